Background: an optimization exercise with open tools, aiming at small area. Do not read the settings as production practice.
Function was checked by simulation only, so behaviour that the tests miss may differ from the original.
The runs stand in the order in which they began. Some may have run side by side, so a run need not build on the results above it, and the first need not be the original design.
Some runs may be left out. An edit can pass the tests and still lose a function that they never use.
Power and IR drop assume default switching activity.

[flow/run.sh]
#!/bin/bash
# synth_recipe.tcl (not shown) runs the flow's synth.tcl, then flattens the netlist and writes it again
# the make line also repeats each setting of config.mk as NAME=value (left out here)
make -C /OpenROAD-flow-scripts/flow DESIGN_CONFIG=/design/flow/config.mk WORK_HOME=/design/flow/orfs CLKGATE_MAP_FILE= SYNTH_SCRIPT=/design/flow/synth_recipe.tcl finish
[flow/constraint.sdc]
create_clock -name core_clock -period 150.0 [get_ports {clk}]
set_input_delay 30.0000 -clock core_clock [delete_from_list [all_inputs] [get_ports {clk}]]
set_output_delay 30.0000 -clock core_clock [all_outputs]
set_load 0.01 [all_outputs]
[flow/config.mk]
export PLATFORM = sky130hd
export DESIGN_NAME = volume_meter
export DESIGN_NICKNAME = volume_meter
export VERILOG_FILES = /design/flow/design.v
export SDC_FILE = /design/flow/constraint.sdc
export NUM_CORES = 4
export LEC_CHECK = 0
export CAP_MARGIN = 20
export CORE_MARGIN = 2
export CORE_UTILIZATION = 40
export SLEW_MARGIN = 20
[flow/design.v]
`timescale 1ns / 1ps
module averaging(
    input clk,
    input rst,
    input en,
    input take_average,
    input [9:0] waveform,
    output reg [9:0] averaged_waveform,
    output reg average_state
    );
    reg [31:0] counter;
    reg [31:0] intermediate;
    always @ (posedge clk) begin
        if (rst) begin
            intermediate <= 32'd0;
            counter <= 32'd0;
            averaged_waveform <= 10'd0;
            average_state <= 1'b0;
        end else if (en) begin
        intermediate <= (counter < 32'd4000 & take_average == 1) ? intermediate + waveform : intermediate;
        counter <= (counter < 32'd4000 & take_average == 1) ? (counter + 1) : counter;
        averaged_waveform <= (counter < 32'd4000 & take_average == 1) ? averaged_waveform : (intermediate / (counter+1));
        average_state <= (counter == 32'd4000 || take_average == 1) ? 1 : 0;
        end
    end
endmodule
`timescale 1ns / 1ps
module LED_calibrate(
    input clk,
    input rst,
    input en_20k,
    input en_5Hz,
    input sw4, 
    input btnC,
    input [9:0]wave,
    output reg [9:0]new_threshold,
    output reg [9:0]interval
    );
    localparam [9:0] max_value = 10'd1023;
    reg [9:0] base;
    reg [9:0] LEDs_needed;
    reg [9:0] difference;
    wire [9:0] average;
    wire average_state;
    wire [9:0] ratio = (LEDs_needed == 0) ? 10'd0 : (difference / LEDs_needed);
    averaging averaged(clk, rst, en_20k, sw4, wave, average, average_state);
    always @ (posedge clk) begin
        if (rst) begin
            base <= 10'd575;
            new_threshold <= 10'd575;
            difference <= 10'd0;
            LEDs_needed <= 10'd0;
            interval <= 10'd28;
        end else if (en_5Hz) begin
        base <= (sw4 == 1) ? ((wave < average) ? (wave + average) : wave) : (btnC == 0) ? base : 10'd575;
        new_threshold <= base;
        difference <= max_value - new_threshold;
        LEDs_needed <= (difference < 16) ? difference : 10'd16;
        interval <= (btnC == 1) ? ratio : (difference < 16 && sw4 == 1) ? 10'd1 : ((sw4 == 1) ? ratio : interval);
        end
    end
endmodule
`timescale 1ns / 1ps
module volume_indicator(
    input clk,
    input rst,
    input en_20k,
    input en_5Hz,
    input sw4,
    input btnC,
    input [9:0] wave,
    output reg [15:0] LED,
    output [9:0] base,
    output [9:0] interval
    );
    localparam [15:0] power = 16'b1111111111111111;
    LED_calibrate calibrate(clk, rst, en_20k, en_5Hz, sw4, btnC, wave, base, interval);
    always @ (posedge clk) begin
        if (rst) begin
            LED <= 16'd0;
        end else if (en_5Hz) begin
        LED <= (wave <= base) ? 0 :
                        (wave <= base + interval) ? power[1:0] :
                        (wave <= base + (interval * 2)) ? power[2:0] :
                        (wave <= base + (interval * 3)) ? power[3:0] :
                        (wave <= base + (interval * 4)) ? power[4:0] :
                        (wave <= base + (interval * 5)) ? power[5:0] :
                        (wave <= base + (interval * 6)) ? power[6:0] :
                        (wave <= base + (interval * 7)) ? power[7:0] :
                        (wave <= base + (interval * 8)) ? power[8:0] :
                        (wave <= base + (interval * 9)) ? power[9:0] :
                        (wave <= base + (interval * 10)) ? power[10:0] :
                        (wave <= base + (interval * 11)) ? power[11:0] :
                        (wave <= base + (interval * 12)) ? power[12:0] :
                        (wave <= base + (interval * 13)) ? power[13:0] :
                        (wave <= base + (interval * 14)) ? power[14:0] :
                        power;             
        end
    end
endmodule
`timescale 1ns / 1ps
module volume_meter(
    input clk,
    input rst,
    input en_20k,
    input en_5hz,
    input sw4,
    input btnC,
    input [9:0] wave,
    output [15:0] led,
    output [9:0] threshold,
    output [9:0] interval
    );
    volume_indicator vi(
        .clk(clk), .rst(rst), .en_20k(en_20k), .en_5Hz(en_5hz),
        .sw4(sw4), .btnC(btnC), .wave(wave),
        .LED(led), .base(threshold), .interval(interval)
    );
endmodule
==> impl_results.md, run 1 <==
* Final Cycle Share at 62.9%
* Clock skew at 18.0 ps
* First-pass GRT wire length at 288 mm
* Die height at 351 um
* Clock latency on the worst-skew pair at 490 ps
* Pin count of the biggest net entering global routing at 62
* DR WL/cell at 23.0 um
* Number of library cell types mapped by synthesis at 109
* CTS tree: built
* Most common cell in the synthesized netlist: ha_1
* # diodes at 0
* Routed vias at 51,100
* I/O pin cnt at 52
* Worst relative slew slack at 24.6%
* Syn_nets at 7,668
* H-tree levels at 4
* Wirelength, routed at 190 mm
* Sequential fraction of the synthesis area at 5.77%
* Highest clock rate at 0.0106 GHz
* CTS resizes at 0
* Slowest stage delay, CP at 940 ps
* Worst-path clk slew at 60 ps
* Max FO, Critical Path at 37
* Startpoint Class: flip-flop
* Clk sinks at 139
* Crit path kind: flip-flop to flip-flop
* RSZ-0062 raised after global routing: false
* Cts hold-fix bufs at 0
* Main synth FF type: dfxtp_1
* Hold crit path type: flip-flop to flip-flop
* Port Buffers at 51
* Die width at 351 um
* Cell Area, Synth at 48,300 um^2
* Synth cell count leaders: 918 x ha_1, 617 x nor2_1, 555 x a21oi_1
* Global-route usage over all layers at 30.0%
* Asr flop ratio synth at 0%
* Yosys warnings at 3
* Top Registers: vi.calibrate.averaged.counter (32), vi.calibrate.averaged.intermediate (32), vi.LED (15)
* FP Rows at 127
* Layout cells sized above 1 at 5.69%
* Initial antenna violation count at 0
* Postcts setup bufs at 0
* Syn Area/Cell at 7.21 um^2
* Outcome: timing/DRC/antenna clean
* Post-route ant nets at 0
* Final Critical Period at 94,420 ps
* Max-cap check violation count at 0
* Cell taking the most area after synthesis: ha_1
* Cell mode on critical path: a21oi_1
* Synth Instances at 6,690
* Gr ovfl total at 0
* Clock tree root driver cell: clkbuf_16
* Vias in the first global route at 47,600
* Via-to-Cell Ratio at 6.18
* DRC at 0
* Placer Congestion at 1.01
* Clock buffer depth at 2
* Worst path slowest cell: nor3_2
* Crit end category: flip-flop
* Synth Register Bits at 139
* Nets at 7,627
* Hpwl dp at 149 mm
* TNS Setup at 0 ps
* EDFF count, synth at 0
* Num CTS Buffers at 17
* Slew @ Worst Pin at 1120 ps
* Endpoints failing setup at 0
* DRT Pass-1 Iters at 6
* DR iter-0 viols at 5,069
* Max Slew Vio Count at 0
* Initial Util at 40.3%
* Area grow syn2layout at 6.77%
* Hold Vio Cnt, Final at 0
* Synth top area cells: ha_1 24%, dfxtp_1 5.8%, a21oi_1 5.8%
* Core region area at 120,000 um^2
* Die Footprint at 123,000 um^2
* Arr. time, crit path at 94,740 ps
* R2r setup slk at 55,580 ps
* Req. time, crit path at 150,320 ps
* Top-area cell type share of the netlist area at 23.8%
-- path summary, 6_finish.rpt --
check,startpoint,end,cells after the start
max reg2reg,vi.calibrate.averaged.counter[1],vi.calibrate.averaged.averaged_waveform[0],334
min reg2reg,vi.LED[5],vi.LED[5],2
max,vi.calibrate.averaged.counter[1],vi.calibrate.averaged.averaged_waveform[0],334
min,vi.LED[5],vi.LED[5],2
-- cell usage in the layout (no fill, tap or decap), types with 109 or more instances in the layout --
| cell type | count |
|---|---|
| dfxtp_1 | 138 |
| nor2_1 | 614 |
| xor2_1 | 207 |
| nand3_1 | 194 |
| o21a_1 | 211 |
| nand4_1 | 112 |
| xnor2_1 | 309 |
| nand2_1 | 532 |
| o21bai_1 | 109 |
| nor3_1 | 239 |
| inv_1 | 382 |
| a21oi_1 | 553 |
| ha_1 | 918 |
| a21o_1 | 245 |
| o21ai_0 | 337 |
-- area by class of cell --
cell class,instances,area [um^2]
clock buffers,20,447
flip-flops and latches,139,2780
clock inverters,12,183
repair buffers,157,1300
multi-input cells,5947,43300
well taps,1612,2020
inverters,387,1450
fillers,12400,68300
-- per-stage QoR --
stage                     setup slack (ps)  hold slack, ps  std cells  instance area (um^2)  utilization, %
after floorplan                      72310             441       6690                 48300               -
after global placement               59050             448       8242                 50900            42.5
after detailed placement             58550             455       8242                 50900            42.5
after CTS                            58240             465       8274                 51500            43.0
after global routing                 49280             485       8274                 51500            43.0
final                                55580             459       8274                 51500            43.0
-- kinds of logic (layout without fill, tap and decap cells) --
logic type	Yosys count	in the layout	synth area share, %
adders and majority gates	962	962	25.6
DFF	139	139	5.77
xor gates and xnor gates	528	528	9.58
muxes	137	137	3.05
buffers and inverters	604	576	4.88
and+or+nand+nor	2253	2253	22.8
AOI/OAI and AO/OA	2067	2067	28.3
-- worst max-delay path, delay by kind of cell (launching register included) --
kind | cells | cell delay (ps)
compound gates | 177 | 47890
flops | 1 | 480
fa+ha+maj | 32 | 10440
simple gates | 97 | 28420
buf+inv | 21 | 3950
mux | 7 | 2850
-- per-layer routing --
metal / up-vias / GRT usage, % / wire length [um] / share of wire, %
met3: 427 / 4.25 / 15300 / 8.0
met2: 2096 / 46.8 / 81500 / 43
met5: - / 0 / 0 / 0
li1: 24600 / - / - / -
met1: 24000 / 41.1 / 84300 / 44
met4: 0 / 12.5 / 9020 / 4.7
Power of run 1 is left out: the tool's default activity adds up to more than one toggle a clock period on the data nets, which glitch-free logic cannot reach.
==> inputs of run 2 (changes only) <==
==> flow/design.v (replaced) <==
`timescale 1ns / 1ps
module averaging(
    input clk,
    input rst,
    input en,
    input take_average,
    input [9:0] waveform,
    output [9:0] averaged_waveform
    );
    reg [11:0] cnt1;
    reg [21:0] sum;
    reg [9:0] avg_reg;
    reg [6:0] rem_hi;
    reg pending;
    wire done = &{cnt1[11:7], cnt1[5], cnt1[0]};
    wire acc = take_average & ~done;
    wire start = en & ~acc & ~pending;
    wire [16:0] num = pending ? {rem_hi, avg_reg[4:0], sum[4:0]} : sum[21:5];
    wire [4:0] q;
    wire [12:0] w5, w4, w3, w2, w1, w0;
    wire [12:0] dv = {1'b0, cnt1};
    wire [12:0] r4, r3, r2, r1, r0;
    vm_divstep #(13) s4(.t(num[16:4]), .d(dv), .q(q[4]), .r(r4));
    vm_divstep #(13) s3(.t({r4[11:0], num[3]}), .d(dv), .q(q[3]), .r(r3));
    vm_divstep #(13) s2(.t({r3[11:0], num[2]}), .d(dv), .q(q[2]), .r(r2));
    vm_divstep #(13) s1(.t({r2[11:0], num[1]}), .d(dv), .q(q[1]), .r(r1));
    vm_divstep #(13) s0(.t({r1[11:0], num[0]}), .d(dv), .q(q[0]), .r(r0));
    assign averaged_waveform = pending ? {avg_reg[9:5], q} : avg_reg;
    wire [21:0] sum_next;
    wire c10;
    vm_add #(10) add_lo(.a(sum[9:0]), .b(waveform), .ci(1'b0), .s(sum_next[9:0]), .co(c10));
    vm_inc #(12) add_hi(.a(sum[21:10]), .ci(c10), .s(sum_next[21:10]));
    wire [11:0] cnt1_next;
    vm_inc #(12) inc(.a(cnt1), .ci(1'b1), .s(cnt1_next));
    always @(posedge clk) begin
        rem_hi <= r0[11:5];
        if (rst) begin
            sum <= 22'd0;
            cnt1 <= 12'd1;
            avg_reg <= 10'd0;
            pending <= 1'b0;
        end else begin
            pending <= start;
            if (en & acc) begin
                sum <= sum_next;
                cnt1 <= cnt1_next;
            end
            if (start)
                avg_reg <= {q, r0[4:0]};
            else if (pending)
                avg_reg[4:0] <= q;
        end
    end
endmodule
`timescale 1ns / 1ps
module LED_calibrate(
    input clk,
    input rst,
    input en_20k,
    input en_5Hz,
    input sw4,
    input btnC,
    input [9:0] wave,
    output reg [9:0] new_threshold,
    output reg [9:0] interval
    );
    reg [9:0] base;
    reg [4:0] LEDs_needed;
    reg [9:0] difference;
    wire [9:0] average;
    averaging averaged(clk, rst, en_20k, sw4, wave, average);
    wire [9:0] q;
    wire [4:0] r9, r8, r7, r6, r5, r4, r3, r2, r1, r0;
    vm_divstep #(5) d9(.t({4'd0, difference[9]}), .d(LEDs_needed), .q(q[9]), .r(r9));
    vm_divstep #(5) d8(.t({r9[3:0], difference[8]}), .d(LEDs_needed), .q(q[8]), .r(r8));
    vm_divstep #(5) d7(.t({r8[3:0], difference[7]}), .d(LEDs_needed), .q(q[7]), .r(r7));
    vm_divstep #(5) d6(.t({r7[3:0], difference[6]}), .d(LEDs_needed), .q(q[6]), .r(r6));
    vm_divstep #(5) d5(.t({r6[3:0], difference[5]}), .d(LEDs_needed), .q(q[5]), .r(r5));
    vm_divstep #(5) d4(.t({r5[3:0], difference[4]}), .d(LEDs_needed), .q(q[4]), .r(r4));
    vm_divstep #(5) d3(.t({r4[3:0], difference[3]}), .d(LEDs_needed), .q(q[3]), .r(r3));
    vm_divstep #(5) d2(.t({r3[3:0], difference[2]}), .d(LEDs_needed), .q(q[2]), .r(r2));
    vm_divstep #(5) d1(.t({r2[3:0], difference[1]}), .d(LEDs_needed), .q(q[1]), .r(r1));
    vm_ge #(5) d0(.a({r1[3:0], difference[0]}), .b(LEDs_needed), .ge(q[0]));
    wire [9:0] ratio = q & {10{|LEDs_needed}};
    wire diff_small = (difference[9:4] == 6'd0);
    wire lt_n;
    vm_ge #(10) cmp(.a(wave), .b(average), .ge(lt_n));
    wire lt = ~lt_n;
    wire [9:0] base_sw;
    wire unused_co;
    vm_add #(10) add(.a(wave), .b(average & {10{lt}}), .ci(1'b0), .s(base_sw), .co(unused_co));
    always @(posedge clk) begin
        if (rst) begin
            base <= 10'd575;
            new_threshold <= 10'd575;
            difference <= 10'd0;
            LEDs_needed <= 5'd0;
            interval <= 10'd28;
        end else if (en_5Hz) begin
            if (sw4)
                base <= base_sw;
            else if (btnC)
                base <= 10'd575;
            new_threshold <= base;
            difference <= ~new_threshold;
            LEDs_needed <= diff_small ? {1'b0, difference[3:0]} : 5'd16;
            if (btnC)
                interval <= ratio;
            else if (sw4)
                interval <= diff_small ? 10'd1 : ratio;
        end
    end
endmodule
`timescale 1ns / 1ps
module volume_indicator(
    input clk,
    input rst,
    input en_20k,
    input en_5Hz,
    input sw4,
    input btnC,
    input [9:0] wave,
    output [15:0] LED,
    output [9:0] base,
    output [9:0] interval
    );
    reg [3:0] level;
    LED_calibrate calibrate(clk, rst, en_20k, en_5Hz, sw4, btnC, wave, base, interval);
    wire [9:0] e;
    wire above;
    wire [9:0] nb = ~base;
    vm_add #(10) ge_(.a(wave), .b(nb), .ci(1'b0), .s(e), .co(above));
    wire wrap;
    wire [9:0] unused_s;
    vm_add #(10) top(.a(base), .b(interval), .ci(1'b0), .s(unused_s), .co(wrap));
    wire [3:0] q;
    wire [6:0] r3;
    wire [7:0] r2;
    wire [8:0] r1;
    wire q3g, q2g, q1g;
    vm_sub #(7) q3s(.a(e[9:3]), .b(interval[6:0]), .d(r3), .ge(q3g));
    assign q[3] = q3g & (interval[9:7] == 3'd0);
    wire [6:0] m3 = q[3] ? r3 : e[9:3];
    vm_sub #(8) q2s(.a({m3, e[2]}), .b(interval[7:0]), .d(r2), .ge(q2g));
    assign q[2] = q2g & (interval[9:8] == 2'd0);
    wire [7:0] m2 = q[2] ? r2 : {m3, e[2]};
    vm_sub #(9) q1s(.a({m2, e[1]}), .b(interval[8:0]), .d(r1), .ge(q1g));
    assign q[1] = q1g & ~interval[9];
    wire [8:0] m1 = q[1] ? r1 : {m2, e[1]};
    vm_ge #(10) q0s(.a({m1, e[0]}), .b(interval), .ge(q[0]));
    wire [3:0] next_level = !above ? 4'd0 : wrap ? 4'd2 : (q == 4'd15) ? 4'd15 : q + 4'd1;
    always @(posedge clk) begin
        if (rst)
            level <= 4'd0;
        else if (en_5Hz)
            level <= next_level;
    end
    genvar i;
    generate
        for (i = 0; i < 16; i = i + 1) begin : bar
            assign LED[i] = (level >= ((i == 0) ? 1 : i));
        end
    endgenerate
endmodule
`timescale 1ns / 1ps
module volume_meter(
    input clk,
    input rst,
    input en_20k,
    input en_5hz,
    input sw4,
    input btnC,
    input [9:0] wave,
    output [15:0] led,
    output [9:0] threshold,
    output [9:0] interval
    );
    volume_indicator vi(
        .clk(clk), .rst(rst), .en_20k(en_20k), .en_5Hz(en_5hz),
        .sw4(sw4), .btnC(btnC), .wave(wave),
        .LED(led), .base(threshold), .interval(interval)
    );
endmodule
module vm_sub #(parameter W = 8) (
    input [W-1:0] a,
    input [W-1:0] b,
    output [W-1:0] d,
    output ge
    );
    wire [W:0] c;
    assign c[0] = 1'b1;
    genvar i;
    generate
        for (i = 0; i < W; i = i + 1) begin : bit_
            assign d[i] = a[i] ^ ~b[i] ^ c[i];
            assign c[i+1] = (a[i] & ~b[i]) | (c[i] & (a[i] | ~b[i]));
        end
    endgenerate
    assign ge = c[W];
endmodule
module vm_ge #(parameter W = 8) (
    input [W-1:0] a,
    input [W-1:0] b,
    output ge
    );
    wire [W:0] c;
    assign c[0] = 1'b1;
    genvar i;
    generate
        for (i = 0; i < W; i = i + 1) begin : bit_
            assign c[i+1] = (a[i] & ~b[i]) | (c[i] & (a[i] | ~b[i]));
        end
    endgenerate
    assign ge = c[W];
endmodule
module vm_add #(parameter W = 8) (
    input [W-1:0] a,
    input [W-1:0] b,
    input ci,
    output [W-1:0] s,
    output co
    );
    wire [W:0] c;
    assign c[0] = ci;
    genvar i;
    generate
        for (i = 0; i < W; i = i + 1) begin : bit_
            assign s[i] = a[i] ^ b[i] ^ c[i];
            assign c[i+1] = (a[i] & b[i]) | (c[i] & (a[i] | b[i]));
        end
    endgenerate
    assign co = c[W];
endmodule
module vm_inc #(parameter W = 8) (
    input [W-1:0] a,
    input ci,
    output [W-1:0] s
    );
    wire [W:0] c;
    assign c[0] = ci;
    genvar i;
    generate
        for (i = 0; i < W; i = i + 1) begin : bit_
            assign s[i] = a[i] ^ c[i];
            assign c[i+1] = a[i] & c[i];
        end
    endgenerate
endmodule
module vm_divstep #(parameter W = 8) (
    input [W-1:0] t,
    input [W-1:0] d,
    output q,
    output [W-1:0] r
    );
    wire [W-1:0] diff;
    vm_sub #(W) s(.a(t), .b(d), .d(diff), .ge(q));
    assign r = q ? diff : t;
endmodule
==> run 2 against run 1 <==
  * Synthesized cell count is 84% lower
  * Global-route usage down 11 points
  * Critical path type is now input port to flip-flop
  * Routed wire length decreased by 87%
  * Worst hold slack better by 17 ps
  * Count of clock-buffer cells in the layout shrank 11
==> impl_results.md, run 2 <==
* Final Cycle Share at 31.1%
* Synth Register Bits at 101
* Clk sinks at 101
* Cell mode on critical path: fa_1
* Synth Instances at 1,072
* Main synth FF type: dfxtp_1
* CTS resizes at 0
* DR WL/cell at 16.7 um
* Largest Register: vi.calibrate.averaged.sum
* DRT Pass-1 Iters at 5
* Synth top area cells: fa_1 25%, dfxtp_1 21%, ha_1 6.2%
* Most frequent cells in the layout: 122 x nand2_1, 122 x fa_1, 109 x inv_1
* Cell taking the most area after synthesis: fa_1
* Register area at 2020 um^2
* Clock latency on the worst-skew pair at 370 ps
* Power density cells at 12.1 nW/um^2
* Die width at 161 um
* Fin cells at 1,426
* Wirelength, routed at 23.9 mm
* Clock skew at 12.8 ps
* Slowest stage delay, CP at 750 ps
* RSZ-0062 raised after global routing: false
* Asr flop ratio synth at 0%
* Syn Area/Cell at 9.16 um^2
* # diodes at 0
* Routed vias at 7,599
* Fill count at 2,356
* Max reg flops at 22
* Slew @ Worst Pin at 909 ps
* Outcome: timing/DRC/antenna clean
* Sequential fraction of the synthesis area at 20.6%
* Global-route usage over all layers at 19.4%
* Hold crit path type: flip-flop to flip-flop
* DRC at 0
* Nets at 1,284
* Top Registers: vi.calibrate.averaged.sum (22), vi.calibrate.averaged.cnt1 (12)
* Initial Util at 40.6%
* Req. time, crit path at 150,230 ps
* Final Critical Period at 46,660 ps
* Vias in the first global route at 7,759
* Layout cells sized above 1 at 9.07%
* Clock tree root driver cell: clkbuf_16
* Port Buffers at 51
* Pin count of the biggest net entering global routing at 80
* Gr ovfl total at 0
* FP Rows at 57
* Worst path slowest cell: nor4b_1
* Startpoint Class: input port
* Worst relative slew slack at 38.6%
* Core region area at 24,200 um^2
* Endpoints failing setup at 0
* First-pass GRT wire length at 40.4 mm
* Die Footprint at 25,800 um^2
* Static Leak at 4.41 nW
* Syn_nets at 1,259
* Die height at 161 um
* Area taken by multi-input logic gates at 7190 um^2
* Crit end category: flip-flop
* Yosys warnings at 3
* H-tree levels at 3
* DR iter-0 viols at 417
* Placer Congestion at 0.802
* Number of library cell types mapped by synthesis at 77
* Cell Area, Synth at 9820 um^2
* Post-Place Cells at 1,410
* Via-to-Cell Ratio at 5.33
* Hpwl dp at 18.3 mm
* Hold Vio Cnt, Final at 0
* CTS tree: built
* Arr. time, crit path at 46,880 ps
* Cts hold-fix bufs at 0
* Max FO, Critical Path at 12
* Crit path kind: input port to flip-flop
* Initial antenna violation count at 0
* Top-area cell type share of the netlist area at 24.9%
* TNS Setup at 0 ps
* Max Slew Vio Count at 0
* Post-route ant nets at 0
* Num CTS Buffers at 9
* Peak supply drop at 0.00000919 V
* Max-cap check violation count at 0
* Highest clock rate at 0.0214 GHz
* Synth cell count leaders: 122 x fa_1, 122 x nand2_1, 109 x inv_1
* Postcts setup bufs at 0
* Area grow syn2layout at 11.3%
* I/O pin cnt at 52
* Clock buffer depth at 2
* Worst-path clk slew at 80 ps
* EDFF count, synth at 0
## run 2: changes by cell type in the layout (fill, tap and decap cells not counted), sizes merged, moves of 276 or more
cell,previous run,this run
a21oi,558,75
ha,918,49
inv,391,115
nand2,534,123
nor2,622,90
o21ai,354,23
xnor2,317,3
## run 2: area by class of cell
cell class / count / share of cell area, %
clock inverters: 7 / 0.767
flip-flops and latches: 101 / 18.5
repair buffers: 61 / 5.27
multi-input cells: 811 / 65.8
well taps: 324 / 3.71
clock buffers: 9 / 2.06
inverters: 113 / 3.88
## run 2: worst paths after layout
path / slack [ps] / from / depth (start not counted) / to
worst max-delay path: 103340 / wave[0] / 53 / vi.level[3]
worst min-delay path: 480 / vi.calibrate.averaged.sum[20] / 2 / vi.calibrate.averaged.sum[20]
worst max register to register: 118160 / vi.calibrate.averaged.pending / 108 / vi.calibrate.base[9]
worst min register to register: 480 / vi.calibrate.averaged.sum[20] / 2 / vi.calibrate.averaged.sum[20]
## run 2: worst max-delay path, delay by kind of cell
family | cells | cell delay, ps
AO/OA/AOI/OAI | 4 | 730
adder cells (fa/ha/maj) | 33 | 12070
buffers and inverters | 7 | 1210
multiplexers | 3 | 930
AND/OR/NAND/NOR | 6 | 1930
## run 2: kinds of logic after synthesis
logic type / synth area share (%)
and+or+nand+nor: 14.1
xor gates and xnor gates: 0.624
AOI/OAI and AO/OA: 14.0
buffers and inverters: 6.23
DFF: 20.6
adders and majority gates: 33.1
muxes: 11.3
## run 2: power by group
| group | total [mW] | internal, mW | leakage [nW] | switching (mW) |
|---|---|---|---|---|
| Sequential | 0.0322 | 0.0294 | 0.828 | 0.00280 |
| Combinational | 0.0751 | 0.0341 | 3.43 | 0.0411 |
| Clock | 0.0249 | 0.0121 | 0.152 | 0.0128 |
## run 2: layer usage
metal | part of all wire [%] | GRT usage (%) | wire length, um
met5 | 0 | 0 | 0
met4 | 1.2 | 3.77 | 295
met3 | 3.4 | 3.25 | 822
met2 | 49 | 33.4 | 11600
met1 | 47 | 25.9 | 11100
## run 2: per-stage QoR
step	power [mW]	util [%]	setup WS, ps	hold WS [ps]	area [um^2]
4_1_cts	0.134	45.2	103410	481	10900
3_5_place_dp	0.109	43.9	103040	463	10600
6_report	0.132	45.2	103340	476	10900
2_1_floorplan	0.0908	-	104780	438	9820
3_3_place_gp	0.107	43.9	103360	453	10600
5_1_grt	0.146	45.2	102550	498	10900
==> inputs of run 3 (changes only) <==
--- a/flow/config.mk
+++ b/flow/config.mk
@@ -5,6 +5,7 @@
 export SDC_FILE = /design/flow/constraint.sdc
 export NUM_CORES = 4
 export LEC_CHECK = 0
+export ABC_AREA = 1
 export CAP_MARGIN = 20
 export CORE_MARGIN = 2
 export CORE_UTILIZATION = 40
==> run 3 against run 2 <==
  * Setup slack better by 2600 ps
  * Sequential share of layout area is 0.44 points higher
  * Final area is 2.3% lower
  * Worst hold slack worse by 10 ps
  * Via count is 5.3% higher
  * Die area is 2.5% lower
==> impl_results.md, run 3 <==
* Gr ovfl total at 0
* Cts hold-fix bufs at 0
* Hold crit path type: flip-flop to flip-flop
* R2r setup slk at 118,960 ps
* Top-area cell type share of the netlist area at 25.5%
* Die width at 159 um
* Final instance area at 10,700 um^2
* Clock buffer depth at 2
* Outcome: timing/DRC/antenna clean
* Largest Register: vi.calibrate.averaged.sum
* FP Rows at 56
* Crit end category: flip-flop
* Hpwl dp at 18.9 mm
* Initial Util at 40.7%
* TNS Setup at 0 ps
* Asr flop ratio synth at 0%
* EDFF count, synth at 0
* Max reg flops at 22
* Post-Place Cells at 1,578
* Placer Congestion at 0.859
* Worst-path clk slew at 80 ps
* Crit path from: wave[0]
* Core region area at 23,500 um^2
* Die Footprint at 25,200 um^2
* Static Leak at 5.01 nW
* Post-route ant nets at 0
* CTS tree: built
* Vias in the first global route at 7,883
* Synth cell count leaders: 306 x nand2_1, 194 x inv_1, 123 x o21ai_0
* Final Cycle Share at 29.4%
* Setup crit end: vi.level[3]
* Highest clock rate at 0.0227 GHz
* Nets at 1,457
* Endpoints failing setup at 0
* Slew @ Worst Pin at 739 ps
* Die height at 159 um
* Clock latency on the worst-skew pair at 360 ps
* Initial antenna violation count at 0
* Max FO, Critical Path at 14
* Largest family of logic cells by synthesized area: adder cells
* Cell taking the most area after synthesis: fa_1
* Xor and xnor area share after synthesis at 0.366%
* Syn Area/Cell at 7.71 um^2
* Peak supply drop at 0.0000101 V
* Hold Vio Cnt, Final at 0
* Worst relative slew slack at 50.7%
* Finished Core Util at 45.5%
* DRC at 0
* Clock tree root driver cell: clkbuf_16
* H-tree levels at 3
* I/O pin cnt at 52
* Fin cells at 1,594
* Synth top area cells: fa_1 26%, dfxtp_1 21%, nand2_1 12%
* Crit path kind: input port to flip-flop
* Synth Register Bits at 101
* DR iter-0 viols at 522
* Mux cell area share after synthesis at 1.05%
* Clk sinks at 101
* Final Critical Period at 44,070 ps
* Routed vias at 8,003
* Slowest stage delay, CP at 500 ps
* Post-layout power at 0.184 mW
* Main synth FF type: dfxtp_1
* Reg2reg path depth at 121
* Synth Area in Compound Gates at 14.8%
* Yosys warnings at 3
* CTS resizes at 0
* Req. time, crit path at 150,220 ps
* Max Slew Vio Count at 0
* Dpl cell area at 10,300 um^2
* Arr. time, crit path at 44,290 ps
* Top Registers: vi.calibrate.averaged.sum (22), vi.calibrate.averaged.cnt1 (12)
* Number of library cell types mapped by synthesis at 42
* Startpoint Class: input port
* Num CTS Buffers at 9
* Via-to-Cell Ratio at 5.02
* Worst path slowest cell: clkdlybuf4s50_1
* DRT Pass-1 Iters at 5
* Clock skew at 7.88 ps
* Sequential fraction of the synthesis area at 21.1%
* Most common cell in the synthesized netlist: nand2_1
* Wirelength, routed at 24.0 mm
* R2R Path End: vi.calibrate.base[9]
* Postcts setup bufs at 0
* Worst r2r src: vi.calibrate.averaged.pending
* Syn_nets at 1,428
* Area grow syn2layout at 11.6%
* # diodes at 0
* Pin count of the biggest net entering global routing at 55
* Cell mode on critical path: fa_1
* Synth Area in Adders at 32.1%
* Max-cap check violation count at 0
* Layout cells sized above 1 at 6.59%
* Most common cell after layout, fill and taps aside: nand2_1
* Synth Instances at 1,241
* Simple-Gate Fraction of Synth Area at 20.6%
* Port Buffers at 51
* First-pass GRT wire length at 40.0 mm
* RSZ-0062 raised after global routing: false
* Most frequent cells in the layout: 306 x nand2_1, 194 x inv_1, 123 x o21ai_0
* Power density cells at 17.2 nW/um^2
* Global-route usage over all layers at 20.3%
* Cell Area, Synth at 9560 um^2
* DR WL/cell at 15.1 um
## run 3: cell types whose count changed after synthesis, moves of 14 or more
| cell | delta |
|---|---|
| o21ai_0 | +103 |
| nor2_1 | -57 |
| a21oi_1 | +19 |
| mux2_2 | -50 |
| inv_1 | +85 |
| a211oi_1 | -20 |
| nand2_1 | +184 |
| maj3_1 | -14 |
| nand3_1 | +46 |
| mux2i_1 | -42 |
## run 3: worst min-delay path by stage
stage	start	end	slack, ps	cells after the start
4_1_cts	vi.calibrate.base[8]	vi.calibrate.base[8]	470	2
6_report	vi.calibrate.averaged.avg_reg[5]	vi.calibrate.averaged.avg_reg[5]	470	2
2_1_floorplan	vi.calibrate.base[6]	vi.calibrate.base[6]	440	2
3_5_place_dp	vi.calibrate.base[8]	vi.calibrate.base[8]	460	2
3_3_place_gp	vi.calibrate.base[9]	vi.calibrate.new_threshold[9]	450	2
5_1_grt	vi.calibrate.averaged.avg_reg[5]	vi.calibrate.averaged.avg_reg[5]	490	2
## run 3: kinds of logic (layout without fill, tap and decap cells)
| family | count (synthesis) | count (layout) |
|---|---|---|
| mux | 10 | 10 |
| fa+ha+maj | 172 | 172 |
| simple gates | 443 | 443 |
| xor+xnor | 4 | 4 |
| buf+inv | 246 | 280 |
| flops | 101 | 101 |
| compound gates | 265 | 265 |
## run 3: per-stage QoR
step,hold slack (ps),worst slack (ps)
2_1_floorplan,438,107690
3_3_place_gp,453,105820
3_5_place_dp,456,105650
4_1_cts,468,106010
5_1_grt,488,104970
6_report,466,105930
## run 3: critical path: cells and delay by family
| kind | cells | cell delay, ps |
|---|---|---|
| AOI/OAI and AO/OA | 12 | 1560 |
| adders and majority gates | 28 | 10120 |
| buffers and inverters | 8 | 1680 |
| and+or+nand+nor | 7 | 920 |
## run 3: cell type report
type,count,area (um^2)
Clock buffer,9,225
Clock inverter,7,100
Fill cell,2388,12800
Inverter,207,777
Multi-Input combinational cell,894,6600
Sequential cell,101,2020
Tap cell,319,399
Timing Repair Buffer,57,551
## run 3: power by group
group | switching, mW | internal (mW) | total [mW]
clock network | 0.0122 | 0.0136 | 0.0258
logic | 0.0755 | 0.0480 | 0.123
registers | 0.00322 | 0.0312 | 0.0344
total | 0.0909 | 0.0927 | 0.184
## run 3: layer usage
metal	vias to the layer above	GRT usage [%]	wire (um)
met5	-	0	0
met3	22	3.02	1080
li1	4007	-	-
met4	0	3.86	323
met2	170	34.5	11300
met1	3804	27.5	11300
==> inputs of run 4 (changes only) <==
--- a/flow/config.mk
+++ b/flow/config.mk
@@ -9,4 +9,5 @@
 export CAP_MARGIN = 20
 export CORE_MARGIN = 2
 export CORE_UTILIZATION = 40
+export CTS_BUF_LIST = sky130_fd_sc_hd__clkbuf_8
 export SLEW_MARGIN = 20
==> run 4 against run 3 <==
  * Critical path type unchanged
  * Cell count did not move
  * Critical path depth did not move
  * Largest power group unchanged
  * Clock power fell by 23%
  * Register-to-register slack barely moved
  * Non-clock buffer count did not move
  * Largest cell class unchanged
  * Core utilization fell by 0.43 points
  * Fmax barely moved
  * Sequential power barely moved
  * Setup slack improved by 33 ps
==> impl_results.md, run 4 <==
* Outcome: timing/DRC/antenna clean
* Final Critical Period at 44,030 ps
* Combinational power share at 69.5%
* Hold path startpoint: vi.calibrate.averaged.avg_reg[5]
* FP Rows at 56
* Initial Util at 40.7%
* Req. time, crit path at 150,260 ps
* Asr flop ratio synth at 0%
* Clock latency on the worst-skew pair at 390 ps
* Worst path top cell family by delay: adder cells
* Highest clock rate at 0.0227 GHz
* Slew @ Worst Pin at 733 ps
* Cell Area, Synth at 9560 um^2
* Die width at 159 um
* Worst path slowest cell: clkdlybuf4s50_1
* Met3 WL post-DR at 1.01 mm
* Hold path endpoint: vi.calibrate.averaged.avg_reg[5]
* Max Used Layer: met4
* Top-area cell type share of the netlist area at 25.5%
* Hpwl dp at 18.9 mm
* H-tree levels at 3
* Power density cells at 16.8 nW/um^2
* Clock share of power at 11.2%
* Die height at 159 um
* Most frequent cells in the layout: 306 x nand2_1, 194 x inv_1, 123 x o21ai_0
* Hold Vio Cnt, Final at 0
* Clk sinks at 101
* TNS Setup at 0 ps
* Core region area at 23,500 um^2
* R2R Path End: vi.calibrate.base[9]
* Max FO, Critical Path at 14
* Placer Congestion at 0.859
* Clock tree root driver cell: clkbuf_8
* R2r setup slk at 118,950 ps
* Most common cell after layout, fill and taps aside: nand2_1
* Nets at 1,457
* Main synth FF type: dfxtp_1
* Reg2reg path depth at 121
* Largest Register: vi.calibrate.averaged.sum
* Max-cap check violation count at 0
* DRT Pass-1 Iters at 5
* Global-route usage over all layers at 20.2%
* Met1 Wirelength at 11.4 mm
* Worst relative slew slack at 51.1%
* Met2 WL at 11.2 mm
* Cell taking the most area after synthesis: fa_1
* RSZ-0062 raised after global routing: false
* Slowest stage delay, CP at 510 ps
* Sequential fraction of the synthesis area at 21.1%
* Area taken by multi-input logic gates at 6600 um^2
* Crit end category: flip-flop
* Post-Place Cells at 1,578
* I/O pin cnt at 52
* P_int at 0.0875 mW
* Worst-path clk slew at 110 ps
* Crit path kind: input port to flip-flop
* EDFF count, synth at 0
* CTS resizes at 0
* Sw frac at 50.8%
* DR WL/cell at 15.0 um
* Number of library cell types mapped by synthesis at 42
* Via-to-Cell Ratio at 5.02
* Cts hold-fix bufs at 0
* Startpoint Class: input port
* Most common cell in the synthesized netlist: nand2_1
* Endpoints failing setup at 0
* Peak supply drop at 0.00000972 V
* Synth Instances at 1,241
* Post-route ant nets at 0
* Register area at 2020 um^2
* Clock skew at 11.3 ps
* Postcts setup bufs at 0
* Layout cells sized above 1 at 6.59%
* Vias in the first global route at 7,866
* Gr ovfl total at 0
* Area grow syn2layout at 10.5%
* Port Buffers at 51
* Switch Pwr at 0.0902 mW
* Static Leak at 4.96 nW
* Cell mode on critical path: fa_1
* Synth Register Bits at 101
* Syn Area/Cell at 7.71 um^2
* Die Footprint at 25,200 um^2
* DR iter-0 viols at 552
* Synth top area cells: fa_1 26%, dfxtp_1 21%, nand2_1 12%
* Max Slew Vio Count at 0
* Arr. time, crit path at 44,300 ps
* Fill count at 2,404
* Initial antenna violation count at 0
* Syn_nets at 1,428
* Final Cycle Share at 29.4%
* Pin count of the biggest net entering global routing at 55
* CTS tree: built
* Top Registers: vi.calibrate.averaged.sum (22), vi.calibrate.averaged.cnt1 (12)
* DRC at 0
* Routed vias at 7,997
* Max reg flops at 22
* Clock buffer depth at 2
* Wirelength, routed at 23.9 mm
* Hold path cells at 2
* Worst r2r src: vi.calibrate.averaged.pending
* Yosys warnings at 3
* Sequential fraction of design power at 19.4%
* Worst Path Buf+Inv at 8
* Fin cells at 1,594
* Hold crit path type: flip-flop to flip-flop
* # diodes at 0
* Num CTS Buffers at 9
* First-pass GRT wire length at 39.9 mm
* Synth cell count leaders: 306 x nand2_1, 194 x inv_1, 123 x o21ai_0
run 4: cell types whose count changed in the layout (fill, tap and decap cells not counted):
cell	before	now
clkbuf_8	0	9
clkbuf_16	9	0
run 4: through the flow:
step	area [um^2]	total power, mW	hold slack [ps]	setup WS (ps)	util, %
2_1_floorplan	9560	0.132	438	107690	-
6_report	10600	0.178	472	105970	45.0
4_1_cts	10600	0.180	473	106070	45.0
5_1_grt	10600	0.202	493	105020	45.0
3_3_place_gp	10300	0.157	453	105820	44.1
3_5_place_dp	10300	0.159	456	105650	44.1
run 4: worst register-to-register path, delay by kind of cell, from the launching register on:
family / cells / cell delay, ps
compound gates: 11 / 1300
fa+ha+maj: 64 / 23640
buf+inv: 22 / 2340
flops: 1 / 360
mux: 2 / 500
simple gates: 22 / 2800
run 4: layout make-up:
| type | count | area share, % |
|---|---|---|
| inverters | 207 | 7.35 |
| repair buffers | 57 | 5.21 |
| multi-input cells | 894 | 62.4 |
| clock buffers | 9 | 1.17 |
| flip-flops and latches | 101 | 19.1 |
| well taps | 319 | 3.78 |
| clock inverters | 7 | 0.947 |
run 4: routing by layer:
| layer | up-vias | GRT usage [%] |
|---|---|---|
| met2 | 158 | 34.3 |
| li1 | 4009 | - |
| met5 | - | 0 |
| met1 | 3803 | 27.4 |
| met4 | 0 | 4.38 |
| met3 | 27 | 2.75 |
run 4: cells by family (layout without fill, tap and decap cells):
| kind of cell | count (synthesis) | in the layout | share of synthesized area (%) |
|---|---|---|---|
| AO/OA/AOI/OAI | 265 | 265 | 14.8 |
| XOR/XNOR | 4 | 4 | 0.366 |
| adder cells (fa/ha/maj) | 172 | 172 | 32.1 |
| buffers and inverters | 246 | 280 | 9.90 |
| flip-flops | 101 | 101 | 21.1 |
| multiplexers | 10 | 10 | 1.05 |
| AND/OR/NAND/NOR | 443 | 443 | 20.6 |
run 4: how the worst max path moves through the flow:
stage / start / endpoint / slack (ps) / cells after the start
floorplan: wave[0] / vi.level[3] / 107690 / 54
global placement: wave[0] / vi.level[3] / 105820 / 55
detailed placement: wave[0] / vi.level[3] / 105650 / 55
CTS: wave[0] / vi.level[3] / 106070 / 55
global route: wave[0] / vi.level[3] / 105020 / 55
finish: wave[0] / vi.level[3] / 105970 / 55
run 4: power groups by stage:
stage | clock [mW] | sequential (mW) | combinational (mW)
final | 0.0198 | 0.0344 | 0.123
after CTS | 0.0205 | 0.0344 | 0.125
after global routing | 0.0213 | 0.0349 | 0.146
after detailed placement | 0 | 0.0351 | 0.124
after global placement | 0 | 0.0350 | 0.122
after floorplan | 0 | 0.0341 | 0.0980
==> inputs of run 5 (changes only) <==
==> flow/flow/run.sh (new file) <==
#!/bin/bash
# Standard layout, except that the combinational logic of the standard
# synthesis netlist is re-mapped with an area-oriented ABC script before
# floorplanning, and ports are buffered with the smallest buffer.
# Flip-flops (instances, names, cell types) are kept as synthesis made them.
set -euo pipefail
W=$PWD
R=$W/orfs/results/$FLOW_PLATFORM/volume_meter/base
bash standard.sh synth > $W/synth.log 2>&1
cp $R/1_2_yosys.v $W/standard_1_2_yosys.v
REMAP_LIB=$FLOW_HOME/platforms/$FLOW_PLATFORM/lib/sky130_fd_sc_hd__tt_025C_1v80.lib \
REMAP_IN=$W/standard_1_2_yosys.v REMAP_OUT=$W/remap_1_2_yosys.v \
REMAP_SCRIPT=$W/flow/remap.abc REMAP_TOP=$FLOW_TOP \
  yosys -c $W/flow/remap.tcl > $W/remap.log 2>&1
cp $W/remap_1_2_yosys.v $R/1_2_yosys.v
rm -f $R/1_synth.odb $R/1_synth.sdc
bash standard.sh "BUFFER_PORTS_ARGS=-buffer_cell sky130_fd_sc_hd__buf_1" finish > $W/layout.log 2>&1
==> flow/flow/remap.abc (new file) <==
strash; ifraig; dc2; dch -f; amap -m; topo
==> flow/flow/remap.tcl (new file) <==
# Re-map the combinational logic of the standard synthesis netlist with an
# area-oriented ABC script. Flip-flops stay as they are (same instances,
# names and cell types).
set lib $::env(REMAP_LIB)
set in $::env(REMAP_IN)
set out $::env(REMAP_OUT)
set script $::env(REMAP_SCRIPT)
yosys read_liberty -ignore_miss_func $lib
yosys read_verilog $in
yosys hierarchy -top $::env(REMAP_TOP)
# keep sequential and tie cells as black boxes
yosys blackbox sky130_fd_sc_hd__df* sky130_fd_sc_hd__edf* sky130_fd_sc_hd__sdf* sky130_fd_sc_hd__dl* sky130_fd_sc_hd__conb_1
yosys flatten
yosys opt_clean -purge
yosys abc -liberty $lib -script $script -dont_use *probe* -dont_use *lpflow* -dont_use *clkdly* -dont_use *dlygate* -dont_use *dlymetal* -dont_use *clkbuf* -dont_use *clkinv*
yosys opt_clean -purge
yosys hilomap -singleton -hicell sky130_fd_sc_hd__conb_1 HI -locell sky130_fd_sc_hd__conb_1 LO
yosys insbuf -buf sky130_fd_sc_hd__buf_1 A X
yosys splitnets
yosys opt_clean -purge
yosys tee -o $out.stat stat -liberty $lib
yosys write_verilog -noattr -nohex -nodec -noexpr $out
==> flow/standard.sh (new file) <==
#!/bin/bash
# synth_recipe.tcl (not shown) runs the flow's synth.tcl, then flattens the netlist and writes it again
# the make line also repeats each setting of config.mk as NAME=value (left out here)
make -C /OpenROAD-flow-scripts/flow DESIGN_CONFIG=/design/flow/config.mk WORK_HOME=/design/flow/orfs CLKGATE_MAP_FILE= SYNTH_SCRIPT=/design/flow/synth_recipe.tcl "${@:-finish}"
removed: flow/run.sh
==> run 5 against run 4 <==
  * Still clean on timing, DRC and antenna
  * Cell count rose by 12%
  * Sequential power decreased by 11%
  * Area after synthesis decreased by 10%
  * Core utilization fell by 0.93 points
  * Clock skew is essentially flat
  * Critical path type unchanged
  * Highest routed layer unchanged
==> impl_results.md, run 5 <==
* Outcome: timing/DRC/antenna clean
* Num CTS Buffers at 9
* Worst r2r src: vi.calibrate.averaged.pending
* Startpoint Class: input port
* Final instance area at 9270 um^2
* Slowest stage delay, CP at 780 ps
* Syn Area/Cell at 5.90 um^2
* Yosys warnings at 3
* First-pass GRT wire length at 42.8 mm
* CTS tree: built
* R2R Path End: vi.calibrate.base[9]
* Final Cycle Share at 27.2%
* Initial antenna violation count at 0
* Initial Util at 40.7%
* Arr. time, crit path at 41,120 ps
* Clock tree root driver cell: clkbuf_8
* Max-cap check violation count at 0
* Port Buffers at 51
* Die Footprint at 22,600 um^2
* Max Slew Vio Count at 0
* CTS resizes at 0
* Clock buffer depth at 2
* Nets at 1,518
* Clock latency on the worst-skew pair at 390 ps
* Final Critical Period at 40,860 ps
* Placer Congestion at 0.874
* Layout cells sized above 1 at 1.92%
* Post-layout power at 0.104 mW
* Syn_nets at 1,467
* Fill count at 2,293
* Max FO, Critical Path at 11
* DR WL/cell at 15.0 um
* Max reg flops at 22
* Endpoints failing setup at 0
* Cell Area, Synth at 8560 um^2
* Crit path from: wave[1]
* Postcts setup bufs at 0
* Clock skew at 11.3 ps
* Reg2reg path depth at 167
* Cell mode on critical path: nor2_1
* Worst path slowest cell: a221oi_1
* Top Registers: vi.calibrate.averaged.sum (22), vi.calibrate.averaged.cnt1 (12)
* Most common cell after layout, fill and taps aside: nor2_1
* Hpwl dp at 20.1 mm
* Hold path cells at 1
* Most frequent cells in the layout: 370 x nor2_1, 175 x a21oi_1, 158 x inv_1
* Clk sinks at 101
* Fin cells at 1,782
* RSZ-0062 raised after global routing: false
* Peak supply drop at 0.00000473 V
* Hold Vio Cnt, Final at 0
* Crit end category: flip-flop
* Routed vias at 10,000
* Area grow syn2layout at 8.32%
* Post-Place Cells at 1,766
* Vias in the first global route at 8,726
* DRC at 0
* Hold crit path type: flip-flop to flip-flop
* H-tree levels at 3
* Highest clock rate at 0.0245 GHz
* Largest Register: vi.calibrate.averaged.sum
* Wirelength, routed at 26.7 mm
* Dpl cell area at 9100 um^2
* Die width at 150 um
* DR iter-0 viols at 553
* R2r setup slk at 120,800 ps
* Slew @ Worst Pin at 894 ps
* Core region area at 21,000 um^2
* TNS Setup at 0 ps
* Crit path kind: input port to flip-flop
* Via-to-Cell Ratio at 5.64
* Die height at 150 um
* Power density cells at 11.2 nW/um^2
* Req. time, crit path at 150,260 ps
* FP Rows at 53
* Pin count of the biggest net entering global routing at 42
* Static Leak at 3.63 nW
* Hold path startpoint: vi.calibrate.averaged.sum[21]
* Worst-path clk slew at 100 ps
* Global-route usage over all layers at 23.4%
* Worst relative slew slack at 40.4%
* Cts hold-fix bufs at 0
* # diodes at 0
* Hold path endpoint: vi.calibrate.averaged.sum[21]
* I/O pin cnt at 52
* Gr ovfl total at 0
* Synth Instances at 1,451
* Post-route ant nets at 0
* DRT Pass-1 Iters at 5
## run 5: cell types whose count changed in the layout (fill, tap and decap cells not counted), moves of 18 or more
cell	before	now
nor2_1	33	370
nand2_1	306	139
o22ai_1	13	145
fa_1	122	0
a21oi_1	92	175
nand3_1	55	2
buf_1	0	50
clkdlybuf4s50_1	50	0
ha_1	49	0
inv_1	194	158
nor2b_1	0	29
nor3_1	1	25
a211oi_1	1	21
o22a_1	0	18
## run 5: final cells by class
type | instances | area (um^2) | area share (%)
repair buffers | 62 | 275 | 2.97
clock buffers | 9 | 124 | 1.34
inverters | 158 | 593 | 6.40
flip-flops and latches | 101 | 2020 | 21.8
clock inverters | 7 | 48.8 | 0.526
multi-input cells | 1170 | 5870 | 63.3
well taps | 275 | 344 | 3.71
## run 5: metal layers
| layer | global-route usage (%) | part of all wire (%) |
|---|---|---|
| met5 | 0 | 0 |
| met4 | 4.86 | 1.5 |
| met3 | 3.45 | 3.9 |
| met2 | 42.7 | 49 |
| met1 | 29.1 | 46 |
## run 5: where the power goes
part | internal (mW) | switching [mW]
logic | 0.0206 | 0.0352
registers | 0.0291 | 0.00167
clock network | 0.00614 | 0.0108
## run 5: how the worst max path moves through the flow
| stage | to | slack, ps | cells past startpoint |
|---|---|---|---|
| CTS | vi.level[0] | 109290 | 69 |
| global placement | vi.level[0] | 109210 | 70 |
| detailed placement | vi.level[0] | 108900 | 69 |
| global route | vi.level[0] | 107610 | 67 |
| finish | vi.level[0] | 109140 | 70 |
| floorplan | vi.level[0] | 110750 | 68 |
## run 5: metrics by stage
step | setup slack [ps] | hold slack [ps] | utilization, %
finish | 109140 | 465 | 44.1
detailed placement | 108900 | 451 | 43.3
global placement | 109210 | 443 | 43.3
floorplan | 110750 | 420 | -
global route | 107610 | 489 | 44.1
CTS | 109290 | 467 | 44.1
## run 5: worst max-delay path: cells and delay by family
family | cells | cell delay (ps)
AO/OA/AOI/OAI | 37 | 7690
buffers and inverters | 8 | 1050
AND/OR/NAND/NOR | 25 | 2310
==> inputs of run 6 (changes only) <==
--- a/flow/flow/run.sh
+++ b/flow/flow/run.sh
@@ -1,7 +1,8 @@
 #!/bin/bash
 # Standard layout, except that the combinational logic of the standard
 # synthesis netlist is re-mapped with an area-oriented ABC script before
-# floorplanning, and ports are buffered with the smallest buffer.
+# floorplanning (flow/remap.tcl, flow/remap.abc), and the make variables in
+# flow/extra_args (one per line) are added to the layout steps.
 # Flip-flops (instances, names, cell types) are kept as synthesis made them.
 set -euo pipefail
 W=$PWD
@@ -14,4 +15,8 @@
   yosys -c $W/flow/remap.tcl > $W/remap.log 2>&1
 cp $W/remap_1_2_yosys.v $R/1_2_yosys.v
 rm -f $R/1_synth.odb $R/1_synth.sdc
-bash standard.sh "BUFFER_PORTS_ARGS=-buffer_cell sky130_fd_sc_hd__buf_1" finish > $W/layout.log 2>&1
+extra=()
+if [[ -f $W/flow/extra_args ]]; then
+  while IFS= read -r line; do [[ -n $line ]] && extra+=("$line"); done < $W/flow/extra_args
+fi
+bash standard.sh "${extra[@]}" finish > $W/layout.log 2>&1
==> flow/flow/extra_args (new file) <==
BUFFER_PORTS_ARGS=-buffer_cell sky130_fd_sc_hd__buf_1
CTS_ARGS=-sink_clustering_enable -repair_clock_nets -buf_list sky130_fd_sc_hd__clkbuf_8 -dont_use_dummy_load -sink_clustering_size 34 -sink_clustering_max_diameter 300
--- a/flow/flow/remap.tcl
+++ b/flow/flow/remap.tcl
@@ -11,6 +11,7 @@
 # keep sequential and tie cells as black boxes
 yosys blackbox sky130_fd_sc_hd__df* sky130_fd_sc_hd__edf* sky130_fd_sc_hd__sdf* sky130_fd_sc_hd__dl* sky130_fd_sc_hd__conb_1
 yosys flatten
+yosys rename -hide w:_*_.*
 yosys opt_clean -purge
 yosys abc -liberty $lib -script $script -dont_use *probe* -dont_use *lpflow* -dont_use *clkdly* -dont_use *dlygate* -dont_use *dlymetal* -dont_use *clkbuf* -dont_use *clkinv*
 yosys opt_clean -purge
--- a/flow/config.mk
+++ b/flow/config.mk
@@ -10,4 +10,5 @@
 export CORE_MARGIN = 2
 export CORE_UTILIZATION = 40
 export CTS_BUF_LIST = sky130_fd_sc_hd__clkbuf_8
+export GPL_TIMING_DRIVEN = 0
 export SLEW_MARGIN = 20
==> run 6 against run 5 <==
  * Via count shrank 1.2%
  * Clock power decreased by 12%
  * Sequential power is essentially flat
  * Power down 1.8%
  * Sequential cell count stayed put
  * Setup slack improved by 61 ps
  * Combinational power hardly changed
  * Clock skew is 20 ps higher
  * Non-clock buffer count down 3
  * Area after synthesis down 0.88%
  * Final area is 0.58% lower
==> impl_results.md, run 6 <==
* Outcome: timing/DRC/antenna clean
* Post-route ant nets at 0
* Arr. time, crit path at 41,020 ps
* Global-route usage over all layers at 23.3%
* Hold Vio Cnt, Final at 0
* H-tree levels at 3
* Layout cells sized above 1 at 1.27%
* Yosys warnings at 3
* Postcts setup bufs at 0
* DRC at 0
* Initial antenna violation count at 0
* Highest clock rate at 0.0245 GHz
* Clock tree root driver cell: clkbuf_8
* FP Rows at 53
* DR iter-0 viols at 510
* Cts hold-fix bufs at 0
* Max reg flops at 22
* Max-cap check violation count at 0
* CTS tree: built
* Area grow syn2layout at 8.64%
* Max Slew Vio Count at 0
* Nets at 1,515
* Worst-path clk slew at 120 ps
* Max Used Layer: met4
* DR WL/cell at 14.7 um
* Largest Register: vi.calibrate.averaged.sum
* Core region area at 21,000 um^2
* Via-to-Cell Ratio at 5.60
* TNS Setup at 0 ps
* Vias in the first global route at 8,646
* # diodes at 0
* Met1 Wirelength at 12.1 mm
* Worst Path Buf+Inv at 8
* Hpwl dp at 19.7 mm
* Cell Area, Synth at 8490 um^2
* Slew @ Worst Pin at 1050 ps
* R2R Path End: vi.calibrate.base[9]
* RSZ-0062 raised after global routing: false
* Req. time, crit path at 150,230 ps
* Dpl cell area at 9080 um^2
* Initial Util at 40.5%
* Hold path cells at 1
* Met2 WL at 12.3 mm
* Gr ovfl total at 0
* Wirelength, routed at 26.0 mm
* Clock buffer depth at 2
* Startpoint Class: input port
* Power density cells at 11.0 nW/um^2
* Clock latency on the worst-skew pair at 410 ps
* Most common cell after layout, fill and taps aside: nor2_1
* I/O pin cnt at 52
* Static Leak at 3.59 nW
* Crit end category: flip-flop
* Top Registers: vi.calibrate.averaged.sum (22), vi.calibrate.averaged.cnt1 (12)
* Most frequent cells in the layout: 370 x nor2_1, 175 x a21oi_1, 158 x inv_1
* Crit path kind: input port to flip-flop
* Clk sinks at 101
* Met3 WL post-DR at 1.14 mm
* Final Critical Period at 40,800 ps
* Endpoints failing setup at 0
* Placer Congestion at 0.869
* Worst r2r src: vi.calibrate.averaged.pending
* Post-layout power at 0.102 mW
* Cell mode on critical path: nor2_1
* Finished Core Util at 44.0%
* Worst path slowest cell: o221ai_1
* Worst relative slew slack at 30.2%
* Hold path startpoint: vi.calibrate.base[3]
* Hold crit path type: flip-flop to flip-flop
* Fill count at 2,283
* Synth Instances at 1,431
* DRT Pass-1 Iters at 5
* Worst path top cell family by delay: compound AO/OA/AOI/OAI gates
* Routed vias at 9,924
* Num CTS Buffers at 9
* Hold path endpoint: vi.calibrate.new_threshold[3]
* Pin count of the biggest net entering global routing at 34
* Clock skew at 31.7 ps
* R2r setup slk at 119,300 ps
* Die height at 150 um
* CTS resizes at 0
* Final instance area at 9220 um^2
* Die width at 150 um
* Max FO, Critical Path at 11
* Reg2reg path depth at 160
* Die Footprint at 22,400 um^2
* Slowest stage delay, CP at 680 ps
* Peak supply drop at 0.00000512 V
* Syn Area/Cell at 5.93 um^2
* Final Cycle Share at 27.2%
* Hold WS at 460 ps
* Port Buffers at 51
* Syn_nets at 1,447
* First-pass GRT wire length at 42.5 mm
## run 6: metal layers
layer / vias to the layer above / GRT usage [%]
li1: 5267 / -
met5: - / 0
met4: 0 / 5.85
met1: 4412 / 30.5
met2: 212 / 40.0
met3: 33 / 3.75
## run 6: worst reg2reg max path: cells and delay by family (launching register included)
family          cells  cell delay, ps
simple gates       73            9250
buf+inv            13            3390
compound gates     74           16950
flops               1            1000
## run 6: how the worst max path moves through the flow
stage | startpoint | endpoint | cells after the start
after floorplan | wave[1] | vi.level[0] | 68
after global placement | wave[1] | vi.level[0] | 69
after detailed placement | wave[1] | vi.level[0] | 69
after CTS | wave[1] | vi.level[0] | 69
after global routing | wave[1] | vi.level[0] | 70
final | wave[1] | vi.level[0] | 69
## run 6: power by group
part,switching [mW],internal (mW)
clock network,0.00940,0.00542
logic,0.0352,0.0208
registers,0.00177,0.0291
## run 6: layout make-up
class,count,area [um^2],share of cell area [%]
Sequential cell,101,2020,21.9
Timing Repair Buffer,57,251,2.73
Tap cell,275,344,3.73
Inverter,158,593,6.43
Multi-Input combinational cell,1170,5880,63.8
Buffer,2,7.51,0.0814
Clock buffer,9,124,1.34
## run 6: stage by stage
step                instances  worst slack [ps]
finish                   1772            109200
global route             1772            107380
CTS                      1770            108650
detailed placement       1761            108270
global placement         1757            108430
floorplan                1431            110720
==> inputs of run 7 (changes only) <==
==> flow/flow/extra_args (replaced) <==
BUFFER_PORTS_ARGS=-buffer_cell sky130_fd_sc_hd__buf_1
CTS_ARGS=-sink_clustering_enable -repair_clock_nets -buf_list sky130_fd_sc_hd__clkbuf_16 -dont_use_dummy_load -sink_clustering_size 51 -sink_clustering_max_diameter 300
==> run 7 against run 6 <==
  * Setup slack worse by 5.0 ps
  * Via count up 0.16%
  * Count of clock-buffer cells in the layout unchanged
  * Global-route usage down 0.090 points
  * Cell count unchanged
  * Area after synthesis unchanged
  * Sequential cell count unchanged
  * Sequential share of layout area down 0.24 points
  * Routed wire length up 0.17%
  * Synthesized cell count unchanged
==> impl_results.md, run 7 <==
* Outcome: timing/DRC/antenna clean
* Worst path slowest cell: o221ai_1
* Via-to-Cell Ratio at 5.61
* Area grow syn2layout at 9.83%
* Max-cap check violation count at 0
* Clock tree root driver cell: clkbuf_16
* Hold crit path type: flip-flop to flip-flop
* Worst relative slew slack at 31.6%
* Switch Pwr at 0.0470 mW
* Global-route usage over all layers at 23.2%
* Clock latency on the worst-skew pair at 360 ps
* Final Cycle Share at 27.2%
* Placer Congestion at 0.869
* Power density cells at 11.5 nW/um^2
* Crit path kind: input port to flip-flop
* Met3 Usage GRT at 3.48%
* Layout cells sized above 1 at 1.27%
* Cell mode on critical path: nor2_1
* Setup WS post-layout at 109,200 ps
* DR iter-0 viols at 522
* Clk sinks at 101
* Post-route ant nets at 0
* DRC at 0
* Max Slew Vio Count at 0
* First-pass GRT wire length at 42.5 mm
* Port Buffers at 51
* Clock skew at 20.6 ps
* Syn Area/Cell at 5.93 um^2
* Initial antenna violation count at 0
* Cell Area, Synth at 8490 um^2
* Fill count at 2,269
* Combinational power share at 52.1%
* Cts hold-fix bufs at 0
* Top Registers: vi.calibrate.averaged.sum (22), vi.calibrate.averaged.cnt1 (12)
* DRT Pass-1 Iters at 5
* Most common cell after layout, fill and taps aside: nor2_1
* Crit end category: flip-flop
* Num CTS Buffers at 9
* Startpoint Class: input port
* Busiest grt layer: met2
* CTS resizes at 0
* Endpoints failing setup at 0
* Req. time, crit path at 150,190 ps
* Final Critical Period at 40,800 ps
* P_int at 0.0605 mW
* Worst-path clk slew at 70 ps
* Pin count of the biggest net entering global routing at 34
* Static Leak at 3.64 nW
* H-tree levels at 3
* Met2 Usage GRT at 40.1%
* Arr. time, crit path at 40,990 ps
* Peak supply drop at 0.00000517 V
* Core region area at 21,000 um^2
* Max FO, Critical Path at 11
* Register area at 2020 um^2
* # diodes at 0
* Dpl ws at 108,270 ps
* Yosys warnings at 3
* Slew @ Worst Pin at 1020 ps
* Clock buffer depth at 2
* Fin cells at 1,772
* Met1 usage at 30.5%
* Syn_nets at 1,447
* Die height at 150 um
* Hpwl dp at 19.7 mm
* TNS Setup at 0 ps
* DR WL/cell at 14.7 um
* Sequential fraction of design power at 28.7%
* Synth Instances at 1,431
* Vias in the first global route at 8,662
* Initial Util at 40.5%
* Area taken by multi-input logic gates at 5880 um^2
* Largest Register: vi.calibrate.averaged.sum
* Sw frac at 43.7%
* Gr ovfl total at 0
* Clock share of power at 19.2%
* FP Rows at 53
* Slowest stage delay, CP at 670 ps
* Nets at 1,515
* Hold WS at 461 ps
* Wirelength, routed at 26.1 mm
* Max reg flops at 22
* Die width at 150 um
* Post-Place Cells at 1,761
* CTS tree: built
* Postcts setup bufs at 0
* Most frequent cells in the layout: 370 x nor2_1, 175 x a21oi_1, 158 x inv_1
* Routed vias at 9,940
* I/O pin cnt at 52
* Dpl cell area at 9080 um^2
* RSZ-0062 raised after global routing: false
* Die Footprint at 22,400 um^2
* Hold Vio Cnt, Final at 0
* Highest clock rate at 0.0245 GHz
* Final instance area at 9320 um^2
[run 7: power groups by stage]
stage	sequential (mW)	clock, mW	combinational, mW
detailed placement	0.0314	0	0.0551
global placement	0.0314	0	0.0534
finish	0.0308	0.0206	0.0560
floorplan	0.0309	0	0.0447
global route	0.0311	0.0219	0.0645
CTS	0.0308	0.0211	0.0554
[run 7: worst paths after layout]
kind | end | start | slack (ps) | cells after the start
max | vi.level[0] | wave[1] | 109200 | 69
max reg2reg | vi.calibrate.base[9] | vi.calibrate.averaged.pending | 119310 | 160
min | vi.calibrate.averaged.sum[21] | vi.calibrate.averaged.sum[21] | 460 | 1
min reg2reg | vi.calibrate.averaged.sum[21] | vi.calibrate.averaged.sum[21] | 460 | 1
[run 7: cell type report]
cell class,count,area share [%]
clock buffer,9,2.42
inverter,158,6.36
timing repair buffer,57,2.70
sequential,101,21.7
buffer,2,0.0805
multi-input combinational,1170,63.1
tap,275,3.69
[run 7: per-stage QoR]
stage	util, %	power, mW
final	44.5	0.107
after global routing	44.5	0.117
after CTS	44.4	0.107
after detailed placement	43.3	0.0866
after global placement	43.1	0.0848
after floorplan	-	0.0756
[run 7: metal layers]
metal	part of all wire, %	vias to the layer above	routed length (um)
met5	0	-	0
li1	-	5259	-
met3	4.0	26	1050
met2	47	200	12400
met1	47	4455	12200
met4	1.8	0	463
[run 7: worst max-delay path, delay by kind of cell]
kind	cells	cell delay (ps)
compound gates	37	7600
simple gates	24	2370
buf+inv	8	1030
==> inputs of run 8 (changes only) <==
==> flow/flow/extra_args (replaced) <==
BUFFER_PORTS_ARGS=-buffer_cell sky130_fd_sc_hd__buf_1
CTS_ARGS=-sink_clustering_enable -repair_clock_nets -buf_list sky130_fd_sc_hd__clkbuf_8 -dont_use_dummy_load
==> run 8 against run 7 <==
  * Still clean
  * Worst hold slack got worse by 0.99 ps
  * Area after synthesis unchanged
  * Non-clock buffer count unchanged
  * Combinational power about the same
  * Global-route usage grew 0.090 points
  * Final area fell by 1.1%
  * Highest routed layer unchanged
==> impl_results.md, run 8 <==
* Max reg flops at 22
* Clock skew at 31.7 ps
* DRC at 0
* Cts hold-fix bufs at 0
* Final Critical Period at 40,800 ps
* DRT Pass-1 Iters at 5
* Slew @ Worst Pin at 1050 ps
* Worst path slowest cell: o221ai_1
* Vias in the first global route at 8,646
* Finished Core Util at 44.0%
* Hold path cells at 1
* Worst relative slew slack at 30.2%
* Port Buffers at 51
* DR WL/cell at 14.7 um
* Layout cells sized above 1 at 1.27%
* Nets at 1,515
* CTS resizes at 0
* Clk sinks at 101
* Cell Area, Synth at 8490 um^2
* Endpoints failing setup at 0
* Final Cycle Share at 27.2%
* Global-route usage over all layers at 23.3%
* Via-to-Cell Ratio at 5.60
* DR iter-0 viols at 510
* H-tree levels at 3
* Clock share of power at 14.6%
* Die Footprint at 22,400 um^2
* Slowest stage delay, CP at 680 ps
* Postcts setup bufs at 0
* Yosys warnings at 3
* Register area at 2020 um^2
* Die height at 150 um
* Hold crit path type: flip-flop to flip-flop
* Combinational power share at 55.1%
* # diodes at 0
* Area grow syn2layout at 8.64%
* Cell mode on critical path: nor2_1
* Initial antenna violation count at 0
* Max FO, Critical Path at 11
* Arr. time, crit path at 41,020 ps
* First-pass GRT wire length at 42.5 mm
* Clock buffer depth at 2
* Outcome: timing/DRC/antenna clean
* Post-route ant nets at 0
* Startpoint Class: input port
* Wirelength, routed at 26.0 mm
* Clock tree root driver cell: clkbuf_8
* Switch Pwr at 0.0464 mW
* Core region area at 21,000 um^2
* Top Registers: vi.calibrate.averaged.sum (22), vi.calibrate.averaged.cnt1 (12)
* Largest Register: vi.calibrate.averaged.sum
* Worst-path clk slew at 120 ps
* Clock latency on the worst-skew pair at 410 ps
* Placer Congestion at 0.869
* Crit path kind: input port to flip-flop
* Hold Vio Cnt, Final at 0
* Req. time, crit path at 150,230 ps
* Peak supply drop at 0.00000512 V
* Routed vias at 9,924
* Static Leak at 3.59 nW
* Most common cell after layout, fill and taps aside: nor2_1
* Sw frac at 45.6%
* Syn_nets at 1,447
* CTS tree: built
* P_int at 0.0553 mW
* RSZ-0062 raised after global routing: false
* Syn Area/Cell at 5.93 um^2
* Synth Instances at 1,431
* Die width at 150 um
* Fill count at 2,283
* Max Slew Vio Count at 0
* I/O pin cnt at 52
* Highest clock rate at 0.0245 GHz
* R2r setup slk at 119,300 ps
* Most frequent cells in the layout: 370 x nor2_1, 175 x a21oi_1, 158 x inv_1
* Reg2reg path depth at 160
* Max-cap check violation count at 0
* Hpwl dp at 19.7 mm
* FP Rows at 53
* Pin count of the biggest net entering global routing at 34
* TNS Setup at 0 ps
* Gr ovfl total at 0
* Area taken by multi-input logic gates at 5880 um^2
* Sequential fraction of design power at 30.3%
* Crit end category: flip-flop
* Num CTS Buffers at 9
* Initial Util at 40.5%
* Power density cells at 11.0 nW/um^2
==> run 8: cell count changes in the layout (fill, tap and decap cells not counted) <==
cell	before	now
clkbuf_16	9	0
clkbuf_8	0	9
==> run 8: cell type report <==
type | count | share of cell area (%)
Multi-Input combinational cell | 1170 | 63.8
Sequential cell | 101 | 21.9
Inverter | 158 | 6.43
Tap cell | 275 | 3.73
Timing Repair Buffer | 57 | 2.73
Clock buffer | 9 | 1.34
Buffer | 2 | 0.0814
==> run 8: path summary, 6_finish.rpt <==
| kind | end | start |
|---|---|---|
| hold / removal | vi.calibrate.new_threshold[3] | vi.calibrate.base[3] |
| hold reg to reg | vi.calibrate.new_threshold[3] | vi.calibrate.base[3] |
| setup / recovery | vi.level[0] | wave[1] |
| setup reg to reg | vi.calibrate.base[9] | vi.calibrate.averaged.pending |
==> run 8: power groups by stage <==
stage	clock network (mW)	registers (mW)	logic, mW
2_1_floorplan	0	0.0309	0.0447
3_3_place_gp	0	0.0314	0.0534
3_5_place_dp	0	0.0314	0.0551
4_1_cts	0.0152	0.0308	0.0554
5_1_grt	0.0161	0.0311	0.0645
6_report	0.0148	0.0308	0.0560
==> run 8: metal layers <==
| layer | global-route usage, % | routed length (um) | vias up |
|---|---|---|---|
| met5 | 0 | 0 | - |
| met4 | 5.85 | 497 | 0 |
| met3 | 3.75 | 1140 | 33 |
| met2 | 40.0 | 12300 | 212 |
| met1 | 30.5 | 12100 | 4412 |
| li1 | - | - | 5267 |
==> run 8: critical path, delay by kind of cell <==
kind	cells	cell delay (ps)
compound gates	37	7620
simple gates	24	2410
buf+inv	8	1030
==> run 8: per-stage QoR <==
stage                     hold slack (ps)  setup WS (ps)  power (mW)  std cells  instance area (um^2)
final                                 460         109200       0.102       1772                  9220
after global routing                  480         107380       0.112       1772                  9220
after CTS                             465         108650       0.101       1770                  9210
after detailed placement              450         108270      0.0866       1761                  9080
after global placement                442         108430      0.0848       1757                  9020
after floorplan                       420         110720      0.0756       1431                  8490
==> inputs of run 9 (changes only) <==
==> flow/flow/extra_args (replaced) <==
BUFFER_PORTS_ARGS=-buffer_cell sky130_fd_sc_hd__buf_1
CTS_ARGS=-sink_clustering_enable -repair_clock_nets -root_buf sky130_fd_sc_hd__clkbuf_16 -buf_list sky130_fd_sc_hd__clkbuf_4 -dont_use_dummy_load
==> run 9 against run 8 <==
  * Synthesized cell count stayed put
  * Die area unchanged
  * Clock power is 39% higher
  * Via count grew 0.16%
  * Register-to-register slack hardly changed
  * Global-route usage decreased by 0.090 points
  * Clock skew down 11 ps
  * Fmax hardly changed
  * Sequential share of layout area is 0.24 points lower
  * Critical path type unchanged
==> impl_results.md, run 9 <==
* Outcome: timing/DRC/antenna clean
* Arr. time, crit path at 40,990 ps
* Placer Congestion at 0.869
* Cell mode on critical path: nor2_1
* Via-to-Cell Ratio at 5.61
* Worst r2r src: vi.calibrate.averaged.pending
* DR WL/cell at 14.7 um
* Post-layout power at 0.107 mW
* Highest clock rate at 0.0245 GHz
* Area grow syn2layout at 9.83%
* Global-route usage over all layers at 23.2%
* Endpoints failing setup at 0
* Peak supply drop at 0.00000517 V
* Worst relative slew slack at 31.6%
* R2R Path End: vi.calibrate.base[9]
* Clock tree root driver cell: clkbuf_16
* Crit path kind: input port to flip-flop
* Top Registers: vi.calibrate.averaged.sum (22), vi.calibrate.averaged.cnt1 (12)
* Hpwl dp at 19.7 mm
* Max-cap check violation count at 0
* Die Footprint at 22,400 um^2
* Hold path endpoint: vi.calibrate.averaged.sum[21]
* Crit end category: flip-flop
* I/O pin cnt at 52
* Final Cycle Share at 27.2%
* Reg2reg path depth at 160
* Syn_nets at 1,447
* Max FO, Critical Path at 11
* Die height at 150 um
* Vias in the first global route at 8,662
* Most common cell after layout, fill and taps aside: nor2_1
* Port Buffers at 51
* Post-route ant nets at 0
* Hold Vio Cnt, Final at 0
* TNS Setup at 0 ps
* Initial Util at 40.5%
* Max reg flops at 22
* Cts hold-fix bufs at 0
* Slew @ Worst Pin at 1020 ps
* Num CTS Buffers at 9
* DRT Pass-1 Iters at 5
* Syn Area/Cell at 5.93 um^2
* DR iter-0 viols at 522
* Post-Place Cells at 1,761
* Synth Instances at 1,431
* First-pass GRT wire length at 42.5 mm
* Clk sinks at 101
* RSZ-0062 raised after global routing: false
* Slowest stage delay, CP at 670 ps
* Max Slew Vio Count at 0
* Core region area at 21,000 um^2
* Most frequent cells in the layout: 370 x nor2_1, 175 x a21oi_1, 158 x inv_1
* Fin cells at 1,772
* Hold path cells at 1
* H-tree levels at 3
* Largest Register: vi.calibrate.averaged.sum
* CTS tree: built
* Clock skew at 20.6 ps
* Nets at 1,515
* CTS resizes at 0
* Clock buffer depth at 2
* Routed vias at 9,940
* Cell Area, Synth at 8490 um^2
* Final Critical Period at 40,800 ps
* Worst path slowest cell: o221ai_1
* Power density cells at 11.5 nW/um^2
* Startpoint Class: input port
* # diodes at 0
* Finished Core Util at 44.5%
* Gr ovfl total at 0
* Worst-path clk slew at 70 ps
* Initial antenna violation count at 0
* Hold WS at 461 ps
* Wirelength, routed at 26.1 mm
* FP Rows at 53
* Layout cells sized above 1 at 1.27%
* Postcts setup bufs at 0
* Req. time, crit path at 150,190 ps
* Clock latency on the worst-skew pair at 360 ps
* Pin count of the biggest net entering global routing at 34
* Hold crit path type: flip-flop to flip-flop
* Die width at 150 um
* DRC at 0
* Yosys warnings at 3
* R2r setup slk at 119,310 ps
* Static Leak at 3.64 nW
* Hold path startpoint: vi.calibrate.averaged.sum[21]
-- run 9: cell type report --
class	instances	area (um^2)
Clock buffer	9	225
Inverter	158	593
Buffer	2	7.51
Tap cell	275	344
Timing Repair Buffer	57	251
Sequential cell	101	2020
Fill cell	2269	11600
Multi-Input combinational cell	1170	5880
-- run 9: where the power goes --
| part | internal (mW) | leakage, nW | total (mW) | switching [mW] |
|---|---|---|---|---|
| sequential | 0.0291 | 0.826 | 0.0308 | 0.00177 |
| clock | 0.0106 | 0.111 | 0.0206 | 0.0100 |
| combinational | 0.0208 | 2.70 | 0.0560 | 0.0352 |
| total | 0.0605 | 3.64 | 0.107 | 0.0470 |
-- run 9: how the worst max path moves through the flow --
stage | start | slack, ps | cells past startpoint | to
after global routing | wave[1] | 107330 | 70 | vi.level[0]
after global placement | wave[1] | 108430 | 69 | vi.level[0]
after CTS | wave[1] | 108600 | 69 | vi.level[0]
final | wave[1] | 109200 | 69 | vi.level[0]
after detailed placement | wave[1] | 108270 | 69 | vi.level[0]
after floorplan | wave[1] | 110720 | 68 | vi.level[0]
-- run 9: layer usage --
| metal | vias up | GRT usage (%) | wire, um |
|---|---|---|---|
| met2 | 200 | 40.1 | 12400 |
| met1 | 4455 | 30.5 | 12200 |
| met3 | 26 | 3.48 | 1050 |
| met5 | - | 0 | 0 |
| li1 | 5259 | - | - |
| met4 | 0 | 5.57 | 463 |
-- run 9: worst max-delay path, delay by kind of cell --
kind                   cells  cell delay, ps
buffers and inverters      8            1030
AOI/OAI and AO/OA         37            7600
and+or+nand+nor           24            2370
-- run 9: stage by stage --
stage,area [um^2],worst slack [ps]
5_1_grt,9320,107330
3_5_place_dp,9080,108270
3_3_place_gp,9020,108430
6_report,9320,109200
2_1_floorplan,8490,110720
4_1_cts,9310,108600
==> inputs of run 10 (changes only) <==
==> flow/flow/extra_args (replaced) <==
BUFFER_PORTS_ARGS=-buffer_cell sky130_fd_sc_hd__buf_1
CTS_ARGS=-sink_clustering_enable -repair_clock_nets -buf_list sky130_fd_sc_hd__clkbuf_8 -dont_use_dummy_load
==> flow/flow/remap.abc (replaced) <==
strash; ifraig; balance -l; resub -K 6 -l; rewrite -l; resub -K 6 -N 2 -l; refactor -l; resub -K 8 -l; balance -l; resub -K 8 -N 2 -l; rewrite -l; resub -K 10 -l; rewrite -z -l; resub -K 10 -N 2 -l; balance -l; resub -K 12 -l; refactor -z -l; resub -K 12 -N 2 -l; rewrite -z -l; balance -l; balance -l; resub -K 6 -l; rewrite -l; resub -K 6 -N 2 -l; refactor -l; resub -K 8 -l; balance -l; resub -K 8 -N 2 -l; rewrite -l; resub -K 10 -l; rewrite -z -l; resub -K 10 -N 2 -l; balance -l; resub -K 12 -l; refactor -z -l; resub -K 12 -N 2 -l; rewrite -z -l; balance -l; balance -l; resub -K 6 -l; rewrite -l; resub -K 6 -N 2 -l; refactor -l; resub -K 8 -l; balance -l; resub -K 8 -N 2 -l; rewrite -l; resub -K 10 -l; rewrite -z -l; resub -K 10 -N 2 -l; balance -l; resub -K 12 -l; refactor -z -l; resub -K 12 -N 2 -l; rewrite -z -l; balance -l; balance -l; resub -K 6 -l; rewrite -l; resub -K 6 -N 2 -l; refactor -l; resub -K 8 -l; balance -l; resub -K 8 -N 2 -l; rewrite -l; resub -K 10 -l; rewrite -z -l; resub -K 10 -N 2 -l; balance -l; resub -K 12 -l; refactor -z -l; resub -K 12 -N 2 -l; rewrite -z -l; balance -l; dch; amap -m -F 2 -A 4; topo
==> run 10 against run 9 <==
  * Critical endpoint is now vi.level[1]
  * Critical path type unchanged
  * Fmax is 3.8% lower
  * First-iteration DRC count is 2.9% lower
  * Still clean
  * Highest routed layer unchanged
  * Sequential cell count stayed put
==> impl_results.md, run 10 <==
* Slowest stage delay, CP at 500 ps
* Crit path kind: input port to flip-flop
* Gr ovfl total at 0
* Crit path from: wave[0]
* Clk sinks at 101
* Yosys warnings at 3
* Cts hold-fix bufs at 0
* Pin count of the biggest net entering global routing at 29
* Hold Vio Cnt, Final at 0
* Max reg flops at 22
* Most frequent cells in the layout: 178 x o22ai_1, 175 x o21ai_0, 167 x nor2_1
* Met3 Usage GRT at 3.43%
* Final Cycle Share at 28.3%
* Cell Area, Synth at 7960 um^2
* Worst relative slew slack at 32.0%
* Wirelength, routed at 24.7 mm
* Max Slew Vio Count at 0
* Die width at 145 um
* Clock skew at 28.5 ps
* Startpoint Class: input port
* Max-cap check violation count at 0
* Worst path slowest cell: a21oi_1
* Highest clock rate at 0.0236 GHz
* Met1 usage at 29.5%
* Arr. time, crit path at 42,700 ps
* Die Footprint at 21,100 um^2
* Slew @ Worst Pin at 1020 ps
* First-pass GRT wire length at 41.0 mm
* Clock buffer depth at 2
* Post-route ant nets at 0
* Initial antenna violation count at 1
* DR WL/cell at 15.6 um
* Clock latency on the worst-skew pair at 400 ps
* Max FO, Critical Path at 12
* Busiest grt layer: met2
* CTS resizes at 0
* # diodes at 0
* Syn Area/Cell at 6.35 um^2
* DRT Pass-1 Iters at 5
* Largest Register: vi.calibrate.averaged.sum
* Hold WS at 445 ps
* Nets at 1,334
* Final Critical Period at 42,430 ps
* DR iter-0 viols at 507
* Worst r2r src: vi.calibrate.averaged.pending
* TNS Setup at 0 ps
* Crit end category: flip-flop
* CTS tree: built
* Initial Util at 40.8%
* Cell mode on critical path: nor2_1
* Port Buffers at 51
* Endpoints failing setup at 0
* Met2 Usage GRT at 41.8%
* Clock tree root driver cell: clkbuf_8
* H-tree levels at 3
* RSZ-0062 raised after global routing: false
* Routed vias at 9,208
* Hpwl dp at 18.8 mm
* Top Registers: vi.calibrate.averaged.sum (22), vi.calibrate.averaged.cnt1 (12)
* Layout cells sized above 1 at 1.29%
* Outcome: timing/DRC/antenna clean
* Vias in the first global route at 8,361
* DRC at 0
* Postcts setup bufs at 0
* Placer Congestion at 0.826
* Area grow syn2layout at 8.75%
* Core region area at 19,500 um^2
* Hold crit path type: flip-flop to flip-flop
* Most common cell after layout, fill and taps aside: o22ai_1
* Req. time, crit path at 150,270 ps
* Num CTS Buffers at 9
* FP Rows at 51
* I/O pin cnt at 52
* Global-route usage over all layers at 23.4%
* Synth Instances at 1,254
* Worst-path clk slew at 110 ps
* Die height at 145 um
* Via-to-Cell Ratio at 5.82
* Syn_nets at 1,270
* Hold path startpoint: vi.calibrate.base[6]
## run 10: critical path, delay by kind of cell
family	cells	cell delay, ps
buf+inv	4	930
simple gates	23	2980
compound gates	40	8780
## run 10: worst paths after layout
kind,to,slack (ps),cells after the start
max,vi.level[1],107570,67
min,vi.calibrate.new_threshold[6],450,2
max reg2reg,vi.calibrate.base[9],122870,143
min reg2reg,vi.calibrate.new_threshold[6],450,2
## run 10: stage by stage
step	utilization [%]	cell area [um^2]	instances	worst slack, ps
finish	44.4	8660	1581	107570
global route	44.4	8660	1581	105930
CTS	44.3	8660	1581	107780
detailed placement	43.7	8530	1572	107430
global placement	43.5	8490	1570	107720
floorplan	-	7960	1254	109830
## run 10: cell type report
class                      count  area [um^2]
clock buffer                   9          124
timing repair buffer          53          211
multi-input combinational   1003         5410
inverter                     148          556
tap                          265          332
fill                        2140        10900
sequential                   101         2020
buffer                         2         7.51
## run 10: routing by layer
| metal | vias to the layer above | routed length, um | part of all wire (%) |
|---|---|---|---|
| li1 | 4810 | - | - |
| met1 | 4187 | 11200 | 45 |
| met2 | 180 | 11800 | 48 |
| met3 | 31 | 1100 | 4.5 |
| met4 | 0 | 586 | 2.4 |
| met5 | - | 0 | 0 |
Power of run 10 is not shown: the default activity estimate is doubtful for this run.
==> inputs of run 11 (changes only) <==
==> flow/flow/extra_args (replaced) <==
BUFFER_PORTS_ARGS=-buffer_cell sky130_fd_sc_hd__buf_1
CTS_ARGS=-repair_clock_nets -buf_list sky130_fd_sc_hd__clkbuf_8 -dont_use_dummy_load
==> run 11 against run 10 <==
  * First-iteration DRC count is the same
  * Worst hold slack is the same
  * Cell count is the same
  * Critical path type unchanged
  * Global-route usage is the same
==> impl_results.md, run 11 <==
* Outcome: timing/DRC/antenna clean
* Reg2reg path depth at 143
* Hold path cells at 2
* Worst path slowest cell: a21oi_1
* I/O pin cnt at 52
* Hold crit path type: flip-flop to flip-flop
* CTS resizes at 0
* Most common cell after layout, fill and taps aside: o22ai_1
* DRC at 0
* Cell Area, Synth at 7960 um^2
* DR WL/cell at 15.6 um
* DR iter-0 viols at 507
* CTS tree: built
* Max Slew Vio Count at 0
* Via-to-Cell Ratio at 5.82
* Startpoint Class: input port
* Hold Vio Cnt, Final at 0
* Hpwl dp at 18.8 mm
* Worst r2r src: vi.calibrate.averaged.pending
* DRT Pass-1 Iters at 5
* Max FO, Critical Path at 12
* Initial antenna violation count at 1
* TNS Setup at 0 ps
* Yosys warnings at 3
* Dpl ws at 107,430 ps
* Endpoints failing setup at 0
* Global-route usage over all layers at 23.4%
* Most frequent cells in the layout: 178 x o22ai_1, 175 x o21ai_0, 167 x nor2_1
* Final Critical Period at 42,430 ps
* Clock tree root driver cell: clkbuf_8
* Die Footprint at 21,100 um^2
* Slew @ Worst Pin at 1020 ps
* Die width at 145 um
* Worst relative slew slack at 32.0%
* Clock skew at 28.5 ps
* Clk sinks at 101
* R2r setup slk at 122,870 ps
* Top Registers: vi.calibrate.averaged.sum (22), vi.calibrate.averaged.cnt1 (12)
* Setup WS post-layout at 107,570 ps
* Pin count of the biggest net entering global routing at 29
* Req. time, crit path at 150,270 ps
* Crit end category: flip-flop
* Layout cells sized above 1 at 1.29%
* Fill count at 2,140
* Vias in the first global route at 8,361
* Cts hold-fix bufs at 0
* Largest Register: vi.calibrate.averaged.sum
* Highest clock rate at 0.0236 GHz
* Clock buffer depth at 2
* Max-cap check violation count at 0
* Wirelength, routed at 24.7 mm
* Gr ovfl total at 0
* Routed vias at 9,208
* RSZ-0062 raised after global routing: false
* FP Rows at 51
* # diodes at 0
* Clock latency on the worst-skew pair at 400 ps
* Slowest stage delay, CP at 500 ps
* Placer Congestion at 0.826
* Syn_nets at 1,270
* Nets at 1,334
* Num CTS Buffers at 9
* Initial Util at 40.8%
* Crit path kind: input port to flip-flop
* First-pass GRT wire length at 41.0 mm
* Postcts setup bufs at 0
* Arr. time, crit path at 42,700 ps
* Area grow syn2layout at 8.75%
* Final Cycle Share at 28.3%
* R2R Path End: vi.calibrate.base[9]
* Die height at 145 um
* Post-route ant nets at 0
* Core region area at 19,500 um^2
* Hold path endpoint: vi.calibrate.new_threshold[6]
* Synth Instances at 1,254
* Port Buffers at 51
* Syn Area/Cell at 6.35 um^2
* Cell mode on critical path: nor2_1
* H-tree levels at 3
* Max reg flops at 22
* Hold path startpoint: vi.calibrate.base[6]
* Worst-path clk slew at 110 ps
[run 11: final cells by class]
| type | instances | area [um^2] | area share (%) |
|---|---|---|---|
| Timing Repair Buffer | 53 | 211 | 2.44 |
| Sequential cell | 101 | 2020 | 23.3 |
| Buffer | 2 | 7.51 | 0.0867 |
| Multi-Input combinational cell | 1003 | 5410 | 62.5 |
| Inverter | 148 | 556 | 6.41 |
| Tap cell | 265 | 332 | 3.83 |
| Clock buffer | 9 | 124 | 1.43 |
[run 11: critical path, delay by kind of cell]
kind,cells,cell delay [ps]
compound gates,40,8780
simple gates,23,2980
buf+inv,4,930
[run 11: how the worst max path moves through the flow]
| stage | to | cells past startpoint | from |
|---|---|---|---|
| 2_1_floorplan | vi.level[1] | 66 | wave[0] |
| 3_3_place_gp | vi.level[1] | 67 | wave[0] |
| 3_5_place_dp | vi.level[1] | 67 | wave[0] |
| 4_1_cts | vi.level[1] | 67 | wave[0] |
| 5_1_grt | vi.level[3] | 67 | wave[0] |
| 6_report | vi.level[1] | 67 | wave[0] |
[run 11: per-stage QoR]
step | hold WS (ps) | utilization [%] | area [um^2] | std cells
after global placement | 440 | 43.5 | 8490 | 1570
after detailed placement | 446 | 43.7 | 8530 | 1572
after floorplan | 424 | - | 7960 | 1254
after CTS | 445 | 44.3 | 8660 | 1581
after global routing | 457 | 44.4 | 8660 | 1581
final | 445 | 44.4 | 8660 | 1581
[run 11: routing by layer]
metal	GRT usage (%)	vias up	routed length, um
li1	-	4810	-
met1	29.5	4187	11200
met2	41.8	180	11800
met3	3.43	31	1100
met4	6.27	0	586
met5	0	-	0
Power of run 11 is not shown: the default activity estimate is doubtful for this run.
==> inputs of run 12 (changes only) <==
--- a/flow/design.v
+++ b/flow/design.v
@@ -28,10 +28,11 @@
     assign averaged_waveform = pending ? {avg_reg[9:5], q} : avg_reg;
     wire [21:0] sum_next;
     wire c10;
-    vm_add #(10) add_lo(.a(sum[9:0]), .b(waveform), .ci(1'b0), .s(sum_next[9:0]), .co(c10));
+    wire take = en & acc;
+    vm_add #(10) add_lo(.a(sum[9:0]), .b(waveform & {10{take}}), .ci(1'b0), .s(sum_next[9:0]), .co(c10));
     vm_inc #(12) add_hi(.a(sum[21:10]), .ci(c10), .s(sum_next[21:10]));
     wire [11:0] cnt1_next;
-    vm_inc #(12) inc(.a(cnt1), .ci(1'b1), .s(cnt1_next));
+    vm_inc #(12) inc(.a(cnt1), .ci(take), .s(cnt1_next));
     always @(posedge clk) begin
         rem_hi <= r0[11:5];
         if (rst) begin
@@ -41,10 +42,8 @@
             pending <= 1'b0;
         end else begin
             pending <= start;
-            if (en & acc) begin
-                sum <= sum_next;
-                cnt1 <= cnt1_next;
-            end
+            sum <= sum_next;
+            cnt1 <= cnt1_next;
             if (start)
                 avg_reg <= {q, r0[4:0]};
             else if (pending)
==> flow/flow/extra_args (replaced) <==
BUFFER_PORTS_ARGS=-buffer_cell sky130_fd_sc_hd__buf_1
CTS_ARGS=-sink_clustering_enable -repair_clock_nets -buf_list sky130_fd_sc_hd__clkbuf_8 -dont_use_dummy_load
==> flow/flow/remap.abc (replaced) <==
strash; ifraig; balance -l; resub -K 6 -l; rewrite -l; resub -K 6 -N 2 -l; refactor -l; resub -K 8 -l; balance -l; resub -K 8 -N 2 -l; rewrite -l; resub -K 10 -l; rewrite -z -l; resub -K 10 -N 2 -l; balance -l; resub -K 12 -l; refactor -z -l; resub -K 12 -N 2 -l; rewrite -z -l; balance -l; balance -l; resub -K 6 -l; rewrite -l; resub -K 6 -N 2 -l; refactor -l; resub -K 8 -l; balance -l; resub -K 8 -N 2 -l; rewrite -l; resub -K 10 -l; rewrite -z -l; resub -K 10 -N 2 -l; balance -l; resub -K 12 -l; refactor -z -l; resub -K 12 -N 2 -l; rewrite -z -l; balance -l; balance -l; resub -K 6 -l; rewrite -l; resub -K 6 -N 2 -l; refactor -l; resub -K 8 -l; balance -l; resub -K 8 -N 2 -l; rewrite -l; resub -K 10 -l; rewrite -z -l; resub -K 10 -N 2 -l; balance -l; resub -K 12 -l; refactor -z -l; resub -K 12 -N 2 -l; rewrite -z -l; balance -l; balance -l; resub -K 6 -l; rewrite -l; resub -K 6 -N 2 -l; refactor -l; resub -K 8 -l; balance -l; resub -K 8 -N 2 -l; rewrite -l; resub -K 10 -l; rewrite -z -l; resub -K 10 -N 2 -l; balance -l; resub -K 12 -l; refactor -z -l; resub -K 12 -N 2 -l; rewrite -z -l; balance -l; &get -n; &deepsyn -T 60; &put; balance -l; resub -K 6 -l; rewrite -l; resub -K 6 -N 2 -l; refactor -l; resub -K 8 -l; balance -l; resub -K 8 -N 2 -l; rewrite -l; resub -K 10 -l; rewrite -z -l; resub -K 10 -N 2 -l; balance -l; resub -K 12 -l; refactor -z -l; resub -K 12 -N 2 -l; rewrite -z -l; balance -l; &get -n; &deepsyn -T 60; &put; balance -l; resub -K 6 -l; rewrite -l; resub -K 6 -N 2 -l; refactor -l; resub -K 8 -l; balance -l; resub -K 8 -N 2 -l; rewrite -l; resub -K 10 -l; rewrite -z -l; resub -K 10 -N 2 -l; balance -l; resub -K 12 -l; refactor -z -l; resub -K 12 -N 2 -l; rewrite -z -l; balance -l; dch; amap -m -F 2 -A 4; topo
==> run 12 against run 11 <==
  * Highest routed layer unchanged
  * Clock skew up 2.7 ps
  * First-iteration DRC count down 5.1%
  * Area after synthesis down 2.5%
  * Die area down 2.4%
  * Critical path type unchanged
  * Setup slack better by 340 ps
  * Synthesized cell count down 1.4%
==> impl_results.md, run 12 <==
* CTS tree: built
* Worst path slowest cell: nor2_1
* Via-to-Cell Ratio at 5.56
* Highest clock rate at 0.0238 GHz
* Wirelength, routed at 22.3 mm
* Syn Area/Cell at 6.28 um^2
* Static Leak at 3.16 nW
* Die width at 143 um
* Global-route usage over all layers at 22.0%
* # diodes at 0
* Endpoints failing setup at 0
* Final Critical Period at 42,090 ps
* TNS Setup at 0 ps
* Max-cap check violation count at 0
* Hold Vio Cnt, Final at 0
* CTS resizes at 0
* Die height at 143 um
* Crit end category: flip-flop
* Postcts setup bufs at 0
* Port Buffers at 51
* Worst path top cell family by delay: compound AO/OA/AOI/OAI gates
* RSZ-0062 raised after global routing: false
* Post-layout power at 0.0840 mW
* Most common cell after layout, fill and taps aside: nor2_1
* Req. time, crit path at 150,240 ps
* H-tree levels at 3
* Cts hold-fix bufs at 0
* Routed vias at 8,678
* Crit path kind: input port to flip-flop
* Arr. time, crit path at 42,330 ps
* Pin count of the biggest net entering global routing at 29
* Hpwl dp at 17.4 mm
* Syn_nets at 1,253
* Max Slew Vio Count at 0
* Nets at 1,319
* DRT Pass-1 Iters at 5
* Worst Path Buf+Inv at 8
* Fill count at 2,011
* Layout cells sized above 1 at 1.38%
* Clock tree root driver cell: clkbuf_8
* Num CTS Buffers at 9
* Post-route ant nets at 0
* First-pass GRT wire length at 36.9 mm
* Worst-path clk slew at 90 ps
* I/O pin cnt at 52
* DR WL/cell at 14.3 um
* Largest Register: vi.calibrate.averaged.sum
* Slew @ Worst Pin at 1040 ps
* DR iter-0 viols at 481
* Hold crit path type: flip-flop to flip-flop
* Vias in the first global route at 7,610
* Cell mode on critical path: nor2_1
* Initial Util at 41.1%
* Max reg flops at 22
* Slowest stage delay, CP at 490 ps
* Most frequent cells in the layout: 269 x nor2_1, 145 x o21ai_0, 133 x nand2_1
* DRC at 0
* Startpoint Class: input port
* Final Cycle Share at 28.1%
* Clock buffer depth at 2
* Outcome: timing/DRC/antenna clean
* Core region area at 18,900 um^2
* Gr ovfl total at 0
* Initial antenna violation count at 0
* FP Rows at 50
* Cell Area, Synth at 7770 um^2
* Clock skew at 31.2 ps
* Peak supply drop at 0.00000414 V
* Clk sinks at 101
* Area grow syn2layout at 9.15%
* Worst relative slew slack at 30.4%
* Max FO, Critical Path at 8
* Top Registers: vi.calibrate.averaged.sum (22), vi.calibrate.averaged.cnt1 (12)
* Placer Congestion at 0.837
* Power density cells at 9.91 nW/um^2
* Clock latency on the worst-skew pair at 390 ps
* Synth Instances at 1,237
* Yosys warnings at 3
* Die Footprint at 20,500 um^2
* Hold WS at 454 ps
[run 12: power by group]
part | total [mW] | switching [mW] | internal [mW]
sequential | 0.0308 | 0.00174 | 0.0291
clock | 0.0145 | 0.00909 | 0.00542
combinational | 0.0387 | 0.0252 | 0.0135
total | 0.0840 | 0.0360 | 0.0480
[run 12: final cells by class]
| cell class | instances | area, um^2 | share of cell area [%] |
|---|---|---|---|
| multi-input cells | 1026 | 5350 | 63.1 |
| flip-flops and latches | 101 | 2020 | 23.8 |
| inverters | 108 | 405 | 4.78 |
| well taps | 260 | 325 | 3.84 |
| repair buffers | 55 | 243 | 2.86 |
| clock buffers | 9 | 124 | 1.46 |
| plain buffers | 2 | 7.51 | 0.0885 |
[run 12: path summary, 6_finish.rpt]
| check | startpoint | endpoint | slack (ps) | depth (start not counted) |
|---|---|---|---|---|
| setup / recovery | wave[1] | vi.level[1] | 107910 | 78 |
| hold / removal | vi.calibrate.averaged.sum[21] | vi.calibrate.averaged.sum[21] | 450 | 1 |
| setup reg to reg | vi.calibrate.averaged.pending | vi.calibrate.base[9] | 120290 | 158 |
| hold reg to reg | vi.calibrate.averaged.sum[21] | vi.calibrate.averaged.sum[21] | 450 | 1 |
[run 12: layer usage]
metal / GRT usage, % / routed length [um]
met2: 37.6 / 10200
met3: 3.47 / 754
met1: 30.0 / 11100
met5: 0 / 0
met4: 3.46 / 184
[run 12: per-stage QoR]
| stage | std cells | setup slack, ps | cell area, um^2 | utilization [%] |
|---|---|---|---|---|
| final | 1561 | 107910 | 8480 | 44.9 |
| after global routing | 1561 | 106120 | 8480 | 44.9 |
| after CTS | 1561 | 108030 | 8480 | 44.9 |
| after detailed placement | 1552 | 107630 | 8350 | 44.2 |
| after global placement | 1548 | 107890 | 8280 | 43.8 |
| after floorplan | 1237 | 110190 | 7770 | - |
==> inputs of run 13 (changes only) <==
--- a/flow/design.v
+++ b/flow/design.v
@@ -28,11 +28,10 @@
     assign averaged_waveform = pending ? {avg_reg[9:5], q} : avg_reg;
     wire [21:0] sum_next;
     wire c10;
-    wire take = en & acc;
-    vm_add #(10) add_lo(.a(sum[9:0]), .b(waveform & {10{take}}), .ci(1'b0), .s(sum_next[9:0]), .co(c10));
+    vm_add #(10) add_lo(.a(sum[9:0]), .b(waveform), .ci(1'b0), .s(sum_next[9:0]), .co(c10));
     vm_inc #(12) add_hi(.a(sum[21:10]), .ci(c10), .s(sum_next[21:10]));
     wire [11:0] cnt1_next;
-    vm_inc #(12) inc(.a(cnt1), .ci(take), .s(cnt1_next));
+    vm_inc #(12) inc(.a(cnt1), .ci(1'b1), .s(cnt1_next));
     always @(posedge clk) begin
         rem_hi <= r0[11:5];
         if (rst) begin
@@ -42,8 +41,10 @@
             pending <= 1'b0;
         end else begin
             pending <= start;
-            sum <= sum_next;
-            cnt1 <= cnt1_next;
+            if (en & acc) begin
+                sum <= sum_next;
+                cnt1 <= cnt1_next;
+            end
             if (start)
                 avg_reg <= {q, r0[4:0]};
             else if (pending)
==> flow/flow/extra_args (replaced) <==
BUFFER_PORTS_ARGS=-buffer_cell sky130_fd_sc_hd__buf_1
CTS_ARGS=-sink_clustering_enable -repair_clock_nets -buf_list sky130_fd_sc_hd__clkbuf_8 -dont_use_dummy_load -sink_buffer_max_cap_derate 1.0 -sink_clustering_size 50 -sink_clustering_max_diameter 400
==> flow/flow/remap.abc (replaced) <==
strash; ifraig; dc2; dch -f; amap -m; topo
==> run 13 against run 12 <==
  * Fmax increased by 3.2%
  * Register-to-register slack got worse by 990 ps
  * Clock skew is essentially flat
  * Routed wire length grew 17%
  * Core utilization down 0.87 points
  * Die area increased by 9.0%
  * Final area increased by 8.8%
  * Area after synthesis is 9.3% higher
  * Critical path type unchanged
  * Critical endpoint is now vi.level[0]
  * Largest cell class unchanged
  * Highest routed layer unchanged
==> impl_results.md, run 13 <==
* Routed vias at 9,924
* Worst path slowest cell: o221ai_1
* CTS resizes at 0
* Slew @ Worst Pin at 1050 ps
* Clock share of power at 14.6%
* Hpwl dp at 19.7 mm
* Highest clock rate at 0.0245 GHz
* Pin count of the biggest net entering global routing at 34
* Most frequent cells in the layout: 370 x nor2_1, 175 x a21oi_1, 158 x inv_1
* Port Buffers at 51
* Wirelength, routed at 26.0 mm
* Nets at 1,515
* Clk sinks at 101
* Cell mode on critical path: nor2_1
* Cts hold-fix bufs at 0
* Clock tree root driver cell: clkbuf_8
* Switch Pwr at 0.0464 mW
* P_int at 0.0553 mW
* Cell Area, Synth at 8490 um^2
* First-pass GRT wire length at 42.5 mm
* DRT Pass-1 Iters at 5
* Gr ovfl total at 0
* Max-cap check violation count at 0
* I/O pin cnt at 52
* Core region area at 21,000 um^2
* Post-route ant nets at 0
* Max reg flops at 22
* Max FO, Critical Path at 11
* CTS tree: built
* Startpoint Class: input port
* Static Leak at 3.59 nW
* Fill count at 2,283
* Hold Vio Cnt, Final at 0
* Met3 Usage GRT at 3.75%
* Postcts setup bufs at 0
* R2r setup slk at 119,300 ps
* Setup WS post-layout at 109,200 ps
* DR iter-0 viols at 510
* Post-Place Cells at 1,761
* Peak supply drop at 0.00000512 V
* Final Critical Period at 40,800 ps
* Top Registers: vi.calibrate.averaged.sum (22), vi.calibrate.averaged.cnt1 (12)
* H-tree levels at 3
* FP Rows at 53
* Crit path kind: input port to flip-flop
* Yosys warnings at 3
* Initial antenna violation count at 0
* Arr. time, crit path at 41,020 ps
* Placer Congestion at 0.869
* Met2 Usage GRT at 40.0%
* Sequential fraction of design power at 30.3%
* Sw frac at 45.6%
* Final Cycle Share at 27.2%
* Via-to-Cell Ratio at 5.60
* Global-route usage over all layers at 23.3%
* Endpoints failing setup at 0
* Clock latency on the worst-skew pair at 410 ps
* Die Footprint at 22,400 um^2
* Layout cells sized above 1 at 1.27%
* Largest Register: vi.calibrate.averaged.sum
* Die width at 150 um
* Met1 usage at 30.5%
* Vias in the first global route at 8,646
* DR WL/cell at 14.7 um
* Register area at 2020 um^2
* Area grow syn2layout at 8.64%
* Dpl ws at 108,270 ps
* Initial Util at 40.5%
* Slowest stage delay, CP at 680 ps
* Num CTS Buffers at 9
* Worst relative slew slack at 30.2%
* TNS Setup at 0 ps
* Clock skew at 31.7 ps
* Max Slew Vio Count at 0
* Syn_nets at 1,447
* Most common cell after layout, fill and taps aside: nor2_1
* Outcome: timing/DRC/antenna clean
* Fin cells at 1,772
* Clock buffer depth at 2
* Synth Instances at 1,431
* DRC at 0
* Crit end category: flip-flop
* Syn Area/Cell at 5.93 um^2
* Hold crit path type: flip-flop to flip-flop
* Worst-path clk slew at 120 ps
* Req. time, crit path at 150,230 ps
* Combinational power share at 55.1%
* Busiest grt layer: met2
* Power density cells at 11.0 nW/um^2
* RSZ-0062 raised after global routing: false
* # diodes at 0
* Die height at 150 um
* Area taken by multi-input logic gates at 5880 um^2
## run 13: cell types whose count changed in the layout (fill, tap and decap cells not counted), moves of 9 or more
cell      before  now
a211oi_1      58   21
nor2b_1       20   29
o21a_1        23    7
a21oi_1      114  175
nor3_1        58   25
inv_1        108  158
nor2_1       269  370
o221ai_1      19   10
o21ai_0      145  132
o22ai_1       67  145
## run 13: through the flow
step                      util (%)  hold WS [ps]  area (um^2)  total power [mW]
final                         44.0           460         9220             0.102
after global routing          44.0           480         9220             0.112
after CTS                     43.9           465         9210             0.101
after detailed placement      43.3           450         9080            0.0866
after global placement        43.1           442         9020            0.0848
after floorplan                  -           420         8490            0.0756
## run 13: critical path, delay by kind of cell
kind	cells	cell delay, ps
compound gates	37	7620
buf+inv	8	1030
simple gates	24	2410
## run 13: path summary, 6_finish.rpt
check / start / to / cells after the start
max: wave[1] / vi.level[0] / 69
min: vi.calibrate.base[3] / vi.calibrate.new_threshold[3] / 1
max reg2reg: vi.calibrate.averaged.pending / vi.calibrate.base[9] / 160
min reg2reg: vi.calibrate.base[3] / vi.calibrate.new_threshold[3] / 1
## run 13: power groups by stage
stage	clock [mW]	sequential, mW	combinational, mW
finish	0.0148	0.0308	0.0560
global route	0.0161	0.0311	0.0645
CTS	0.0152	0.0308	0.0554
detailed placement	0	0.0314	0.0551
global placement	0	0.0314	0.0534
floorplan	0	0.0309	0.0447
## run 13: cell type report
| type | instances | share of cell area, % |
|---|---|---|
| Sequential cell | 101 | 21.9 |
| Buffer | 2 | 0.0814 |
| Multi-Input combinational cell | 1170 | 63.8 |
| Inverter | 158 | 6.43 |
| Timing Repair Buffer | 57 | 2.73 |
| Clock buffer | 9 | 1.34 |
| Tap cell | 275 | 3.73 |
## run 13: layer usage
layer / share of wire [%] / vias to the layer above
li1: - / 5267
met1: 47 / 4412
met2: 47 / 212
met3: 4.4 / 33
met4: 1.9 / 0
met5: 0 / -
==> inputs of run 14 (changes only) <==
==> flow/flow/extra_args (replaced) <==
BUFFER_PORTS_ARGS=-buffer_cell sky130_fd_sc_hd__buf_1
CTS_ARGS=-sink_clustering_enable -repair_clock_nets -buf_list sky130_fd_sc_hd__clkbuf_8 -dont_use_dummy_load
==> flow/flow/remap.abc (replaced) <==
strash; ifraig; balance -l; resub -K 6 -l; rewrite -l; resub -K 6 -N 2 -l; refactor -l; resub -K 8 -l; balance -l; resub -K 8 -N 2 -l; rewrite -l; resub -K 10 -l; rewrite -z -l; resub -K 10 -N 2 -l; balance -l; resub -K 12 -l; refactor -z -l; resub -K 12 -N 2 -l; rewrite -z -l; balance -l; balance -l; resub -K 6 -l; rewrite -l; resub -K 6 -N 2 -l; refactor -l; resub -K 8 -l; balance -l; resub -K 8 -N 2 -l; rewrite -l; resub -K 10 -l; rewrite -z -l; resub -K 10 -N 2 -l; balance -l; resub -K 12 -l; refactor -z -l; resub -K 12 -N 2 -l; rewrite -z -l; balance -l; balance -l; resub -K 6 -l; rewrite -l; resub -K 6 -N 2 -l; refactor -l; resub -K 8 -l; balance -l; resub -K 8 -N 2 -l; rewrite -l; resub -K 10 -l; rewrite -z -l; resub -K 10 -N 2 -l; balance -l; resub -K 12 -l; refactor -z -l; resub -K 12 -N 2 -l; rewrite -z -l; balance -l; balance -l; resub -K 6 -l; rewrite -l; resub -K 6 -N 2 -l; refactor -l; resub -K 8 -l; balance -l; resub -K 8 -N 2 -l; rewrite -l; resub -K 10 -l; rewrite -z -l; resub -K 10 -N 2 -l; balance -l; resub -K 12 -l; refactor -z -l; resub -K 12 -N 2 -l; rewrite -z -l; balance -l; &get -n; &deepsyn -T 60; &put; balance -l; resub -K 6 -l; rewrite -l; resub -K 6 -N 2 -l; refactor -l; resub -K 8 -l; balance -l; resub -K 8 -N 2 -l; rewrite -l; resub -K 10 -l; rewrite -z -l; resub -K 10 -N 2 -l; balance -l; resub -K 12 -l; refactor -z -l; resub -K 12 -N 2 -l; rewrite -z -l; balance -l; &get -n; &deepsyn -T 60; &put; balance -l; resub -K 6 -l; rewrite -l; resub -K 6 -N 2 -l; refactor -l; resub -K 8 -l; balance -l; resub -K 8 -N 2 -l; rewrite -l; resub -K 10 -l; rewrite -z -l; resub -K 10 -N 2 -l; balance -l; resub -K 12 -l; refactor -z -l; resub -K 12 -N 2 -l; rewrite -z -l; balance -l; dch; amap -m -F 2 -A 4; topo
==> run 14 against run 13 <==
  * Still clean
  * Core utilization is 0.17 points lower
  * Combinational power decreased by 38%
  * Global-route usage shrank 0.33 points
  * Die area shrank 8.0%
  * Setup slack lost 2100 ps
  * Largest power group unchanged
  * Highest routed layer unchanged
==> impl_results.md, run 14 <==
* Crit end category: flip-flop
* Vias in the first global route at 7,808
* Final Critical Period at 42,920 ps
* Sw frac at 41.3%
* FP Rows at 51
* Routed vias at 8,899
* Worst-path clk slew at 80 ps
* I/O pin cnt at 52
* Cts hold-fix bufs at 0
* Switch Pwr at 0.0327 mW
* DRT Pass-1 Iters at 5
* Layout cells sized above 1 at 1.08%
* Clock tree root driver cell: clkbuf_8
* Max-cap check violation count at 0
* Hpwl dp at 18.0 mm
* Most common cell after layout, fill and taps aside: nor2_1
* Wirelength, routed at 23.5 mm
* Port Buffers at 51
* Max FO, Critical Path at 9
* Synth Instances at 1,237
* Pin count of the biggest net entering global routing at 30
* Hold WS at 462 ps
* Nets at 1,315
* Highest clock rate at 0.0233 GHz
* Combinational power share at 43.5%
* Yosys warnings at 3
* Core region area at 19,300 um^2
* Final Cycle Share at 28.6%
* Postcts setup bufs at 0
* Initial antenna violation count at 0
* Endpoints failing setup at 0
* Worst r2r src: vi.calibrate.averaged.pending
* Largest Register: vi.calibrate.averaged.sum
* Setup crit end: vi.level[1]
* Syn Area/Cell at 6.30 um^2
* First-pass GRT wire length at 38.5 mm
* Static Leak at 3.17 nW
* Max Slew Vio Count at 0
* Clock skew at 28.0 ps
* Most frequent cells in the layout: 269 x nor2_1, 141 x o21ai_0, 127 x nand2_1
* Cell mode on critical path: o21ai_0
* Max Used Layer: met4
* Clk sinks at 101
* Hold Vio Cnt, Final at 0
* Req. time, crit path at 150,210 ps
* Slowest stage delay, CP at 800 ps
* Via-to-Cell Ratio at 5.70
* Met2 WL at 11.0 mm
* Die height at 144 um
* Placer Congestion at 0.850
* Syn_nets at 1,253
* Num CTS Buffers at 9
* H-tree levels at 3
* P_int at 0.0465 mW
* Met1 Wirelength at 10.9 mm
* Worst path slowest cell: o21ai_0
* Gr ovfl total at 0
* DR WL/cell at 15.0 um
* Max reg flops at 22
* Global-route usage over all layers at 23.0%
* Power density cells at 9.37 nW/um^2
* Top Registers: vi.calibrate.averaged.sum (22), vi.calibrate.averaged.cnt1 (12)
* Met3 WL post-DR at 1.17 mm
* Clock buffer depth at 2
* Slew @ Worst Pin at 1020 ps
* R2r setup slk at 120,790 ps
* Clock share of power at 17.9%
* Area grow syn2layout at 8.47%
* # diodes at 0
* Cell Area, Synth at 7790 um^2
* Outcome: timing/DRC/antenna clean
* CTS resizes at 0
* Clock latency on the worst-skew pair at 390 ps
* Post-route ant nets at 0
* Die Footprint at 20,600 um^2
* Initial Util at 40.4%
* Worst relative slew slack at 31.1%
* DR iter-0 viols at 621
* Hold crit path type: flip-flop to flip-flop
* Arr. time, crit path at 43,120 ps
* Die width at 144 um
* Startpoint Class: input port
* DRC at 0
* Crit path kind: input port to flip-flop
* CTS tree: built
* Crit path from: wave[1]
* Hold path cells at 1
* TNS Setup at 0 ps
* Sequential fraction of design power at 38.6%
* R2R Path End: vi.calibrate.base[9]
* RSZ-0062 raised after global routing: false
* Peak supply drop at 0.00000437 V
* Reg2reg path depth at 150
[run 14: power by group through the flow]
stage               sequential (mW)  combinational [mW]  clock (mW)
finish                       0.0305              0.0345      0.0141
global route                 0.0308              0.0395      0.0154
CTS                          0.0305              0.0342      0.0145
detailed placement           0.0311              0.0341           0
global placement             0.0311              0.0334           0
floorplan                    0.0307              0.0269           0
[run 14: how the worst min path moves through the flow]
| stage | from | end | slack (ps) |
|---|---|---|---|
| 3_3_place_gp | vi.calibrate.averaged.sum[21] | vi.calibrate.averaged.sum[21] | 440 |
| 5_1_grt | vi.calibrate.averaged.sum[21] | vi.calibrate.averaged.sum[21] | 490 |
| 3_5_place_dp | vi.calibrate.averaged.sum[21] | vi.calibrate.averaged.sum[21] | 440 |
| 4_1_cts | vi.calibrate.averaged.sum[21] | vi.calibrate.averaged.sum[21] | 460 |
| 2_1_floorplan | vi.calibrate.averaged.sum[21] | vi.calibrate.averaged.sum[21] | 420 |
| 6_report | vi.calibrate.averaged.sum[21] | vi.calibrate.averaged.sum[21] | 460 |
[run 14: critical path: cells and delay by family]
kind | cells | cell delay [ps]
compound gates | 41 | 8380
simple gates | 28 | 3280
buf+inv | 5 | 1260
xor+xnor | 1 | 210
[run 14: cell type report]
cell class	instances	area, um^2
Fill cell	2131	10800
Multi-Input combinational cell	1023	5350
Sequential cell	101	2020
Inverter	111	417
Tap cell	265	332
Timing Repair Buffer	51	193
Clock buffer	9	124
Buffer	2	7.51
[run 14: per-stage QoR]
stage          total power, mW  instances  worst slack [ps]  utilization, %  cell area, um^2
6_report                0.0791       1562            107080            43.8             8450
5_1_grt                 0.0857       1562            105320            43.8             8450
4_1_cts                 0.0793       1562            107250            43.8             8450
3_5_place_dp            0.0652       1553            106920            43.2             8320
3_3_place_gp            0.0645       1553            107060            43.1             8310
2_1_floorplan           0.0576       1237            109540               -             7790
[run 14: layer usage]
metal  track usage, %  up-vias
met3             2.90       26
met1             30.6     4038
met4             5.11        0
met2             39.6      193
li1                 -     4642
met5                0        -
==> inputs of run 15 (changes only) <==
--- a/flow/design.v
+++ b/flow/design.v
@@ -28,10 +28,11 @@
     assign averaged_waveform = pending ? {avg_reg[9:5], q} : avg_reg;
     wire [21:0] sum_next;
     wire c10;
-    vm_add #(10) add_lo(.a(sum[9:0]), .b(waveform), .ci(1'b0), .s(sum_next[9:0]), .co(c10));
+    wire take = en & acc;
+    vm_add #(10) add_lo(.a(sum[9:0]), .b(waveform & {10{take}}), .ci(1'b0), .s(sum_next[9:0]), .co(c10));
     vm_inc #(12) add_hi(.a(sum[21:10]), .ci(c10), .s(sum_next[21:10]));
     wire [11:0] cnt1_next;
-    vm_inc #(12) inc(.a(cnt1), .ci(1'b1), .s(cnt1_next));
+    vm_inc #(12) inc(.a(cnt1), .ci(take), .s(cnt1_next));
     always @(posedge clk) begin
         rem_hi <= r0[11:5];
         if (rst) begin
@@ -41,10 +42,8 @@
             pending <= 1'b0;
         end else begin
             pending <= start;
-            if (en & acc) begin
-                sum <= sum_next;
-                cnt1 <= cnt1_next;
-            end
+            sum <= sum_next;
+            cnt1 <= cnt1_next;
             if (start)
                 avg_reg <= {q, r0[4:0]};
             else if (pending)
--- a/flow/config.mk
+++ b/flow/config.mk
@@ -6,9 +6,9 @@
 export NUM_CORES = 4
 export LEC_CHECK = 0
 export ABC_AREA = 1
-export CAP_MARGIN = 20
+export CAP_MARGIN = 0
 export CORE_MARGIN = 2
 export CORE_UTILIZATION = 40
 export CTS_BUF_LIST = sky130_fd_sc_hd__clkbuf_8
 export GPL_TIMING_DRIVEN = 0
-export SLEW_MARGIN = 20
+export SLEW_MARGIN = 0
==> run 15 against run 14 <==
  * Still clean on timing, DRC and antenna
  * Non-clock buffer count rose by 3
  * Clock power about the same
  * Cell count down 0.13%
  * Area after synthesis is 0.26% lower
  * Critical endpoint unchanged
==> impl_results.md, run 15 <==
* Slew @ Worst Pin at 1070 ps
* Power density cells at 9.89 nW/um^2
* Syn Area/Cell at 6.28 um^2
* RSZ-0062 raised after global routing: false
* Clock buffer depth at 2
* Top Registers: vi.calibrate.averaged.sum (22), vi.calibrate.averaged.cnt1 (12)
* Global-route usage over all layers at 22.0%
* Initial antenna violation count at 0
* Combinational power share at 46.0%
* Yosys warnings at 3
* Nets at 1,318
* Placer Congestion at 0.837
* Worst relative slew slack at 28.7%
* Worst-path clk slew at 100 ps
* Port Buffers at 51
* Final Cycle Share at 28.0%
* Post-layout power at 0.0837 mW
* Core region area at 18,900 um^2
* Max FO, Critical Path at 8
* Pin count of the biggest net entering global routing at 43
* Most common cell after layout, fill and taps aside: nor2_1
* Req. time, crit path at 150,250 ps
* Clock skew at 35.1 ps
* P_int at 0.0479 mW
* Wirelength, routed at 22.3 mm
* # diodes at 0
* Endpoints failing setup at 0
* FP Rows at 50
* DR iter-0 viols at 503
* First-pass GRT wire length at 36.7 mm
* Startpoint Class: input port
* Switch Pwr at 0.0358 mW
* Gr ovfl total at 0
* Clk sinks at 101
* H-tree levels at 3
* Cell mode on critical path: nor2_1
* Layout cells sized above 1 at 1.23%
* Sw frac at 42.8%
* Clock latency on the worst-skew pair at 390 ps
* Static Leak at 3.15 nW
* Peak supply drop at 0.00000500 V
* Highest clock rate at 0.0238 GHz
* Hpwl dp at 17.3 mm
* Fill count at 2,002
* Final Critical Period at 41,990 ps
* Area grow syn2layout at 8.89%
* Outcome: timing/DRC/antenna clean
* Initial Util at 41.1%
* Clock share of power at 17.2%
* Crit end category: flip-flop
* TNS Setup at 0 ps
* CTS tree: built
* Syn_nets at 1,253
* I/O pin cnt at 52
* Hold crit path type: flip-flop to flip-flop
* Postcts setup bufs at 0
* Die Footprint at 20,500 um^2
* Most frequent cells in the layout: 269 x nor2_1, 145 x o21ai_0, 133 x nand2_1
* Arr. time, crit path at 42,240 ps
* DRT Pass-1 Iters at 5
* Hold Vio Cnt, Final at 0
* Routed vias at 8,700
* Largest Register: vi.calibrate.averaged.sum
* Slowest stage delay, CP at 490 ps
* Die width at 143 um
* Vias in the first global route at 7,589
* Reg2reg path depth at 159
* DRC at 0
* Max-cap check violation count at 0
* Synth Instances at 1,237
* Die height at 143 um
* Crit path kind: input port to flip-flop
* Max Slew Vio Count at 0
* Max reg flops at 22
* Worst path slowest cell: nor2_1
* Hold path cells at 1
* Post-route ant nets at 0
* CTS resizes at 0
* Cts hold-fix bufs at 0
* Num CTS Buffers at 9
* Clock tree root driver cell: clkbuf_8
* Via-to-Cell Ratio at 5.58
* Cell Area, Synth at 7770 um^2
* DR WL/cell at 14.3 um
* Sequential fraction of design power at 36.8%
run 15: worst paths after layout:
check | startpoint | endpoint | slack (ps)
worst max register to register | vi.calibrate.averaged.pending | vi.calibrate.base[9] | 120470
worst min register to register | vi.calibrate.averaged.sum[21] | vi.calibrate.averaged.sum[21] | 450
worst min-delay path | vi.calibrate.averaged.sum[21] | vi.calibrate.averaged.sum[21] | 450
worst max-delay path | wave[1] | vi.level[1] | 108010
run 15: routing by layer:
metal  vias up  routed length (um)  GRT usage (%)
met5         -                   0              0
met2       136               10100           37.2
met4         0                 264           4.85
li1       4630                   -              -
met1      3916               11100           29.6
met3        18                 765           3.30
run 15: metrics by stage:
stage / worst slack, ps / hold WS, ps / util (%) / area, um^2 / std cells
2_1_floorplan: 110190 / 420 / - / 7770 / 1237
3_3_place_gp: 107890 / 444 / 43.8 / 8280 / 1548
3_5_place_dp: 107660 / 449 / 44.1 / 8330 / 1551
4_1_cts: 108040 / 454 / 44.8 / 8460 / 1560
5_1_grt: 106090 / 493 / 44.8 / 8460 / 1560
6_report: 108010 / 453 / 44.8 / 8460 / 1560
run 15: cell type report:
cell class                 instances  area [um^2]  area share [%]
multi-input combinational       1026         5350            63.2
sequential                       101         2020            23.9
inverter                         108          405            4.79
tap                              260          325            3.85
timing repair buffer              54          226            2.68
clock buffer                       9          124            1.46
buffer                             2         7.51          0.0888
run 15: worst max-delay path: cells and delay by family:
family | cells | cell delay [ps]
simple gates | 33 | 3800
buf+inv | 8 | 1290
compound gates | 37 | 7170
run 15: power by group through the flow:
stage,clock network (mW),registers [mW],logic [mW]
6_report,0.0144,0.0308,0.0385
5_1_grt,0.0156,0.0311,0.0441
4_1_cts,0.0149,0.0308,0.0384
3_5_place_dp,0,0.0314,0.0382
3_3_place_gp,0,0.0314,0.0373
2_1_floorplan,0,0.0309,0.0301

separate check: timing with driven ports:
In the flow no input, the clock included, has a driving cell. The finished layouts below were timed again as built, in two steps.
Step 1 (the two cells are an assumption about what drives the block):
set clk [get_ports {clk}]
set_driving_cell -lib_cell sky130_fd_sc_hd__clkbuf_16 $clk
set_driving_cell -lib_cell sky130_fd_sc_hd__buf_2 [delete_from_list [all_inputs] $clk]
Step 2, shift: input delay + t, output delay - t, t = (earliest + latest rising clock arrival at the registers) / 2. This alone moves slack from input paths to output paths.
Slacks: no drivers / after step 1 / after step 2; pairs: no drivers / after step 1.
run	t (ns)	setup slack, ns	worst setup path after step 2	clock arrival spread, ns	pins driven straight from the clock port
run 1	0.548	55.583 / 55.583 / 55.583	register to register	0.023 / 0.023	1
run 2	0.407	103.342 / 103.349 / 102.942	input to register	0.013 / 0.013	1
run 3	0.400	105.933 / 105.948 / 105.548	input to register	0.011 / 0.010	1
run 4	0.426	105.966 / 105.976 / 105.550	input to register	0.015 / 0.015	1
run 5	0.432	109.142 / 109.147 / 108.715	input to register	0.011 / 0.011	1
run 6	0.436	109.203 / 109.206 / 108.770	input to register	0.034 / 0.034	1
run 7	0.402	109.198 / 109.206 / 108.804	input to register	0.021 / 0.022	1
run 8	0.436	109.203 / 109.206 / 108.770	input to register	0.034 / 0.034	1
run 9	0.402	109.198 / 109.206 / 108.804	input to register	0.021 / 0.022	1
run 10	0.427	107.570 / 107.566 / 107.138	input to register	0.029 / 0.029	1
run 11	0.427	107.570 / 107.566 / 107.138	input to register	0.029 / 0.029	1
run 12	0.415	107.912 / 107.930 / 107.515	input to register	0.032 / 0.032	1
run 13	0.436	109.203 / 109.206 / 108.770	input to register	0.034 / 0.034	1
run 14	0.405	107.080 / 107.091 / 106.686	input to register	0.035 / 0.034	1
run 15	0.415	108.007 / 108.027 / 107.612	input to register	0.036 / 0.036	1
After both steps every run listed still meets setup and hold.
